This is an optimization exercise on Yosys and OpenROAD, whose aim is a short achievable clock period and few clock cycles, not a production implementation. Only simulation tests tie the RTL to the original design; equivalence was not proved. Runs are listed by start time; runs that overlapped did not see each other's results, and the first one shown may already differ from the original design. Some runs may be left out. An edit can pass the tests and still lose a function that they never use.

`config.mk`:
```
export PLATFORM = sky130hd
export DESIGN_NAME = mips_core
export DESIGN_NICKNAME = mips_core
export VERILOG_FILES = /design/flow/design.v
export SDC_FILE = /design/flow/constraint.sdc
export NUM_CORES = 4
export LEC_CHECK = 0
export CAP_MARGIN = 20
export CORE_MARGIN = 2
export CORE_UTILIZATION = 40
export SLEW_MARGIN = 20
```
`constraint.sdc`:
```
create_clock -name core_clock -period 125.0 [get_ports {clk}]
set_input_delay 25.0000 -clock core_clock [delete_from_list [all_inputs] [get_ports {clk}]]
set_output_delay 25.0000 -clock core_clock [all_outputs]
set_load 0.01 [all_outputs]
```
`design.v`:
```
`timescale 1ns / 1ps
module ALU(ALU_OP,X,Y,shamt,Result,Result2,equal,overflow);
parameter digit_number=32;  
input [3:0] ALU_OP;
input [digit_number-1:0] X; 
input [digit_number-1:0] Y; 
input [4:0] shamt;
output reg [digit_number-1:0] Result;
output reg [digit_number-1:0] Result2;
output  equal;
output  reg overflow; 
reg sign;
wire signx;
wire signy;
assign equal=((X==Y)? 1:0);
assign signx=X[31];
assign signy=Y[31];
always @(*)
begin
	sign=1'b0;
	overflow=1'b0;
	case(ALU_OP)
	4'b0000: begin
		Result=Y<<shamt;
		Result2=0;
		end
    4'b0001: begin
		Result=$signed(Y)>>>shamt;
		Result2=0;
		end
    4'b0010: begin
		Result=Y>>shamt;
		Result2=0;
		end
    4'b0011: {Result2,Result}=X*Y;
    4'b0100: begin
    	Result=(Y==0)? 32'hffffffff : X/Y;
    	Result2=(Y==0)? X : X%Y;
    	end
    4'b0101: begin
    	{sign,Result}={signx,X}+{signy,Y};
    	Result2=0;
    	overflow=sign^Result[31];
    	end
    4'b0110: begin
    	{sign,Result}={signx,X}-{signy,Y};
    	Result2=0;
    	overflow=sign^Result[31];
    	end
    4'b0111: begin
    	Result=X&Y;
    	Result2=0;
    	end          
    4'b1000: begin
    	Result=X|Y;
    	Result2=0;
    	end
    4'b1001: begin
    	Result=X^Y;
    	Result2=0;
    	end
    4'b1010: begin
    	Result=~(X|Y);
    	Result2=0;
    	end
    4'b1011: begin
    	Result=($signed(X)<$signed(Y))? 1:0;
    	Result2=0;
    	end
    4'b1100: begin
		Result2=0;
		Result = (X < Y) ? 1 : 0;
		end
    default: begin
    	Result=0;
    	Result2=0;
    	end
	endcase
end
endmodule
`timescale 1ns / 1ps
module ALUInputAdapter
#(
    parameter   DATA_BITS = 32
) (
    input   wire    [DATA_BITS - 1:0]   RegOut1,
    input   wire    [DATA_BITS - 1:0]   RegOut2,
    input   wire    [15:0]              Immediate,
    input   wire    [4:0]               ShamtIn,
    input   wire                        AluSrcB,     
    input   wire    [1:0]               ShamtSel,
    input   wire                        SignedExt,
    output  wire    [DATA_BITS - 1:0]   AluA,
    output  reg     [DATA_BITS - 1:0]   AluB,
    output  reg     [4:0]               ShamtOut
);
assign AluA = RegOut1;
wire    [DATA_BITS - 1:0] immediate_extended;
assign immediate_extended = SignedExt ? { {16{Immediate[15]}}, Immediate } : Immediate;
always @ * begin
    case (AluSrcB)
        0:      AluB <= RegOut2;
        1:      AluB <= immediate_extended;
    endcase
end
always @ * begin
    case (ShamtSel)
        0:  ShamtOut <= ShamtIn;
        1:  ShamtOut <= RegOut1[4:0];
        2:  ShamtOut <= 16;
        3:  ShamtOut <= 0;   
    endcase
end
endmodule
`timescale 1ns / 1ps
module ConditionBranch
    #(parameter DATA_BITS = 32)
    (
    input wire Beq,  
    input wire Bne,
    input wire Equal,    
    input wire Bltz,
    input wire Bgtz,
    input wire Blez,
    input wire Bgez,
    input wire [DATA_BITS - 1:0] regfile_out1,     
    output wire pcsel
    );
    wire bltz,bgtz,blez,bgez;
    assign pcsel = (Beq & Equal) | (Bne & (!Equal)) | bltz | bgtz | blez | bgez;
    assign bltz = (Bltz & ( $signed(regfile_out1) < $signed(0) ));
    assign bgtz = (Bgtz & ( $signed(regfile_out1) > $signed(0) ));
    assign blez = (Blez &(( $signed(regfile_out1) < $signed(0) ) | ( $signed(regfile_out1) == $signed(0) )));
    assign bgez = (Bgez &( ( $signed(regfile_out1) > $signed(0) ) | ( $signed(regfile_out1) == $signed(0) )));
endmodule
`timescale 1ns / 1ps
module Controller
(
    input wire [5:0] OP,     
    input wire [5:0] Func,   
    input wire [4:0]Rt,           
    output wire Jmp,         
    output wire Jr,          
    output wire Jal,         
    output wire Beq,         
    output wire Bne,         
    output wire MemToReg,    
    output wire MemWrite,    
    output wire [3:0]AluOP,       
    output wire AluSrcB,     
    output wire RegWrite,    
    output wire RegDst,      
    output wire Syscall,     
    output wire SignedExt,   
    output wire [1:0] ExtrWord,    
    output wire ToLH,        
    output wire ExtrSigned,    
    output wire Sh,
    output wire Sb,
    output wire [1:0] ShamtSel,  
    output wire [1:0] LHToReg,   
    output wire Bltz,
    output wire Blez,
    output wire Bgez,
    output wire Bgtz,
    output wire Load     
);
wire SLL,SRA,SRL,ADD,ADDU,SUB,AND,OR,NOR,SLT,SLTU,JR;
wire SYSCALL,J,JAL,BEQ,BNE,ADDI,ADDIU,SLTI,ANDI,ORI,LW,SRAV,SLTIU,SW;
wire SH,SLLV,SRLV,SUBU,XOR,XORI,LUI,MULTU,DIVU,MFLO,MFHI,LB,LH,LBU,LHU,SB,BLEZ,BGTZ,BGEZ,BLTZ;
wire ShamtSel1,ShamtSel2,LHToReg1,LHToReg2,ExtrWord1,ExtrWord2;
wire S1,S2,S3,S0;
assign SLL = (OP == 6'd0) & (Func == 6'd0);
assign SRA = (OP == 6'd0) & (Func == 6'd3);
assign SRL = (OP == 6'd0) & (Func == 6'd2);
assign ADD = (OP == 6'd0) & (Func == 6'd32);
assign ADDU = (OP == 6'd0) & (Func == 6'd33);
assign SUB = (OP == 6'd0) & (Func == 6'd34);
assign AND = (OP == 6'd0) & (Func == 6'd36);
assign OR = (OP == 6'd0) & (Func == 6'd37);
assign NOR = (OP == 6'd0) & (Func == 6'd39);
assign SLT = (OP == 6'd0) & (Func == 6'd42);
assign SLTU = (OP == 6'd0) & (Func == 6'd43);
assign JR = (OP == 6'd0) & (Func == 6'd8);
assign SYSCALL = (OP == 6'd0) & (Func == 6'd12);
assign J = (OP == 6'd2);
assign JAL = (OP == 6'd3);
assign BEQ = (OP == 6'd4);
assign BNE = (OP == 6'd5);
assign ADDI = (OP == 6'd8);
assign ADDIU = (OP == 6'd9);
assign SLTI = (OP == 6'd10);
assign ANDI = (OP == 6'd12);
assign ORI = (OP == 6'd13);
assign LW = (OP == 6'd35);
assign SW = (OP == 6'd43);
assign SRAV = (OP == 6'd0) & (Func == 6'd7);
assign SLTIU = (OP == 6'd11);
assign SH = (OP == 6'd41);
assign SLLV = (OP == 6'd0) & (Func == 6'd4);
assign SRLV = (OP == 6'd0) & (Func == 6'd6);
assign SUBU = (OP == 6'd0) & (Func == 6'd35);
assign XOR = (OP == 6'd0) & (Func == 6'd38);
assign XORI = (OP == 6'd14);
assign LUI = (OP == 6'd15);
assign MULTU = (OP == 6'd0) & (Func == 6'd25);
assign DIVU = (OP == 6'd0) & (Func == 6'd27);
assign MFLO = (OP == 6'd0) & (Func == 6'd18);
assign MFHI = (OP == 6'd0) & (Func == 6'd16);
assign LB = (OP == 6'd32);
assign LH = (OP == 6'd33);
assign LBU = (OP == 6'd36);
assign LHU = (OP == 6'd37);
assign SB = (OP == 6'd40);
assign BGEZ = (OP == 6'd1) & (Rt == 5'd1);
assign BLEZ = (OP == 6'd6) & (Rt == 5'd0);
assign BGTZ = (OP == 6'd7) & (Rt == 5'd0);
assign BLTZ = (OP == 6'd1) & (Rt == 5'd0);
assign MemToReg = LW | LB | LH | LBU | LHU;
assign MemWrite = SW | SH | SB;
assign AluSrcB = SYSCALL | ADDI | ANDI | ADDIU | SLTI | ORI | LW | SW | SLTIU | SH | XORI | LUI | LB | LH | LBU | LHU | SB;
assign RegWrite = SLL | SRA | SRL | ADD | ADDU | SUB | AND | OR | NOR | SLT | SLTU | JAL | ADDI | ANDI | SLTI | ORI | LW | ADDIU | SRAV | SLTIU | SLLV | SRLV | SUBU | XOR | XORI | LUI | MFLO | MFHI | LB | LH | LBU | LHU;
assign Syscall = SYSCALL;
assign SignedExt = ADDI | ADDIU | SLTI | LW | SW | SLTIU | SH | LB | LH | LBU | LHU | SB;
assign RegDst = SLL | SRA | SRL | ADD | ADDU | SUB | AND | OR | NOR | SLT | SLTU | JAL | SRAV | SLLV | SRLV | SUBU | XOR | MULTU | DIVU | MFLO | MFHI;
assign Beq = BEQ;
assign Bne = BNE;
assign Jr = JR;
assign Jmp = JR | J | JAL;
assign Jal = JAL;
assign ExtrSigned = LB | LH;
assign Sh = SH;
assign Sb = SB;
assign ToLH = MULTU | DIVU;
assign Blez = BLEZ;
assign Bgtz = BGTZ;
assign Bgez = BGEZ;
assign Bltz = BLTZ;
assign ShamtSel1 = SRAV | SLLV | SRLV;
assign ShamtSel2 = LUI;
assign LHToReg1 = MFLO;
assign LHToReg2 = MFHI;
assign ExtrWord1 = LB | LBU;
assign ExtrWord2 =  LH | LHU;
assign ShamtSel = {ShamtSel2, ShamtSel1};
assign LHToReg = {LHToReg2, LHToReg1};
assign ExtrWord = {ExtrWord2, ExtrWord1};
assign Load = LW | LB | LBU | LH | LHU;
assign S3 = OR | NOR | SLT | SLTU | SLTI | ORI | SLTIU | XOR | XORI;
assign S2 = ADD | ADDU | SUB | AND | SLTU | SLTIU | ADDI | ANDI | ADDIU | LW | SW | SH | SUBU | DIVU | LB | LH | LBU | LHU | SB;
assign S1 = SRL | SUB | AND | ANDI | NOR | SLT | SLTI | SUBU | MULTU | SRLV;
assign S0 = SRA | ADD | ADDU | AND | SLT | ADDI | ANDI | ADDIU | SLTI | LW | SW | SRAV | SH | XOR | XORI | MULTU | LB | LH | LBU | LHU | SB;
assign AluOP = {S3,S2,S1,S0};
endmodule
`timescale 1ns / 1ps
module DRegister
#(parameter DATA_BITS = 32)
(
    input wire clk,  
    input wire rst,  
    input wire enable,   
    input wire [DATA_BITS - 1:0] data_in,    
    output wire [DATA_BITS - 1:0] data_out   
);
    reg [DATA_BITS - 1:0] REG;
    assign data_out = REG;
    always @ ( posedge clk ) begin
        if(rst) begin
            REG <= 0;
        end
        else if(enable) begin
            REG <= data_in;
        end
    end
endmodule
`timescale 1ns / 1ps
module InstructionWordSpliter
(
    input   wire    [31:0]      instr_word,  
    output  wire    [5:0]       opcode,      
    output  wire    [4:0]       rs,          
    output  wire    [4:0]       rt,          
    output  wire    [4:0]       rd,          
    output  wire    [4:0]       shamt,       
    output  wire    [5:0]       funct,       
    output  wire    [15:0]      immediate,   
    output  wire    [25:0]      instr_idx    
);
assign opcode   = instr_word[31:26];
assign rs       = instr_word[25:21];
assign rt       = instr_word[20:16];
assign rd       = instr_word[15:11];
assign shamt    = instr_word[10:6];
assign funct    = instr_word[5:0];
assign immediate = instr_word[15:0];
assign instr_idx = instr_word[25:0];
endmodule
`timescale 1ns / 1ps
module LHSpecialRegisters
#(
    parameter   DATA_BITS   = 32
)(
    input   wire                            clk,
    input   wire    [DATA_BITS * 2 - 1:0]   result,      
    input   wire                            ready,       
    output  wire    [DATA_BITS - 1:0]       lo,
    output  wire    [DATA_BITS - 1:0]       hi
);
reg     [DATA_BITS * 2 - 1:0]   hi_lo;
always @ (posedge clk) begin
    if (ready) begin
        hi_lo <= result;
    end
end
assign  lo = hi_lo[DATA_BITS - 1:0];
assign  hi = hi_lo[DATA_BITS * 2 - 1:DATA_BITS];
endmodule
`timescale 1ns / 1ps
module PcInputAdapter
#(parameter ADDR_BITS = 32)
(
    input wire Jmp,      
    input wire Jr,       
    input wire pcsel,    
    input wire [ADDR_BITS - 1:0] pc,     
    input wire [15:0] imm_16,
    input wire [25:0] imm_26,
    input wire [31:0] regfile_out1,  
    output reg [ADDR_BITS - 1:0] pc_next     
);
    wire [1:0]PJ;
    assign PJ = {pcsel, Jmp};
    always @ ( PJ or Jr or imm_16 or imm_26 or regfile_out1 or pc) begin
        case(PJ)
            2'b00:  pc_next <= pc + 4;
            2'b01:  pc_next <= (Jr ? regfile_out1 : {pc[ADDR_BITS - 1:28],imm_26,2'b00} );
            2'b10:  pc_next <= pc + 4 + ( { {( ADDR_BITS - 16){ imm_16[15] } }, imm_16 }<<2 );
            default: pc_next <= pc + 4;
        endcase
    end
endmodule
`timescale 1ns / 1ps
module RamInputAdapter
#(
    parameter  ADDR_BITS = 32,   
    parameter  DATA_BITS = 32    
)
(
    input wire [31:0] result1,   
    input wire [31:0] regfile_out2,  
    input wire Sh,   
    input wire Sb,   
    output wire [ADDR_BITS - 1:0] addr,  
    output reg [DATA_BITS - 1:0] mem_in,     
    output reg [3:0] mem_sel     
);
    wire [1:0] HB;
    assign HB = {Sh, Sb};
    assign addr = (result1 >> 2);
    always @ * begin
        case(HB)
            2'b00:  mem_in <= regfile_out2;
            2'b01:  mem_in <= ( regfile_out2 << (8 * (result1[1:0]) ) );
            2'b10:  mem_in <= ( regfile_out2 << (16 * (result1[1]) ) );
            default: mem_in <= regfile_out2;
        endcase
    end
    always @ * begin
        case(HB)
            2'b00:  mem_sel <= 4'hf;
            2'b01:  mem_sel <= (1 << (result1[1:0]) );
            2'b10:  mem_sel <= (3 << (2 * (result1[1]) ) );
            default: mem_sel <= 4'hf;
        endcase
    end
endmodule
`timescale 1ns / 1ps
module RegfileInputAdapter
#(
    parameter   DATA_BITS   = 32
) (
    input   wire    [4:0]               rs,
    input   wire    [4:0]               rt,
    input   wire    [4:0]               rd,
    input   wire    [DATA_BITS - 1:0]   alu_out,     
    input   wire    [DATA_BITS - 1:0]   mem_out,
    input   wire    [DATA_BITS - 1:0]   lo,          
    input   wire    [DATA_BITS - 1:0]   hi,
    input   wire    [1:0]               addr_byte,   
    input   wire    [DATA_BITS - 1:0]   pc,          
    input   wire                        Jal,
    input   wire                        RegDst,
    input   wire                        MemToReg,
    input   wire    [1:0]               ExtrWord,    
    input   wire                        ExtrSigned,  
    input   wire    [1:0]               LHToReg,     
    output  wire    [4:0]               IR1,
    output  wire    [4:0]               IR2,
    output  reg     [4:0]               W,           
    output  reg     [DATA_BITS - 1:0]   Din          
);
assign IR1 = rs;
assign IR2 = rt;
always @ * begin
    if (Jal) begin
        W <= 31;     
        Din <= pc;
    end else begin
        W <= RegDst ? rd : rt;
        if (MemToReg) begin
            case (ExtrWord)
                0:  Din <= mem_out;
                1:  begin
                    case (addr_byte)
                        0:  Din <= ExtrSigned ? {{24{mem_out[7]}}, mem_out[7:0]} : mem_out[7:0];
                        1:  Din <= ExtrSigned ? {{24{mem_out[15]}}, mem_out[15:8]} : mem_out[15:8];
                        2:  Din <= ExtrSigned ? {{24{mem_out[23]}}, mem_out[23:16]} : mem_out[23:16];
                        3:  Din <= ExtrSigned ? {{24{mem_out[31]}}, mem_out[31:24]} : mem_out[31:24];
                    endcase
                end
                2:  begin
                    case (addr_byte[1])
                        0:  Din <= ExtrSigned ? {{16{mem_out[15]}}, mem_out[15:0]} : mem_out[15:0];
                        1:  Din <= ExtrSigned ? {{16{mem_out[31]}}, mem_out[31:16]} : mem_out[31:16];
                    endcase
                end
                3:  Din <= 0;    
            endcase
        end else if (LHToReg) begin
            case (LHToReg)
                0:  Din <= 0;    
                1:  Din <= lo;
                2:  Din <= hi;
                3:  Din <= 0;    
            endcase
        end else begin
            Din <= alu_out;
        end
    end
end
endmodule
`timescale 1ns / 1ps
module Regfile(
    IR1,IR2,W,Din,WE,CLK,RST,OR1,OR2,a0,v0,ra
    );
    input wire [4:0] IR1;    
    input wire [4:0] IR2;    
    input wire [4:0] W;      
    input wire [31:0] Din;   
    input wire WE;           
    input wire CLK;
    input wire RST;
    output wire [31:0] OR1;  
    output wire [31:0] OR2;  
    output wire [31:0] a0;   
    output wire [31:0] v0;   
    output wire [31:0] ra;   
    reg [31:0] REG [1:31];   
    assign OR1 = (IR1 == 0) ? 32'd0 : REG[IR1];
    assign OR2 = (IR2 == 0) ? 32'd0 : REG[IR2];
    assign a0 = REG[4];
    assign v0 = REG[2];
    assign ra = REG[31];
    always @(posedge CLK) begin
        if(WE & (W != 0)) begin
            REG[W] <= Din;
        end
    end
endmodule
`timescale 1ns / 1ps
module mips_core
#(parameter DATA_BITS = 32)
(
    input  wire        clk,
    input  wire        rst,
    output wire [31:0] imem_addr,
    input  wire [31:0] imem_rdata,
    output wire [31:0] dmem_addr,
    output wire [31:0] dmem_wdata,
    output wire [3:0]  dmem_wstrb,
    output wire        dmem_we,
    input  wire [31:0] dmem_rdata,
    output wire        print_valid,
    output wire [31:0] print_data,
    output wire        halted
);
    wire [DATA_BITS - 1:0] pc;
    wire pcsel, pcen;
    wire [DATA_BITS - 1:0] pc_next;
    wire [5:0] opcode;
    wire [4:0] rs;
    wire [4:0] rt;
    wire [4:0] rd;
    wire [4:0] shamt;
    wire [5:0] funct;
    wire [15:0]imm_16;
    wire [25:0]imm_26;
    wire Jmp, Jr, Jal, Beq, Bne, MemToReg, MemWrite,  AluSrcB, RegWrite, RegDst, Syscall, SignedExt;
    wire ToLH, ExtrSigned, Sh, Sb, Bltz, Blez, Bgez, Bgtz, Equal;
    wire [3:0] AluOP;
    wire [1:0] ExtrWord;
    wire [1:0] ShamtSel;
    wire [1:0] LHToReg;
    wire [DATA_BITS - 1:0] rom_out;
    wire [4:0] IR1;
    wire [4:0] IR2;
    wire [4:0] regfile_w;
    wire [DATA_BITS - 1:0] regfile_in;
    wire [DATA_BITS - 1:0] regfile_out1;
    wire [DATA_BITS - 1:0] regfile_out2;
    wire [DATA_BITS - 1:0] reg_a0;
    wire [DATA_BITS - 1:0] reg_v0;
    wire [DATA_BITS - 1:0] reg_ra;
    wire [DATA_BITS - 1:0] AluA;
    wire [DATA_BITS - 1:0] AluB;
    wire [4:0] ShamtOut;
    wire [DATA_BITS - 1:0] AluResult;
    wire [DATA_BITS - 1:0] AluResult2;
    wire [DATA_BITS - 1:0] mem_in;
    wire [3:0] mem_sel;
    wire [DATA_BITS - 1:0] mem_out;
    wire [DATA_BITS - 1:0] lo;
    wire [DATA_BITS - 1:0] hi;
    wire Load;
    assign pcen = ~( (Syscall) & (reg_v0 != 32'd34) );
    DRegister #(.DATA_BITS(DATA_BITS)) ProcesserCounter(.clk(clk), .rst(rst), .enable(pcen), .data_in(pc_next), .data_out(pc));
    PcInputAdapter #(.ADDR_BITS(DATA_BITS)) PcInput(.Jmp(Jmp), .Jr(Jr), .pcsel(pcsel), .pc(pc), .imm_16(imm_16), .imm_26(imm_26), .regfile_out1(regfile_out1), .pc_next(pc_next));
    InstructionWordSpliter InsWorSpl(.instr_word(rom_out), .opcode(opcode), .rs(rs), .rt(rt), .rd(rd), .shamt(shamt), .funct(funct), .immediate(imm_16), .instr_idx(imm_26));
    Controller  controller (.OP(opcode), .Func(funct), .Rt(rt), .Jmp(Jmp), .Jr(Jr), .Jal(Jal), .Beq(Beq), .Bne(Bne), .MemToReg(MemToReg), .MemWrite(MemWrite), .AluOP(AluOP), .AluSrcB(AluSrcB), .RegWrite(RegWrite),.RegDst(RegDst), .Syscall(Syscall), .SignedExt(SignedExt), .ExtrWord(ExtrWord), .ToLH(ToLH), .ExtrSigned(ExtrSigned), .Sh(Sh), .Sb(Sb), .ShamtSel(ShamtSel), .LHToReg(LHToReg), .Bltz(Bltz), .Blez(Blez), .Bgez(Bgez), .Bgtz(Bgtz), .Load(Load));
    assign imem_addr = pc;
    assign rom_out = imem_rdata;
    RegfileInputAdapter #(.DATA_BITS(DATA_BITS)) regfileinput( .rs(rs), .rt(rt),.rd(rd), .alu_out(AluResult), .mem_out(mem_out), .lo(lo), .hi(hi), .addr_byte(AluResult[1:0]), .pc(pc+4), .Jal(Jal), .RegDst(RegDst), .MemToReg(MemToReg), .ExtrWord(ExtrWord), .ExtrSigned(ExtrSigned), .LHToReg(LHToReg), .IR1(IR1), .IR2(IR2), .W(regfile_w), .Din(regfile_in) );
    Regfile regfile (.IR1(IR1), .IR2(IR2), .W(regfile_w), .Din(regfile_in), .WE(RegWrite), .CLK(clk), .RST(rst), .OR1(regfile_out1), .OR2(regfile_out2), .a0(reg_a0), .v0(reg_v0), .ra(reg_ra));
    ALUInputAdapter #(.DATA_BITS(DATA_BITS)) aluinput(.RegOut1(regfile_out1), .RegOut2(regfile_out2), .Immediate(imm_16), .ShamtIn(shamt), .AluSrcB(AluSrcB), .ShamtSel(ShamtSel), .SignedExt(SignedExt), .AluA(AluA), .AluB(AluB), .ShamtOut(ShamtOut));
    ALU alu(.ALU_OP(AluOP), .X(AluA), .Y(AluB), .shamt(ShamtOut), .Result(AluResult), .Result2(AluResult2), .equal(Equal), .overflow());
    ConditionBranch #(.DATA_BITS(DATA_BITS)) conbra(.Beq(Beq), .Bne(Bne), .Equal(Equal), .Bltz(Bltz), .Bgtz(Bgtz), .Blez(Blez), .Bgez(Bgez), .regfile_out1(regfile_out1), .pcsel(pcsel));
    RamInputAdapter #(.ADDR_BITS(DATA_BITS), .DATA_BITS(DATA_BITS)) raminput(.result1(AluResult), .regfile_out2(regfile_out2), .Sh(Sh), .Sb(Sb), .addr(), .mem_in(mem_in), .mem_sel(mem_sel));
    assign dmem_addr  = AluResult;
    assign dmem_wdata = mem_in;
    assign dmem_wstrb = mem_sel;
    assign dmem_we    = MemWrite;
    assign mem_out    = dmem_rdata;
    LHSpecialRegisters #(.DATA_BITS(DATA_BITS)) lhreg(.clk(clk), .result({AluResult2,AluResult}), .ready(ToLH), .lo(lo), .hi(hi));
    assign print_valid = Syscall && (reg_v0 == 32'd34);
    assign print_data  = reg_a0;
    assign halted      = ~pcen;
endmodule
```
`run.sh`:
```
#!/bin/bash
# synth_recipe.tcl (not shown) runs the flow's synth.tcl, then flattens the netlist and writes it again
# the make line also repeats each setting of config.mk as NAME=value (left out here)
make -C /OpenROAD-flow-scripts/flow DESIGN_CONFIG=/design/flow/config.mk WORK_HOME=/design/flow/orfs CLKGATE_MAP_FILE= SYNTH_SCRIPT=/design/flow/synth_recipe.tcl finish
```
==> run summary, run 1 <==
The tools report the number of cells in the finished layout apart from fillers as 19100. The adder and majority cell fraction of the synthesized area was 23.3%. After the first detailed-routing iteration, the DRC count stood at 15600. The slowest stage of the critical path belongs to the cell nor4_1. In the synthesized netlist the dominant register cell turns out to be edfxtp_1.

Data on the critical path arrives at its endpoint at 97280 ps. Count of fill cells added during filler insertion: 29700. The sequential cell area fraction in the yosys report came out at 25.5%. For the final database, setup skew stands at 57.2 ps.

The clock transition time at the flip-flop clock pins of the worst setup and hold paths was 60 ps; the number of buffers inserted by port buffering was 200. For the final routed database, the setup TNS stands at 0 ps. No sink is reached through more buffers than the 3 on the longest clock path. The hold violation total from the final report was 0; the area growth from synthesis to layout was 20.2%. The cell accounting for the most synthesized area is edfxtp_1. The area fraction of the dominant cell type after synthesis is 25.0%, and the top-level port count is 201.

The number of rows in the core area came out at 206. Ranked by total cell area, the synthesized netlist is headed by edfxtp_1 25%, fa_1 14%, ha_1 9.1%. The tools report the total of max-cap violations as 0.

After detailed routing, the average wire length per cell comes to 33.0 um. The horizontal die dimension was 567 um; the synthesized area per cell was 9.50 sq um. The first global-routing pass estimated 873 mm of wire. Most frequent cell after synthesis: nand2_1. The setup path with the least slack is of type primary input to primary output.

The largest single stage delay on the critical path is 650 ps. The floorplan step defined a core boundary enclosing 315000 sq um. The total routing usage reported by global routing came out at 38.1%. The min-delay analysis places its worst path in the category flip-flop to flip-flop. The run gives 13300 as the number of standard cells after synthesis. In this run the worst path has a maximum fanout of 19. The worst path needs 122280 ps of the cycle, external delays included. The tools report the number of antenna violations at the first check in global routing as 63.

The pin count of the biggest net entering global routing came out at 78. The beginning of the critical path was imem_rdata[16]. Number of buffers inserted by hold repair at cts: 0. Once detail routing completed, the nets flagged for antenna violations numbered 0. The peak clock frequency supported by timing came out at 8.18 MHz.

For the number of buffers inserted during clock tree synthesis, the log shows 106. STA classifies the critical path startpoint as a primary input. For the depth of the CTS H-tree, the log shows 3. The initial utilization of the core area, before any placement, comes to 40.2%. The post-route netlist has 21.5% of its cells at a drive strength greater than 1.

The run gives 120000 as the total number of vias. Data on the critical path is required at its endpoint by 100000 ps. The worst hold path begins at ProcesserCounter.REG[18]$_SDFFE_PP0N_. The slew at the pin closest to its max-slew limit is 1320 ps. Routability-driven placement finished with a final weighted congestion of 1.07. The run gives 11.3% as the worst relative slew slack. The run gives 115000 as the via count of the first global-routing pass. Counting tap cells, the placed design contains a total of 18800 instances. Summing the areas of all compound-gate instances in the mapped netlist gives 16.5% of the synthesized area. The remaining global-route overflow is 0, and the setup slack after layout is 2720 ps. The routed design has 631 mm of wire. For the latest clock arrival within the worst-skew pair, the log shows 790 ps. The commonest cells after synthesis are 1601 x nand2_1, 1274 x inv_1, 1097 x nor2_1, 1056 x edfxtp_1, 925 x ha_1.

In the synthesized netlist, mux cells make up 10.8% of the area. Registers take 32400 sq um. OpenSTA, run right after detailed placement, puts the worst setup slack at -1830 ps.

Worst reg2reg path startpoint: regfile.REG[4][23]$_DFFE_PP_. In the final layout, the multi-input gates occupy 89000 sq um. The netlist uses 138 different library cells. The final count of negative-setup-slack endpoints is 0, and the area share of and/or/nand/nor cells after synthesis is 13.9%. The worst path uses 97.8% of the clock period. After synthesis, the largest family of logic cells by area is adder cells.

The mapped netlist covers 127000 sq um. The number of clock sinks is 1088, and the die area is 321000 sq um. The number of flops mapped to enable cells by yosys was 1056. Root buffer cell: clkbuf_16. TritonCTS built the clock tree. The run finished with no timing, DRC or antenna violations. After synthesis the netlist holds a flip-flop and latch count of 1088.

The first detailed-routing pass took 7 iterations. The detailed-route vias per instance was 6.29. For the synthesis warning total, the log shows 8.

At the end of the flow, the number of nets in the layout was 16700. The logs give 503 ps for the worst hold slack and 0 for the final max-slew violation count. Cell occurring most often along the worst timing path: buf_4. Summing the areas of all xor and xnor instances in the mapped netlist gives 3.27% of the synthesized area.

The number of remaining DRC errors was 0; the height of the die was 567 um. In the synthesized netlist the async set-or-reset flop fraction comes to 0%. The tools report the kind of end point of the critical path as a primary output.

Detailed placement finished with a half-perimeter wire length of 485 mm.
## final cells by class
class                           instances  area share, %
Antenna cell                           40         0.0657
Clock buffer                          120           1.79
Clock inverter                         81          0.626
Inverter                             1305           3.22
Multi-Input combinational cell      10200           58.4
Sequential cell                      1088           21.2
Tap cell                             4160           3.42
Timing Repair Buffer                 2122           11.2
## logic make-up (layout without fill, tap and decap cells)
kind of cell | Yosys count | after routing
xor+xnor | 473 | 473
fa+ha+maj | 1825 | 1825
compound gates | 3085 | 3087
simple gates | 3943 | 3944
mux | 887 | 887
buf+inv | 2046 | 3628
other cells | 0 | 40
flops | 1088 | 1088
## per-stage QoR
| stage | utilization (%) | cell area, sq um |
|---|---|---|
| 6_report | 48.3 | 152000 |
| 5_1_grt | 48.3 | 152000 |
| 4_1_cts | 47.6 | 150000 |
| 3_5_place_dp | 46.3 | 146000 |
| 3_3_place_gp | 46.3 | 146000 |
| 2_1_floorplan | - | 127000 |
## worst paths after layout
path | slack, ps | to | depth (start not counted)
hold reg to reg | 500 | ProcesserCounter.REG[18]$_SDFFE_PP0N_ | 2
hold / removal | 500 | ProcesserCounter.REG[18]$_SDFFE_PP0N_ | 2
setup reg to reg | 50680 | regfile.REG[25][5]$_DFFE_PP_ | 349
setup / recovery | 2720 | dmem_wdata[14] | 354
## sequential cells by signal, summed over array words and instances, names as in the netlist
register and cells:
lhreg.hi_lo 64, regfile.REG 992, ProcesserCounter.REG 32
## routing by layer
metal | up-vias | wire, um | share of wire, % | track usage, %
li1 | 51000 | - | - | -
met1 | 60000 | 229000 | 36 | 46.5
met2 | 7479 | 272000 | 43 | 57.8
met3 | 1877 | 70800 | 11 | 9.53
met4 | 40 | 59000 | 9.4 | 28.9
met5 | - | 315 | 0.050 | 0
## worst max-delay path: cells and delay by family
| kind | cells | cell delay (ps) |
|---|---|---|
| compound gates | 171 | 35870 |
| simple gates | 91 | 16730 |
| xor+xnor | 1 | 120 |
| mux | 7 | 2400 |
| buf+inv | 53 | 8680 |
| fa+ha+maj | 31 | 8240 |
## cells in the final DEF (no fill, tap or decap), types with 101 or more instances in the layout
cell type / synthesis / final
a211oi_1: 129 / 109
a21o_1: 231 / 227
a21oi_1: 808 / 760
a22oi_1: 120 / 110
buf_4: 50 / 1871
clkbuf_16: 0 / 113
clkdlybuf4s50_1: 0 / 163
edfxtp_1: 1056 / 1056
fa_1: 900 / 900
ha_1: 925 / 918
inv_1: 1274 / 1263
mux2i_1: 409 / 404
mux4_2: 376 / 376
nand2_1: 1601 / 1583
nand3_1: 258 / 252
nor2_1: 1097 / 1036
nor2b_1: 114 / 107
nor3_1: 230 / 208
o211ai_1: 101 / 101
o21a_1: 156 / 149
o21ai_0: 488 / 448
xnor2_1: 297 / 296
xor2_1: 176 / 176
## repair_timing
item                                    4_1_cts  5_1_grt
resized for setup                            63      333
pin swaps                                     6      111
buffers inserted                             10       73
cloned                                        2       10
endpoints found under the setup margin       37       39
Testbench counts, summed over its fixed seeds: cycles 41,192.
Power of run 1 is not shown: default switching activity piles up to over one toggle a cycle in this logic, so the estimate is an artifact.
==> run 2, diff against run 1 <==
==> design.v (replaced) <==
`timescale 1ns / 1ps
module mips_exu
(
    input  wire [31:0] ir,
    input  wire [31:0] a,
    input  wire [31:0] b,
    input  wire [31:0] hi,
    input  wire [31:0] lo,
    input  wire [31:0] pc4,
    output reg  [31:0] res,
    output wire        wen,       
    output wire [4:0]  widx
);
    wire [5:0]  op = ir[31:26];
    wire [4:0]  rt = ir[20:16];
    wire [4:0]  rd = ir[15:11];
    wire [4:0]  sh = ir[10:6];
    wire [5:0]  fn = ir[5:0];
    wire [31:0] simm = {{16{ir[15]}}, ir[15:0]};
    wire [31:0] zimm = {16'd0, ir[15:0]};
    wire isR     = (op == 6'd0);
    wire i_sll   = isR & (fn == 6'd0);
    wire i_srl   = isR & (fn == 6'd2);
    wire i_sra   = isR & (fn == 6'd3);
    wire i_sllv  = isR & (fn == 6'd4);
    wire i_srlv  = isR & (fn == 6'd6);
    wire i_srav  = isR & (fn == 6'd7);
    wire i_mfhi  = isR & (fn == 6'd16);
    wire i_mflo  = isR & (fn == 6'd18);
    wire i_add   = isR & ((fn == 6'd32) | (fn == 6'd33));
    wire i_sub   = isR & ((fn == 6'd34) | (fn == 6'd35));
    wire i_and   = isR & (fn == 6'd36);
    wire i_or    = isR & (fn == 6'd37);
    wire i_xor   = isR & (fn == 6'd38);
    wire i_nor   = isR & (fn == 6'd39);
    wire i_slt   = isR & (fn == 6'd42);
    wire i_sltu  = isR & (fn == 6'd43);
    wire i_jal   = (op == 6'd3);
    wire i_addi  = (op == 6'd8) | (op == 6'd9);
    wire i_slti  = (op == 6'd10);
    wire i_sltiu = (op == 6'd11);
    wire i_andi  = (op == 6'd12);
    wire i_ori   = (op == 6'd13);
    wire i_xori  = (op == 6'd14);
    wire i_lui   = (op == 6'd15);
    wire i_alu3 = i_sll | i_srl | i_sra | i_sllv | i_srlv | i_srav | i_add | i_sub | i_and
                | i_or | i_xor | i_nor | i_slt | i_sltu | i_mfhi | i_mflo;
    wire i_imm  = i_addi | i_slti | i_sltiu | i_andi | i_ori | i_xori | i_lui;
    wire [31:0] opb   = i_imm ? simm : b;
    wire [31:0] sum   = a + opb;
    wire [31:0] diff  = a - b;
    wire        lt_s  = ($signed(a) < $signed(opb));
    wire        lt_u  = (a < opb);
    wire [4:0]  shamt = (i_sllv | i_srlv | i_srav) ? a[4:0] : sh;
    wire [31:0] shl   = b << shamt;
    wire [31:0] shr   = b >> shamt;
    wire [31:0] sar   = $signed(b) >>> shamt;
    always @(*) begin
        res = 32'd0;
        if (i_sll | i_sllv)         res = shl;
        else if (i_srl | i_srlv)    res = shr;
        else if (i_sra | i_srav)    res = sar;
        else if (i_add | i_addi)    res = sum;
        else if (i_sub)             res = diff;
        else if (i_and)             res = a & b;
        else if (i_or)              res = a | b;
        else if (i_xor)             res = a ^ b;
        else if (i_nor)             res = ~(a | b);
        else if (i_slt | i_slti)    res = {31'd0, lt_s};
        else if (i_sltu | i_sltiu)  res = {31'd0, lt_u};
        else if (i_andi)            res = a & zimm;
        else if (i_ori)             res = a | zimm;
        else if (i_xori)            res = a ^ zimm;
        else if (i_lui)             res = {ir[15:0], 16'd0};
        else if (i_mfhi)            res = hi;
        else if (i_mflo)            res = lo;
        else if (i_jal)             res = pc4;
    end
    assign wen  = i_alu3 | i_imm | i_jal;
    assign widx = i_jal ? 5'd31 : (i_alu3 ? rd : rt);
endmodule
module mips_core
#(parameter DATA_BITS = 32,
  parameter DIV_R4 = 4)          
(
    input  wire        clk,
    input  wire        rst,
    output wire [31:0] imem_addr,
    input  wire [31:0] imem_rdata,
    output wire [31:0] dmem_addr,
    output wire [31:0] dmem_wdata,
    output wire [3:0]  dmem_wstrb,
    output wire        dmem_we,
    input  wire [31:0] dmem_rdata,
    output wire        print_valid,
    output wire [31:0] print_data,
    output wire        halted
);
    integer k;
    reg        rst_r;           
    reg [31:0] pcF;
    reg        vE;
    reg [31:0] irE;
    reg [31:0] pcE;
    reg        halt_r;
    reg [31:0] REG [1:31];
    reg [31:0] hi, lo;
    reg        mLd;
    reg [4:0]  mRt;
    reg [2:0]  mOp;             
    reg [31:0] daddr_r;
    reg [31:0] dwdata_r;
    reg [3:0]  dwstrb_r;
    reg        dwe_r;
    reg        pv_r;
    reg [31:0] pd_r;
    reg        e2v;
    reg [31:0] ir2;
    assign imem_addr   = pcF;
    assign dmem_addr   = daddr_r;
    assign dmem_wdata  = dwdata_r;
    assign dmem_wstrb  = dwstrb_r;
    assign dmem_we     = dwe_r;
    assign print_valid = pv_r;
    assign print_data  = pd_r;
    assign halted      = halt_r;
    wire [4:0]  rs2 = ir2[25:21];
    wire [4:0]  rt2 = ir2[20:16];
    wire [31:0] a2  = (rs2 == 5'd0) ? 32'd0 : REG[rs2];
    wire [31:0] b2  = (rt2 == 5'd0) ? 32'd0 : REG[rt2];
    wire        md2_mul = (ir2[31:26] == 6'd0) & (ir2[5:0] == 6'd25);
    wire        md2_div = (ir2[31:26] == 6'd0) & (ir2[5:0] == 6'd27);
    wire [31:0] res2;
    wire        wen2;
    wire [4:0]  widx2;
    mips_exu exu2(.ir(ir2), .a(a2), .b(b2), .hi(hi), .lo(lo), .pc4(32'd0),
                  .res(res2), .wen(wen2), .widx(widx2));
    wire        go2 = e2v & ~rst_r;
    wire [5:0]  op2 = ir2[31:26];
    wire        ld2 = (op2 == 6'd32) | (op2 == 6'd33) | (op2 == 6'd35) | (op2 == 6'd36) | (op2 == 6'd37);
    wire        st2 = (op2 == 6'd40) | (op2 == 6'd41) | (op2 == 6'd43);
    wire        e2mem = e2v & (ld2 | st2);       
    wire        e2ld  = e2v & ld2 & (rt2 != 5'd0);
    wire        w2  = go2 & wen2 & (widx2 != 5'd0);
    wire [5:0]  op = irE[31:26];
    wire [4:0]  rs = irE[25:21];
    wire [4:0]  rt = irE[20:16];
    wire [5:0]  fn = irE[5:0];
    wire [31:0] simm = {{16{irE[15]}}, irE[15:0]};
    wire isR     = (op == 6'd0);
    wire i_sll   = isR & (fn == 6'd0);
    wire i_srl   = isR & (fn == 6'd2);
    wire i_sra   = isR & (fn == 6'd3);
    wire i_sllv  = isR & (fn == 6'd4);
    wire i_srlv  = isR & (fn == 6'd6);
    wire i_srav  = isR & (fn == 6'd7);
    wire i_jr    = isR & (fn == 6'd8);
    wire i_sys   = isR & (fn == 6'd12);
    wire i_mfhi  = isR & (fn == 6'd16);
    wire i_mflo  = isR & (fn == 6'd18);
    wire i_multu = isR & (fn == 6'd25);
    wire i_divu  = isR & (fn == 6'd27);
    wire i_r3    = isR & ((fn[5:3] == 3'd4) | (fn == 6'd42) | (fn == 6'd43));   
    wire i_bltz  = (op == 6'd1) & (rt == 5'd0);
    wire i_bgez  = (op == 6'd1) & (rt == 5'd1);
    wire i_j     = (op == 6'd2);
    wire i_jal   = (op == 6'd3);
    wire i_beq   = (op == 6'd4);
    wire i_bne   = (op == 6'd5);
    wire i_blez  = (op == 6'd6) & (rt == 5'd0);
    wire i_bgtz  = (op == 6'd7) & (rt == 5'd0);
    wire i_immrs = (op[5:3] == 3'd1) & (op != 6'd15);    
    wire i_load  = (op == 6'd32) | (op == 6'd33) | (op == 6'd35) | (op == 6'd36) | (op == 6'd37);
    wire i_sb    = (op == 6'd40);
    wire i_sh    = (op == 6'd41);
    wire i_sw    = (op == 6'd43);
    wire i_store = i_sb | i_sh | i_sw;
    wire i_shift  = i_sll | i_srl | i_sra | i_sllv | i_srlv | i_srav;
    wire i_branch = i_bltz | i_bgez | i_beq | i_bne | i_blez | i_bgtz;
    wire uses_rs = i_sllv | i_srlv | i_srav | i_jr | i_multu | i_divu | i_r3 | i_branch
                 | i_immrs | i_load | i_store;
    wire uses_rt = i_shift | i_multu | i_divu | i_r3 | i_beq | i_bne | i_store;
    wire defer_ok = i_shift | i_r3 | i_immrs | i_multu | i_divu | i_load | i_store;
    wire [31:0] a  = (rs == 5'd0) ? 32'd0 : (w2 & (widx2 == rs)) ? res2 : REG[rs];
    wire [31:0] b  = (rt == 5'd0) ? 32'd0 : (w2 & (widx2 == rt)) ? res2 : REG[rt];
    wire [31:0] v0 = (w2 & (widx2 == 5'd2)) ? res2 : REG[2];
    wire [31:0] a0 = (w2 & (widx2 == 5'd4)) ? res2 : REG[4];
    wire [31:0] pc4 = pcE + 32'd4;
    wire [31:0] res;
    wire        wen1;
    wire [4:0]  wA_idx;
    mips_exu exu1(.ir(irE), .a(a), .b(b), .hi(hi), .lo(lo), .pc4(pc4),
                  .res(res), .wen(wen1), .widx(wA_idx));
    wire [31:0] btarget = pc4 + {simm[29:0], 2'b00};
    wire [31:0] jtarget = {pcE[31:28], irE[25:0], 2'b00};
    wire        a_zero  = (a == 32'd0);
    wire        a_neg   = a[31];
    wire        taken   = (i_beq & (a == b)) | (i_bne & (a != b))
                        | (i_bltz & a_neg) | (i_bgez & ~a_neg)
                        | (i_blez & (a_neg | a_zero)) | (i_bgtz & ~(a_neg | a_zero));
    wire        sys_print = (v0 == 32'd34);
    wire        sys_halt  = i_sys & ~sys_print;
    wire [31:0] npcE = (i_j | i_jal) ? jtarget
                     : i_jr          ? a
                     : taken         ? btarget
                     : sys_halt      ? pcE
                     : pc4;
    reg  div_busy;
    wire md2       = e2v & (md2_mul | md2_div);
    wire ld_hazard = mLd & (mRt != 5'd0) &
                     ((uses_rs & (rs == mRt)) | (uses_rt & (rt == mRt)) |
                      (i_sys & ((mRt == 5'd2) | (mRt == 5'd4))));
    wire md_hazard = ((div_busy | md2) & (i_mfhi | i_mflo)) | (md2 & (i_multu | i_divu));
    wire defer     = ld_hazard & defer_ok;
    wire e2_hazard = (e2mem & (i_load | i_store | i_sys)) |
                     (e2ld & ((uses_rs & (rs == rt2)) | (uses_rt & (rt == rt2)) |
                              (wen1 & (wA_idx == rt2))));
    wire stall     = vE & ((ld_hazard & ~defer_ok) | md_hazard | e2_hazard);
    wire go        = vE & ~stall & ~halt_r & ~rst_r;    
    wire ex1       = go & ~defer;                       
    wire mispred   = go & (npcE != pcF);
    wire wA        = ex1 & wen1 & (wA_idx != 5'd0);
    wire wB        = mLd & (mRt != 5'd0);
    wire [31:0] pcF4 = pcF + 32'd4;
    wire        res_z  = (res == 32'd0);
    wire        res2_z = (res2 == 32'd0);
    reg  [31:0] flN, flZ, flU;
    reg  [383:0] curlo;    
    reg  [383:0] curh;     
    function [11:0] hash12(input [31:0] v);
        hash12 = v[11:0] ^ v[23:12] ^ {4'd0, v[31:24]};
    endfunction
    integer kf;
    always @(*) begin
        flN[0] = 1'b0; flZ[0] = 1'b1; flU[0] = 1'b0; curlo[11:0] = 12'd0; curh[11:0] = 12'd0;
        for (kf = 1; kf < 32; kf = kf + 1) begin
            if (wA & (wA_idx == kf)) begin
                flN[kf] = res[31];
                flZ[kf] = res_z;
                curlo[12*kf +: 12] = res[11:0];
                curh[12*kf +: 12]  = hash12(res);
            end else if (w2 & (widx2 == kf)) begin
                flN[kf] = res2[31];
                flZ[kf] = res2_z;
                curlo[12*kf +: 12] = res2[11:0];
                curh[12*kf +: 12]  = hash12(res2);
            end else begin
                flN[kf] = REG[kf][31];
                flZ[kf] = (REG[kf] == 32'd0);
                curlo[12*kf +: 12] = REG[kf][11:0];
                curh[12*kf +: 12]  = hash12(REG[kf]);
            end
            flU[kf] = (mLd & (mRt == kf)) | (vE & i_load & (rt == kf)) | (e2ld & (rt2 == kf))
                    | (go & defer & wen1 & (wA_idx == kf));
        end
    end
    wire [31:0] pcF_next;
    mips_fpred fpred(.w(imem_rdata), .pcF(pcF), .pcF4(pcF4), .flN(flN), .flZ(flZ), .flU(flU),
                     .curlo(curlo), .curh(curh), .rst(rst), .rst_r(rst_r), .hold(stall | halt_r),
                     .mispred(mispred), .npcE(npcE), .pcF_next(pcF_next));
    always @(posedge clk) begin
        rst_r <= rst;
        if (rst) halt_r <= 1'b0;
        else if (ex1 & sys_halt) halt_r <= 1'b1;
        pcF <= pcF_next;
        if (rst_r | ~(stall | halt_r)) begin
            if (mispred) begin
                vE  <= 1'b0;
            end else begin
                vE  <= 1'b1;
                irE <= imem_rdata;
                pcE <= pcF;
            end
        end
        if (rst_r) e2v <= 1'b0;
        else       e2v <= go & defer;
        ir2 <= irE;
    end
    wire [31:0] eaddr = a + simm;
    wire [31:0] eaddr2 = a2 + {{16{ir2[15]}}, ir2[15:0]};
    wire        msel2  = e2mem;                   
    wire [31:0] maddr  = msel2 ? eaddr2 : eaddr;
    wire [31:0] mdat   = msel2 ? b2 : b;
    wire [5:0]  mop6   = msel2 ? op2 : op;
    always @(posedge clk) begin
        daddr_r  <= maddr;
        dwdata_r <= (mop6[1:0] == 2'd3) ? mdat : (mop6[1:0] == 2'd1) ? {2{mdat[15:0]}} : {4{mdat[7:0]}};
        dwstrb_r <= (mop6[1:0] == 2'd3) ? 4'b1111
                  : (mop6[1:0] == 2'd1) ? (maddr[1] ? 4'b1100 : 4'b0011)
                  : (4'b0001 << maddr[1:0]);
        mRt <= msel2 ? rt2 : rt;
        mOp <= mop6[2:0];
        mLd <= ~rst_r & ((ex1 & i_load) | (go2 & ld2));
        dwe_r <= ~rst & ((ex1 & i_store) | (go2 & st2));
        pv_r  <= ~rst & ex1 & i_sys & sys_print;
        pd_r  <= a0;
    end
    wire [31:0] wdB;
    mips_ldx ldx(.rdata(dmem_rdata), .la(daddr_r[1:0]), .mop(mOp), .e2(go2), .res2(res2), .wd(wdB));
    always @(posedge clk) begin
        for (k = 1; k < 32; k = k + 1) begin
            if (wA & (wA_idx == k))                          REG[k] <= res;
            else if ((w2 & (widx2 == k)) | (wB & (mRt == k)))  REG[k] <= wdB;
        end
    end
    wire        mul1 = ex1 & i_multu;
    wire        div1 = ex1 & i_divu;
    wire        mul2 = go2 & md2_mul;
    wire        div2 = go2 & md2_div;
    wire [31:0] ma = md2 ? a2 : a;
    wire [31:0] mb = md2 ? b2 : b;
    wire [63:0] prod;
    mips_mul mul(.a(ma), .b(mb), .p(prod));
    localparam NCYC = 16 / DIV_R4;
    reg [31:0] dv_d;        
    reg [33:0] dv_d3;       
    reg [31:0] dv_r;        
    reg [31:0] dv_q;        
    reg [4:0]  dv_cnt;
    wire [31:0] nr, nq;
    mips_div4 #(.STEPS(DIV_R4)) div(.r(dv_r), .q(dv_q), .d(dv_d), .d3(dv_d3), .nr(nr), .nq(nq));
    always @(posedge clk) begin
        if (rst_r)
            div_busy <= 1'b0;
        else if (mul1 | mul2)
            div_busy <= 1'b0;
        else if (div1 | div2)
            div_busy <= 1'b1;
        else if (div_busy & (dv_cnt == NCYC - 1))
            div_busy <= 1'b0;
        if (mul1 | mul2) begin
            hi <= prod[63:32];
            lo <= prod[31:0];
        end else if (div1 | div2) begin
            dv_d   <= mb;
            dv_d3  <= {2'b00, mb} + {1'b0, mb, 1'b0};
            dv_r   <= 32'd0;
            dv_q   <= ma;
            dv_cnt <= 5'd0;
        end else if (div_busy) begin
            dv_r   <= nr;
            dv_q   <= nq;
            dv_cnt <= dv_cnt + 5'd1;
            if (dv_cnt == NCYC - 1) begin
                hi <= nr;
                lo <= nq;
            end
        end
    end
endmodule
module mips_fpred
(
    input  wire [31:0]  w,
    input  wire [31:0]  pcF,
    input  wire [31:0]  pcF4,
    input  wire [31:0]  flN,
    input  wire [31:0]  flZ,
    input  wire [31:0]  flU,
    input  wire [383:0] curlo,
    input  wire [383:0] curh,
    input  wire         rst,
    input  wire         rst_r,
    input  wire         hold,
    input  wire         mispred,
    input  wire [31:0]  npcE,
    output wire [31:0]  pcF_next
);
    wire [5:0]  fop  = w[31:26];
    wire [4:0]  frs  = w[25:21];
    wire [4:0]  frt  = w[20:16];
    wire        fj   = (fop == 6'd2) | (fop == 6'd3);
    wire        fbr1 = (fop == 6'd1) & (frt[4:1] == 4'd0);
    wire        fbr0 = ((fop == 6'd6) | (fop == 6'd7)) & (frt == 5'd0);
    wire        fbeq = (fop == 6'd4) | (fop == 6'd5);
    wire        fbt  = (fbr1 | fbr0 | fbeq) & (w[15] | (fop == 6'd5));
    wire [9:0]  fbtgt = pcF4[11:2] + w[9:0];
    wire [31:0] fbtgt32 = {pcF4[31:12], fbtgt, 2'b00};
    wire [31:0] fguess = fj  ? {pcF[31:28], w[25:0], 2'b00}
                       : fbt ? fbtgt32
                       : pcF4;
    wire        fN  = flN[frs];
    wire        fZ  = flZ[frs];
    wire        fUs = flU[frs];
    wire        fUt = flU[frt];
    wire [11:0] fva = curlo[12*frs +: 12];
    wire [11:0] fha = curh[12*frs +: 12];
    wire [11:0] fhb = curh[12*frt +: 12];
    wire        fjr = (fop == 6'd0) & (w[5:0] == 6'd8) & ~fUs;
    wire        feq = (fha == fhb);
    wire fknown = ~fUs & (fbr1 | fbr0 | (fbeq & ~fUt));
    wire ftk = (fop == 6'd1) ? (fN ^ frt[0])
             : (fop == 6'd6) ? (fN | fZ)
             : (fop == 6'd7) ? ~(fN | fZ)
             : (fop == 6'd4) ? feq
             : ~feq;
    wire [31:0] fpred = fjr    ? {pcF4[31:12], fva[11:2], 2'b00}
                      : fknown ? (ftk ? fbtgt32 : pcF4)
                      : fguess;
    assign pcF_next = rst     ? 32'd0
                    : rst_r   ? pcF4
                    : hold    ? pcF
                    : mispred ? npcE
                    : fpred;
endmodule
module mips_ldx
(
    input  wire [31:0] rdata,
    input  wire [1:0]  la,
    input  wire [2:0]  mop,
    input  wire        e2,
    input  wire [31:0] res2,
    output wire [31:0] wd
);
    wire [7:0]  lbyte = la[1] ? (la[0] ? rdata[31:24] : rdata[23:16])
                              : (la[0] ? rdata[15:8]  : rdata[7:0]);
    wire [15:0] lhalf = la[1] ? rdata[31:16] : rdata[15:0];
    wire [31:0] ldata = (mop[1:0] == 2'd3) ? rdata
                      : (mop[1:0] == 2'd1) ? {{16{lhalf[15] & ~mop[2]}}, lhalf}
                      : {{24{lbyte[7] & ~mop[2]}}, lbyte};
    assign wd = e2 ? res2 : ldata;
endmodule
module mips_mul
(
    input  wire [31:0] a,
    input  wire [31:0] b,
    output wire [63:0] p
);
    assign p = a * b;
endmodule
module mips_div4
#(parameter STEPS = 8)
(
    input  wire [31:0] r,
    input  wire [31:0] q,
    input  wire [31:0] d,
    input  wire [33:0] d3,
    output reg  [31:0] nr,
    output reg  [31:0] nq
);
    reg [34:0] x, t1, t2, t3;
    integer s;
    always @(*) begin
        nr = r;
        nq = q;
        for (s = 0; s < STEPS; s = s + 1) begin
            x  = {1'b0, nr, nq[31:30]};
            t1 = x - {3'b000, d};
            t2 = x - {2'b00, d, 1'b0};
            t3 = x - {1'b0, d3};
            if (~t3[34]) begin
                nr = t3[31:0]; nq = {nq[29:0], 2'd3};
            end else if (~t2[34]) begin
                nr = t2[31:0]; nq = {nq[29:0], 2'd2};
            end else if (~t1[34]) begin
                nr = t1[31:0]; nq = {nq[29:0], 2'd1};
            end else begin
                nr = x[31:0];  nq = {nq[29:0], 2'd0};
            end
        end
    end
endmodule
==> flow/run.sh (new file) <==
#!/bin/bash
# Own flow: the standard synthesis and layout, except that timing repair
# (floorplan, CTS and global-route repair_timing) is asked to reach a setup
# slack of MARGIN ns at the design's clock period instead of 0, so the tools
# keep speeding up the paths that set the achieved period. Constraints, clock
# and period are the design's, unchanged. Each make call's output goes to its
# own log here; ORFS keeps each step's log under orfs/logs.
set -euo pipefail
MARGIN=${MARGIN:-98.4}
bash standard.sh synth > synth.log 2>&1
bash standard.sh SETUP_SLACK_MARGIN=$MARGIN finish > layout.log 2>&1
==> standard.sh (new file) <==
#!/bin/bash
# synth_recipe.tcl (not shown) runs the flow's synth.tcl, then flattens the netlist and writes it again
# the make line also repeats each setting of config.mk as NAME=value (left out here)
make -C /OpenROAD-flow-scripts/flow DESIGN_CONFIG=/design/flow/config.mk WORK_HOME=/design/flow/orfs CLKGATE_MAP_FILE= SYNTH_SCRIPT=/design/flow/synth_recipe.tcl "${@:-finish}"
--- a/config.mk
+++ b/config.mk
@@ -7,2 +7,3 @@
 export LEC_CHECK = 0
+export ABC_CLOCK_PERIOD_IN_PS = 2000
 export CAP_MARGIN = 20
@@ -11 +12,2 @@
 export SLEW_MARGIN = 20
+export SYNTH_HIERARCHICAL = 1
removed: run.sh
==> run summary, run 2 <==
The run gives 299000 as the via count of the first global-routing pass. The number of buffers inserted by port buffering works out to 200 (unchanged). The cell sitting at the root of the clock tree is a clkbuf_16.

The effective utilization at floorplan was 40.2% (-0.051 points). The depth of the CTS H-tree was 4 (+1); the synthesized area per cell was 7.84 sq um (-17%). The weighted congestion at the end of routability-driven global placement came out at 1.41 (+32%). The post-synthesis cell area came out at 212000 sq um (+68%). For the number of rows in the core area, the log shows 267 (+30%). The tools report the number of cells in the design after placement as 33700 (+79%). The top-level port count is 201 (unchanged).

The stage at which the run stopped is 5_1_grt. The remaining global-route overflow is 4714, and the horizontal die dimension is 733 um (+29%). Global routing used 87.6% of the available tracks. Entering global routing, the biggest net connects 74 pins. The logs give 4 (+1) for the maximum clock path buffer count and 42 (+34) for the synthesis warning total.

The run stopped with a tool error. The first global-routing pass estimated 3230 mm of wire. The height of the die works out to 733 um (+29%). The tool reported: "[ERROR GRT-0116] Global routing finished with congestion. Check the congestion regions in the DRC Viewer".

The run gives 1434 (+32%) as the number of clock sinks. The run gives 0 (unchanged) as the number of buffers inserted by hold repair at cts. Total cell area at the placement stage: 233000 sq um (+59%). The number of buffers inserted during clock tree synthesis was 191 (+80%). The tools report the half-perimeter wire length after placement as 1590 mm (+230%).

The number of standard cells after synthesis was 27100 (+100%).
==> run 2: worst max path at each step <==
stage / to / slack (ps)
after floorplan: pcF[3]$_DFF_P_ / 97330
after global placement: pcF[6]$_DFF_P_ / 93810
after detailed placement: pcF[7]$_DFF_P_ / 93780
after CTS: pcF[2]$_DFF_P_ / 97240
==> run 2: layer usage <==
metal | overflow | GRT usage (%)
met5 | 114 | 70.2
met1 | 760 | 90.3
met4 | 1197 | 78.7
met3 | 895 | 82.6
met2 | 1748 | 94.1
==> run 2: repair_timing <==
action | CTS
gates resized for setup | 514
setup buffers | 89
cloned | 22
pin swaps | 18
endpoints found under the setup margin | 570
==> run 2: per-stage QoR <==
| stage | hold WS (ps) | worst slack (ps) |
|---|---|---|
| 2_1_floorplan | 349 | 97330 |
| 3_3_place_gp | 531 | 93810 |
| 3_5_place_dp | 528 | 93780 |
| 4_1_cts | 512 | 97240 |
Testbench counts for the RTL of run 2, summed over its fixed seeds: cycles 41,566.
==> run 3, diff against run 2 <==
--- a/design.v
+++ b/design.v
@@ -118,2 +118,5 @@
     reg [31:0] ir2;
+    reg [31:0] a_d, b_d;        
+    reg        fA, fB;          
+    reg [31:0] ld_r;            
     assign imem_addr   = pcF;
@@ -126,6 +129,5 @@
     assign halted      = halt_r;
-    wire [4:0]  rs2 = ir2[25:21];
     wire [4:0]  rt2 = ir2[20:16];
-    wire [31:0] a2  = (rs2 == 5'd0) ? 32'd0 : REG[rs2];
-    wire [31:0] b2  = (rt2 == 5'd0) ? 32'd0 : REG[rt2];
+    wire [31:0] a2  = fA ? ld_r : a_d;
+    wire [31:0] b2  = fB ? ld_r : b_d;
     wire        md2_mul = (ir2[31:26] == 6'd0) & (ir2[5:0] == 6'd25);
@@ -195,2 +197,6 @@
     wire [31:0] jtarget = {pcE[31:28], irE[25:0], 2'b00};
+    wire [31:0] wdB;
+    mips_ldx ldx(.rdata(dmem_rdata), .la(daddr_r[1:0]), .mop(mOp), .e2(go2), .res2(res2), .wd(wdB));
+    wire        fwdA    = mLd & (mRt != 5'd0) & (rs == mRt);
+    wire        fwdB    = mLd & (mRt != 5'd0) & (rt == mRt);
     wire        a_zero  = (a == 32'd0);
@@ -202,7 +208,7 @@
     wire        sys_halt  = i_sys & ~sys_print;
-    wire [31:0] npcE = (i_j | i_jal) ? jtarget
-                     : i_jr          ? a
-                     : taken         ? btarget
-                     : sys_halt      ? pcE
-                     : pc4;
+    wire [31:0] npc_nb  = (i_j | i_jal) ? jtarget
+                        : i_jr          ? a
+                        : sys_halt      ? pcE
+                        : pc4;
+    wire [31:0] npcE    = (i_branch & taken) ? btarget : npc_nb;
     reg  div_busy;
@@ -220,3 +226,4 @@
     wire ex1       = go & ~defer;                       
-    wire mispred   = go & (npcE != pcF);
+    wire mispred   = go & (i_branch ? (taken ? (btarget != pcF) : (pc4 != pcF))
+                                    : (npc_nb != pcF));
     wire wA        = ex1 & wen1 & (wA_idx != 5'd0);
@@ -227,10 +234,5 @@
     reg  [31:0] flN, flZ, flU;
-    reg  [383:0] curlo;    
-    reg  [383:0] curh;     
-    function [11:0] hash12(input [31:0] v);
-        hash12 = v[11:0] ^ v[23:12] ^ {4'd0, v[31:24]};
-    endfunction
     integer kf;
     always @(*) begin
-        flN[0] = 1'b0; flZ[0] = 1'b1; flU[0] = 1'b0; curlo[11:0] = 12'd0; curh[11:0] = 12'd0;
+        flN[0] = 1'b0; flZ[0] = 1'b1; flU[0] = 1'b0;
         for (kf = 1; kf < 32; kf = kf + 1) begin
@@ -239,4 +241,2 @@
                 flZ[kf] = res_z;
-                curlo[12*kf +: 12] = res[11:0];
-                curh[12*kf +: 12]  = hash12(res);
             end else if (w2 & (widx2 == kf)) begin
@@ -244,4 +244,2 @@
                 flZ[kf] = res2_z;
-                curlo[12*kf +: 12] = res2[11:0];
-                curh[12*kf +: 12]  = hash12(res2);
             end else begin
@@ -249,4 +247,2 @@
                 flZ[kf] = (REG[kf] == 32'd0);
-                curlo[12*kf +: 12] = REG[kf][11:0];
-                curh[12*kf +: 12]  = hash12(REG[kf]);
             end
@@ -258,3 +254,3 @@
     mips_fpred fpred(.w(imem_rdata), .pcF(pcF), .pcF4(pcF4), .flN(flN), .flZ(flZ), .flU(flU),
-                     .curlo(curlo), .curh(curh), .rst(rst), .rst_r(rst_r), .hold(stall | halt_r),
+                     .rst(rst), .rst_r(rst_r), .hold(stall | halt_r),
                      .mispred(mispred), .npcE(npcE), .pcF_next(pcF_next));
@@ -277,2 +273,7 @@
         ir2 <= irE;
+        a_d <= a;
+        b_d <= b;
+        fA  <= fwdA;
+        fB  <= fwdB;
+        ld_r <= wdB;
     end
@@ -297,4 +298,2 @@
     end
-    wire [31:0] wdB;
-    mips_ldx ldx(.rdata(dmem_rdata), .la(daddr_r[1:0]), .mop(mOp), .e2(go2), .res2(res2), .wd(wdB));
     always @(posedge clk) begin
@@ -313,10 +312,13 @@
     mips_mul mul(.a(ma), .b(mb), .p(prod));
-    localparam NCYC = 16 / DIV_R4;
-    reg [31:0] dv_d;        
-    reg [33:0] dv_d3;       
-    reg [31:0] dv_r;        
-    reg [31:0] dv_q;        
-    reg [4:0]  dv_cnt;
-    wire [31:0] nr, nq;
-    mips_div4 #(.STEPS(DIV_R4)) div(.r(dv_r), .q(dv_q), .d(dv_d), .d3(dv_d3), .nr(nr), .nq(nq));
+    localparam NCYC = (16 + DIV_R4 - 1) / DIV_R4;
+    localparam PAD  = NCYC * DIV_R4 - 16;
+    localparam QW   = 32 + 2 * PAD;
+    reg [31:0]   dv_d;      
+    reg [33:0]   dv_d3;     
+    reg [31:0]   dv_r;      
+    reg [QW-1:0] dv_q;      
+    reg [4:0]    dv_cnt;
+    wire [31:0]   nr;
+    wire [QW-1:0] nq;
+    mips_div4 #(.STEPS(DIV_R4), .QW(QW)) div(.r(dv_r), .q(dv_q), .d(dv_d), .d3(dv_d3), .nr(nr), .nq(nq));
     always @(posedge clk) begin
@@ -337,3 +339,3 @@
             dv_r   <= 32'd0;
-            dv_q   <= ma;
+            dv_q   <= {{(QW-32){1'b0}}, ma};
             dv_cnt <= 5'd0;
@@ -345,3 +347,3 @@
                 hi <= nr;
-                lo <= nq;
+                lo <= nq[31:0];
             end
@@ -358,4 +360,2 @@
     input  wire [31:0]  flU,
-    input  wire [383:0] curlo,
-    input  wire [383:0] curh,
     input  wire         rst,
@@ -383,9 +383,5 @@
     wire        fUs = flU[frs];
-    wire        fUt = flU[frt];
-    wire [11:0] fva = curlo[12*frs +: 12];
-    wire [11:0] fha = curh[12*frs +: 12];
-    wire [11:0] fhb = curh[12*frt +: 12];
-    wire        fjr = (fop == 6'd0) & (w[5:0] == 6'd8) & ~fUs;
-    wire        feq = (fha == fhb);
-    wire fknown = ~fUs & (fbr1 | fbr0 | (fbeq & ~fUt));
+    wire        fsame = (frs == frt);
+    wire        feq = fsame | fZ;
+    wire fknown = (~fUs & (fbr1 | fbr0 | (fbeq & (frt == 5'd0)))) | (fbeq & fsame);
     wire ftk = (fop == 6'd1) ? (fN ^ frt[0])
@@ -395,5 +391,4 @@
              : ~feq;
-    wire [31:0] fpred = fjr    ? {pcF4[31:12], fva[11:2], 2'b00}
-                      : fknown ? (ftk ? fbtgt32 : pcF4)
-                      : fguess;
+    wire [31:0] fbase = fknown ? pcF4 : fguess;
+    wire [31:0] fpred = (fknown & ftk) ? fbtgt32 : fbase;
     assign pcF_next = rst     ? 32'd0
@@ -430,10 +425,11 @@
 module mips_div4
-#(parameter STEPS = 8)
+#(parameter STEPS = 8,
+  parameter QW = 32)
 (
-    input  wire [31:0] r,
-    input  wire [31:0] q,
-    input  wire [31:0] d,
-    input  wire [33:0] d3,
-    output reg  [31:0] nr,
-    output reg  [31:0] nq
+    input  wire [31:0]   r,
+    input  wire [QW-1:0] q,
+    input  wire [31:0]   d,
+    input  wire [33:0]   d3,
+    output reg  [31:0]   nr,
+    output reg  [QW-1:0] nq
 );
@@ -445,3 +441,3 @@
         for (s = 0; s < STEPS; s = s + 1) begin
-            x  = {1'b0, nr, nq[31:30]};
+            x  = {1'b0, nr, nq[QW-1:QW-2]};
             t1 = x - {3'b000, d};
@@ -450,9 +446,9 @@
             if (~t3[34]) begin
-                nr = t3[31:0]; nq = {nq[29:0], 2'd3};
+                nr = t3[31:0]; nq = {nq[QW-3:0], 2'd3};
             end else if (~t2[34]) begin
-                nr = t2[31:0]; nq = {nq[29:0], 2'd2};
+                nr = t2[31:0]; nq = {nq[QW-3:0], 2'd2};
             end else if (~t1[34]) begin
-                nr = t1[31:0]; nq = {nq[29:0], 2'd1};
+                nr = t1[31:0]; nq = {nq[QW-3:0], 2'd1};
             end else begin
-                nr = x[31:0];  nq = {nq[29:0], 2'd0};
+                nr = x[31:0];  nq = {nq[QW-3:0], 2'd0};
             end
--- a/config.mk
+++ b/config.mk
@@ -10,3 +10,4 @@
 export CORE_MARGIN = 2
-export CORE_UTILIZATION = 40
+export CORE_UTILIZATION = 35
+export PLACE_DENSITY = 0.55
 export SLEW_MARGIN = 20
==> run summary, run 3 <==
The flow ran to the end, but the layout failed its checks. In this run the layout check failures are max-capacitance violations, max-slew violations. For the number of buffers inserted during clock tree synthesis, the log shows 200 (+4.7%). The via count of the first global-routing pass was 173000; the largest fanout of any net on the critical path was 7. The tools report the total of max-cap violations as 1.

The post-synthesis cell area is 175000 sq um (-18%). The logs give 988 mm (-38%) for the half-perimeter wire length after placement and 175 ps for the worst setup skew after layout. The detailed-routing iteration count for the pre-antenna-repair pass is 13, and the number of antenna violations at the first check in global routing is 332. The worst hold path begins at pcF[24]$_DFF_P_. The highest cell delay on the worst timing path was 510 ps. Traced cell by cell, the critical path runs through buf_16, mux4_2, nand2b_4, a32o_2, nor3_4, mux2i_4, buf_6, buf_6, a211oi_4, buf_6, buf_4, o41ai_2, o311a_1.

Setup violations remaining at the end of the flow were counted as 0. Die area: 506000 sq um. The library cell used most frequently in the layout, excluding fill and tap cells, is nand2_1. The worst register-to-register path has a depth of 58. The effective utilization at floorplan came out at 35.2% (-5.0 points).

After detailed routing, the average wire length per cell comes to 48.5 um. The height of the die is 711 um (-2.9%). The layout cell share with drive strength beyond 1 was 14.4%; the antenna violation net count after detailed routing was 0. The later pin in the worst-skew pair is clocked with a latency of 1050 ps.

Number of buffers inserted by hold repair at cts: 0 (unchanged). For this run, design rule violations remaining after detail routing come to 0. The worst reg-to-reg setup slack is 104740 ps. The endpoint identified for the worst register-to-register timing path is hi[15]$_DFFE_PP_. At the worst endpoint, the arrival time is 27670 ps. The worst setup path is captured at a flip-flop. Maximum clock path buffer count: 4 (unchanged). The number of rows in the core area was 259 (-3.0%).

The logs give 20400 (-25%) for the number of standard cells after synthesis and 1.13 (-20%) for the weighted congestion at the end of routability-driven global placement. In the global route stage, met1 resource usage came out at 66.6%. After layout, the worst path uses 21.5% of the clock period.

The area growth from synthesis to layout was 13.6%. TritonCTS built the clock tree. Clock tree synthesis selected as its root buffer the cell clkbuf_16. Setup repair after global routing could not meet its margin everywhere. In this run the worst hold path is classified as flip-flop to flip-flop. The tools report the synthesis warning total as 42 (unchanged). The master of the slowest instance on the critical path is mux4_2.

The count of fill cells added during filler insertion is 50500, and the number of buffers inserted by port buffering is 200 (unchanged). The hold violation total from the final report was 0. The met3 capacity usage during global routing came out at 25.7%. The required time reported for the critical path endpoint was 125830 ps; the number of clock sinks was 1527 (+6.5%). The most numerous cell type found on the critical path is buf_6. The cell depth of the worst hold path works out to 0. For the depth of the CTS H-tree, the log shows 4 (unchanged). The total area inside the core boundary comes to 498000 sq um. The number of flip-flops in the largest register was 992.

The worst setup path is launched from a primary input. The pin count of the biggest net entering global routing came out at 74. After clock tree synthesis, the clock-pin slew on the worst setup and hold paths is 100 ps. The tools report the worst hold path endpoint as pcE[24]$_DFFE_PP_. The peak clock frequency supported by timing was 37.3 MHz. The worst pin sits at a relative slew slack of -0.474%. At the pin with the least slew margin, the transition time is 1490 ps. The worst reg2reg path startpoint is dv_d[1]$_DFFE_PP_. The register area was 43300 sq um.

The most heavily used metal layer in global routing is met1. The library cells used most frequently in the layout, excluding fill and tap cells, are 2717 x nand2_1, 1480 x inv_1, 1255 x edfxtp_1, 1171 x ha_1, 1052 x a21oi_1. For the final max-slew violation count, the log shows 1.

After the last flow step, the layout net total stands at 22600. The final-layout setup total negative slack is 0 ps. The synthesized area per cell came out at 8.60 sq um (+9.7%). For the remaining global-route overflow, the log shows 0. In the final layout, the multi-input gates occupy 124000 sq um. The post-detailed-routing wire length was 1330 mm. The detailed-route vias per instance came out at 7.08. The type of the setup path with the least slack is primary input to flip-flop. Detailed routing inserted a total of 195000 vias. The minimum period implied by the final worst setup slack works out to 26840 ps.

The register with the most flip-flops is REG. The top-level port count was 201 (unchanged). The horizontal die dimension works out to 711 um (-2.9%). The first global-routing pass estimated 1720 mm of wire. After the first detailed-routing iteration, the DRC count stood at 39100. Global routing consumed, over all layers together, 50.4% of the routing resources. In the global route stage, met2 resource usage came out at 64.7%.
run 3: timing repair:
action | in CTS | in global routing
pin swaps | 27 | 16
cloned | 5 | 2
endpoints found under the hold margin | 0 | 0
setup buffers | 48 | 5
gates resized for setup | 425 | 25
endpoints found under the setup margin | 394 | 163
run 3: through the flow:
stage | std cells | setup WS, ps | hold slack (ps) | cell area [sq um] | utilization [%]
after CTS | 27200 | 98220 | 503 | 198000 | 39.7
after global routing | 27300 | 98110 | 518 | 198000 | 39.8
after floorplan | 20400 | 97710 | 359 | 175000 | -
after detailed placement | 26800 | 96350 | 554 | 190000 | 38.1
after global placement | 26800 | 96470 | 545 | 190000 | 38.1
final | 27500 | 98160 | 506 | 199000 | 39.9
run 3: final cells by class:
| class | instances | area share [%] |
|---|---|---|
| Clock buffer | 249 | 2.75 |
| Clock inverter | 117 | 0.678 |
| Multi-Input combinational cell | 16000 | 62.5 |
| Timing Repair inverter | 1 | 0.00252 |
| Inverter | 1487 | 2.81 |
| Timing Repair Buffer | 1196 | 4.97 |
| Sequential cell | 1527 | 21.8 |
| Antenna cell | 282 | 0.355 |
| Tap cell | 6655 | 4.19 |
run 3: worst max-delay path by stage:
stage | from | to | slack (ps) | cells past startpoint
after floorplan | imem_rdata[21] | pcF[4]$_DFF_P_ | 97710 | 9
after detailed placement | dmem_rdata[31] | REG[25][31]$_DFFE_PP_ | 96350 | 8
after global placement | dmem_rdata[15] | REG[25][31]$_DFFE_PP_ | 96470 | 8
after CTS | imem_rdata[21] | pcF[11]$_DFF_P_ | 98220 | 11
after global routing | imem_rdata[0] | pcF[11]$_DFF_P_ | 98110 | 10
final | imem_rdata[21] | pcF[1]$_DFF_P_ | 98160 | 13
run 3: layer usage:
layer / vias up / part of all wire (%)
met5: - / 0.20
met4: 132 / 7.0
met3: 4266 / 16
met2: 18500 / 37
met1: 98100 / 40
li1: 73800 / -
run 3: worst max-delay path, delay by kind of cell:
family,cells,cell delay [ps]
multiplexers,2,890
AO/OA/AOI/OAI,4,720
buffers and inverters,5,640
AND/OR/NAND/NOR,2,400
Testbench counts for the RTL of run 3, summed over its fixed seeds: cycles 41,811.
Power of run 3 is left out for the same reason.
==> run 4, diff against run 3 <==
--- a/design.v
+++ b/design.v
@@ -233,19 +233,36 @@
     wire        res2_z = (res2 == 32'd0);
-    reg  [31:0] flN, flZ, flU;
+    reg         fN, fZ, fU;
+    reg  [191:0] fdec;
     integer kf;
     always @(*) begin
-        flN[0] = 1'b0; flZ[0] = 1'b1; flU[0] = 1'b0;
+        fdec[5:0] = 6'b010110;    
         for (kf = 1; kf < 32; kf = kf + 1) begin
             if (wA & (wA_idx == kf)) begin
-                flN[kf] = res[31];
-                flZ[kf] = res_z;
+                fN = res[31];
+                fZ = res_z;
             end else if (w2 & (widx2 == kf)) begin
-                flN[kf] = res2[31];
-                flZ[kf] = res2_z;
+                fN = res2[31];
+                fZ = res2_z;
             end else begin
-                flN[kf] = REG[kf][31];
-                flZ[kf] = (REG[kf] == 32'd0);
+                fN = REG[kf][31];
+                fZ = (REG[kf] == 32'd0);
             end
-            flU[kf] = (mLd & (mRt == kf)) | (vE & i_load & (rt == kf)) | (e2ld & (rt2 == kf))
-                    | (go & defer & wen1 & (wA_idx == kf));
+            fU = (mLd & (mRt == kf)) | (vE & i_load & (rt == kf)) | (e2ld & (rt2 == kf))
+               | (go & defer & wen1 & (wA_idx == kf));
+            fdec[6*kf +: 6] = {~fU & ~fZ, ~fU & fZ, ~fU & ~(fN | fZ), ~fU & (fN | fZ),
+                               ~fU & ~fN, ~fU & fN};
+        end
+    end
+    reg        jc_v   [0:15];
+    reg [5:0]  jc_tag [0:15];
+    reg [9:0]  jc_tgt [0:15];
+    wire       jc_hit = jc_v[pcF[5:2]] & (jc_tag[pcF[5:2]] == pcF[11:6]);
+    wire [31:0] jc_pc = {pcF4[31:12], jc_tgt[pcF[5:2]], 2'b00};
+    always @(posedge clk) begin
+        if (rst_r) begin
+            for (k = 0; k < 16; k = k + 1) jc_v[k] <= 1'b0;
+        end else if (ex1 & i_jr) begin
+            jc_v[pcE[5:2]]   <= 1'b1;
+            jc_tag[pcE[5:2]] <= pcE[11:6];
+            jc_tgt[pcE[5:2]] <= a[11:2];
         end
@@ -253,3 +270,3 @@
     wire [31:0] pcF_next;
-    mips_fpred fpred(.w(imem_rdata), .pcF(pcF), .pcF4(pcF4), .flN(flN), .flZ(flZ), .flU(flU),
+    mips_fpred fpred(.jc_hit(jc_hit), .jc_pc(jc_pc), .w(imem_rdata), .pcF(pcF), .pcF4(pcF4), .fdec(fdec),
                      .rst(rst), .rst_r(rst_r), .hold(stall | halt_r),
@@ -357,5 +374,5 @@
     input  wire [31:0]  pcF4,
-    input  wire [31:0]  flN,
-    input  wire [31:0]  flZ,
-    input  wire [31:0]  flU,
+    input  wire [191:0] fdec,
+    input  wire         jc_hit,
+    input  wire [31:0]  jc_pc,
     input  wire         rst,
@@ -377,18 +394,20 @@
     wire [31:0] fbtgt32 = {pcF4[31:12], fbtgt, 2'b00};
-    wire [31:0] fguess = fj  ? {pcF[31:28], w[25:0], 2'b00}
-                       : fbt ? fbtgt32
+    wire [31:0] fguess = jc_hit ? jc_pc
+                       : fj     ? {pcF[31:28], w[25:0], 2'b00}
+                       : fbt    ? fbtgt32
                        : pcF4;
-    wire        fN  = flN[frs];
-    wire        fZ  = flZ[frs];
-    wire        fUs = flU[frs];
+    wire [5:0]  dk   = fdec[6*frs +: 6];
+    wire        z0   = (frt == 5'd0);
+    wire        t_ltz = (fop == 6'd1) & z0;
+    wire        t_gez = (fop == 6'd1) & (frt == 5'd1);
+    wire        t_lez = (fop == 6'd6) & z0;
+    wire        t_gtz = (fop == 6'd7) & z0;
+    wire        t_eq0 = (fop == 6'd4) & z0;
+    wire        t_ne0 = (fop == 6'd5) & z0;
     wire        fsame = (frs == frt);
-    wire        feq = fsame | fZ;
-    wire fknown = (~fUs & (fbr1 | fbr0 | (fbeq & (frt == 5'd0)))) | (fbeq & fsame);
-    wire ftk = (fop == 6'd1) ? (fN ^ frt[0])
-             : (fop == 6'd6) ? (fN | fZ)
-             : (fop == 6'd7) ? ~(fN | fZ)
-             : (fop == 6'd4) ? feq
-             : ~feq;
-    wire [31:0] fbase = fknown ? pcF4 : fguess;
-    wire [31:0] fpred = (fknown & ftk) ? fbtgt32 : fbase;
+    wire        selT = (t_ltz & dk[0]) | (t_gez & dk[1]) | (t_lez & dk[2]) | (t_gtz & dk[3])
+                     | (t_eq0 & dk[4]) | (t_ne0 & dk[5]) | ((fop == 6'd4) & fsame);
+    wire        selN = (t_ltz & dk[1]) | (t_gez & dk[0]) | (t_lez & dk[3]) | (t_gtz & dk[2])
+                     | (t_eq0 & dk[5]) | (t_ne0 & dk[4]) | ((fop == 6'd5) & fsame);
+    wire [31:0] fpred = selT ? fbtgt32 : selN ? pcF4 : fguess;
     assign pcF_next = rst     ? 32'd0
==> flow/run.sh (replaced) <==
#!/bin/bash
# Own flow: the standard synthesis and layout, except that timing repair
# (floorplan, CTS and global-route repair_timing) is asked to reach a setup
# slack of MARGIN ns at the design's clock period instead of 0, so the tools
# keep speeding up the paths that set the achieved period. Constraints, clock
# and period are the design's, unchanged. The global-route repair aims a
# little lower (MARGIN_GRT) to bound its run time. Each make call's output
# goes to its own log here; ORFS keeps each step's log under orfs/logs.
set -euo pipefail
MARGIN=${MARGIN:-98.8}
MARGIN_GRT=${MARGIN_GRT:-98.6}
bash standard.sh synth > synth.log 2>&1
bash standard.sh SETUP_SLACK_MARGIN=$MARGIN cts > place_cts.log 2>&1
bash standard.sh SETUP_SLACK_MARGIN=$MARGIN_GRT finish > route.log 2>&1
--- a/config.mk
+++ b/config.mk
@@ -8,7 +8,7 @@
 export ABC_CLOCK_PERIOD_IN_PS = 2000
-export CAP_MARGIN = 20
+export CAP_MARGIN = 40
 export CORE_MARGIN = 2
-export CORE_UTILIZATION = 35
-export PLACE_DENSITY = 0.55
-export SLEW_MARGIN = 20
+export CORE_UTILIZATION = 28
+export PLACE_DENSITY = 0.45
+export SLEW_MARGIN = 40
 export SYNTH_HIERARCHICAL = 1
==> run summary, run 4 <==
For the number of antenna violations at the first check in global routing, the log shows 235 (-29%). The die area was 682000 sq um (+35%); the total number of vias was 195000 (+0.13%). The post-route fraction of the period consumed by the critical path is 21.5% (about the same), and the detailed-routing iteration count for the pre-antenna-repair pass is 8 (-5). Leaving out fill and tap cells, the most frequent cell in the layout is nand2_1. The antenna violation net count after detailed routing is 1 (+1), and the synthesized area per cell is 9.23 sq um (+7.4%).

The tools report the number of buffers inserted by hold repair at cts as 0 (unchanged). The detailed-route wire length per cell was 42.9 um (-11%). Area of the core region: 672000 sq um (+35%). The critical path arrival was 27750 ps (+80 ps); the layout cell share with drive strength beyond 1 was 19.1% (+4.7 points).

The tools report the final max-slew violation count as 0 (-1). The worst setup path is launched from a primary input. TritonCTS built the clock tree. The area of the multi-input gates was 133000 sq um (+7.0%). The horizontal die dimension is 826 um (+16%). For the post-synthesis cell area, the log shows 189000 sq um (+8.0%).

The tools report the required time reported for the critical path endpoint as 125890 ps (+60 ps). The worst setup path is captured at a flip-flop. Number of remaining DRC errors: 0 (unchanged).

The run gives 1180 ps (+130 ps) as the latest clock arrival within the worst-skew pair. The tools report the number of clock sinks as 1799 (+18%). The worst setup skew after layout is 272 ps (+96.6 ps).

Height of the die: 826 um (+16%). In the layout the commonest cells are 1522 x nand2_1, 1511 x edfxtp_1, 1463 x inv_1, 1174 x ha_1, 1100 x a21oi_1. The largest individual stage delay along the critical path comes from the cell mux4_2. From synthesis to final layout, the design area changed by 16.6%. The maximum clock path buffer count was 4 (unchanged). The signal on the critical path passes through buf_16, buf_16, mux4_2, mux2_4, o22ai_4, nor4_4, a211oi_4, buf_12, nand3_4, a221o_1, o31ai_1, nor3_1. The layout checks failed on antenna violations.

The number of DRC markers after the initial detailed-route iteration was 33700 (-14%). The worst relative slew slack was 22.0% (+22 points). Setup repair after global routing could not meet its margin everywhere. The logs give 301 (+16%) for the number of rows in the core area and 230 (+15%) for the number of buffers inserted during clock tree synthesis. The total of max-cap violations is 0 (-1), and the highest cell delay on the worst timing path is 490 ps (-20 ps).

In this run the clock root is driven by a clkbuf_16. Depth of the CTS H-tree: 4 (unchanged). The pin count of the biggest net entering global routing was 82 (+11%). The peak clock frequency supported by timing was 37.2 MHz (about the same).

The number of flip-flops in the largest register came out at 992 (unchanged). The clock transition time at the flip-flop clock pins of the worst setup and hold paths is 70 ps (-30 ps). For the weighted congestion at the end of routability-driven global placement, the log shows 1.11 (-1.3%). The first-pass GRT wire length is 1680 mm (-2.2%). The setup path with the least slack is of type primary input to flip-flop. The register area was 51300 sq um (+19%); the number of nets in the final layout was 22700 (+0.51%). The via count of the first global-routing pass was 177000 (+2.5%). The slew at the pin closest to its max-slew limit works out to 1160 ps (-334 ps). Kind of path behind the tightest hold check: flip-flop to flip-flop.

More flip-flops sit in one register than any other, and that register is REG. The final-layout setup total negative slack came out at 0 ps (unchanged). The half-perimeter wire length after placement was 943 mm (-4.6%). The logs give 28.1% (-7.1 points) for the effective utilization at floorplan and 0 (unchanged) for the remaining global-route overflow. The minimum period implied by the final worst setup slack is 26860 ps (+17.2 ps). The number of buffers inserted by port buffering works out to 200 (unchanged). The count of fill cells added during filler insertion was 69800 (+38%). The largest fanout of any net on the critical path is 7 (unchanged).

The most numerous cell type found on the critical path is buf_16. The run finished, with violations left. The tools report the hold violation total from the final report as 0 (unchanged).

Number of standard cells after synthesis: 20500 (+0.53%). The final count of negative-setup-slack endpoints is 0 (unchanged), and the synthesis warning total is 42 (unchanged). The top-level port count came out at 201 (unchanged). The detailed-route vias per instance was 6.52 (-7.9%); the post-detailed-routing wire length was 1280 mm (-3.8%). The total routing usage reported by global routing was 36.0% (-14 points).
run 4: cell count changes in the layout (fill, tap and decap cells not counted), sizes merged, moves of 50 or more:
cell           delta
o21ai            -50
nor2             +64
nor3             +50
nand2          -1190
clkdlybuf4s15    -75
mux4             +78
buf             +155
nor2b            +64
mux2            +461
mux2i            +68
edfxtp          +256
run 4: layout make-up:
type                       count  share of cell area [%]
multi-input combinational  15800                    60.4
sequential                  1799                    23.3
tap                         8938                    5.08
timing repair buffer        1217                    4.86
clock buffer                 286                    2.81
inverter                    1474                    2.51
clock inverter               147                   0.804
antenna                      246                   0.279
run 4: path summary, 6_finish.rpt:
kind	slack (ps)	end	cells past startpoint	start
hold / removal	450	jc_v[2]$_DFF_P_	1	jc_v[2]$_DFF_P_
setup / recovery	98140	pcF[6]$_DFF_P_	12	imem_rdata[21]
setup reg to reg	105100	dv_r[29]$_SDFFCE_PN0P_	64	dv_d[1]$_DFFE_PP_
hold reg to reg	450	jc_v[2]$_DFF_P_	1	jc_v[2]$_DFF_P_
run 4: worst max-delay path: cells and delay by family:
family                 cells  cell delay, ps
buffers and inverters      3             460
AND/OR/NAND/NOR            3             350
multiplexers               2             780
AO/OA/AOI/OAI              4            1120
run 4: layer usage:
layer / global-route usage [%] / vias up / share of wire [%]
li1: - / 75400 / -
met1: 45.2 / 98600 / 39
met4: 23.1 / 132 / 8.3
met2: 49.4 / 16100 / 39
met5: 3.38 / - / 0.27
met3: 16.0 / 4781 / 13
run 4: per-stage QoR:
stage	worst slack [ps]	hold slack (ps)	util, %	cell area (sq um)	instances
floorplan	97610	364	-	192000	20500
global placement	95160	432	30.8	207000	29100
detailed placement	95580	441	31.1	209000	29100
CTS	98260	455	32.5	219000	29600
global route	98130	472	32.7	220000	29700
finish	98140	452	32.8	220000	29900
run 4: timing repair:
| action | in CTS | in global routing |
|---|---|---|
| setup endpoints to repair | 953 | 163 |
| endpoints found under the hold margin | 0 | 0 |
| pin swaps | 57 | 37 |
| gates cloned | 11 | 0 |
| buffers inserted | 83 | 10 |
| gates resized for setup | 895 | 108 |
Testbench counts for the RTL of run 4, summed over its fixed seeds: cycles 41,732.
Power of run 4 is left out for the same reason.

==> what the ideal ports hide <==
No port has a modelled driver above. Below, the same layouts with a new extraction and two added sets of constraints.
Step 1 (the two cells are an assumption about what drives the block):
set clk [get_ports {clk}]
set_driving_cell -lib_cell sky130_fd_sc_hd__clkbuf_16 $clk
set_driving_cell -lib_cell sky130_fd_sc_hd__buf_2 [delete_from_list [all_inputs] $clk]
Step 2 also shifts input and output timing later by t, the mid clock arrival at the registers, as if the neighbouring blocks saw the same clock.
Three values: ideal ports, drivers, drivers and shift; two values: the first two.
| run | t (ns) | setup slack, ns | worst setup path after step 2 |
|---|---|---|---|
| run 1 | 0.839 | 2.722 / 2.484 / 2.484 | input to output |
| run 3 | 1.077 | 98.156 / 98.033 / 96.957 | input to register |
| run 4 | 1.170 | 98.139 / 98.122 / 96.952 | input to register |
The setup slack of run 3, which loses most, moves by -0.123 ns with the drivers and by -1.199 ns with both steps.
